This design comes from an exercise in tuning for small area on the open sky130 flow, not from production work.
Where RTL was checked, it was by simulation tests only, not by an equivalence proof against the original.
Order is by start time. A run may have started before the one above it ended, and the first run may already hold edits.
The series may have gaps, and a smaller design here may also do less where the tests do not look.
Only the layout flow was run in runs 3 and 4; the RTL was not checked for function there.
Power and IR drop assume default switching activity.

<file path="flow/design.v">
parameter	IDLE_MSB		=	14;
parameter	SI_DataL		=	15;
parameter	SO_DataL		=	7;
parameter	WRITE_MODE		=	2'b00;
parameter	READ_MODE		  =	2'b10;
parameter	INI_NUMBER	  =	4'd11;
parameter	IDLE		      =	1'b0;
parameter	TRANSFER		  =	1'b1;
parameter	BW_RATE			  =	6'h2c;
parameter	POWER_CONTROL	=	6'h2d;
parameter	DATA_FORMAT		=	6'h31;
parameter	INT_ENABLE		=	6'h2E;
parameter	INT_MAP			  =	6'h2F;
parameter	THRESH_ACT		=	6'h24;
parameter	THRESH_INACT	=	6'h25;
parameter	TIME_INACT		=	6'h26;
parameter	ACT_INACT_CTL	=	6'h27;
parameter	THRESH_FF		  =	6'h28;
parameter	TIME_FF			  =	6'h29;
parameter	INT_SOURCE		=	6'h30;  
parameter	X_LB 			    =	6'h32;  
parameter	X_HB			    =	6'h33;  
parameter	Y_LB			    =	6'h34;  
parameter	Y_HB			    =	6'h35;  
parameter	Z_LB			    =	6'h36;  
parameter	Z_HB			    =	6'h37;  
module spi_controller (		
							iRSTN,
							iSPI_CLK,
							iSPI_CLK_OUT,
							iP2S_DATA,
							iSPI_GO,
							oSPI_END,					
							oS2P_DATA,							
							iSPI_SDI,
							oSPI_SDO,
							oSPI_SDO_EN,
							oSPI_CSN,							
							oSPI_CLK);
parameter	IDLE_MSB		=	14;
parameter	SI_DataL		=	15;
parameter	SO_DataL		=	7;
parameter	WRITE_MODE		=	2'b00;
parameter	READ_MODE		  =	2'b10;
parameter	INI_NUMBER	  =	4'd11;
parameter	IDLE		      =	1'b0;
parameter	TRANSFER		  =	1'b1;
parameter	BW_RATE			  =	6'h2c;
parameter	POWER_CONTROL	=	6'h2d;
parameter	DATA_FORMAT		=	6'h31;
parameter	INT_ENABLE		=	6'h2E;
parameter	INT_MAP			  =	6'h2F;
parameter	THRESH_ACT		=	6'h24;
parameter	THRESH_INACT	=	6'h25;
parameter	TIME_INACT		=	6'h26;
parameter	ACT_INACT_CTL	=	6'h27;
parameter	THRESH_FF		  =	6'h28;
parameter	TIME_FF			  =	6'h29;
parameter	INT_SOURCE		=	6'h30;  
parameter	X_LB 			    =	6'h32;  
parameter	X_HB			    =	6'h33;  
parameter	Y_LB			    =	6'h34;  
parameter	Y_HB			    =	6'h35;  
parameter	Z_LB			    =	6'h36;  
parameter	Z_HB			    =	6'h37;  
input				              iRSTN;
input				              iSPI_CLK;
input				              iSPI_CLK_OUT;
input	      [SI_DataL:0]  iP2S_DATA; 
input	      			        iSPI_GO;
output	  			          oSPI_END;
output	reg [SO_DataL:0]	oS2P_DATA;
input				              iSPI_SDI;
output				            oSPI_SDO;
output				            oSPI_SDO_EN;
output	   			          oSPI_CSN;
output				            oSPI_CLK;
wire          read_mode, write_address;
reg           spi_count_en;
reg  	[3:0]		spi_count;
assign read_mode = iP2S_DATA[SI_DataL];
assign write_address = spi_count[3];
assign oSPI_END = ~|spi_count;
assign oSPI_CSN = ~iSPI_GO;
assign oSPI_CLK = spi_count_en ? iSPI_CLK_OUT : 1'b1;
assign oSPI_SDO_EN = spi_count_en && (!read_mode || write_address);
assign oSPI_SDO = iP2S_DATA[spi_count];
always @ (posedge iSPI_CLK or negedge iRSTN)
	if (!iRSTN)
	begin
		spi_count_en <= 1'b0;
		spi_count <= 4'hf;
		oS2P_DATA <= {(SO_DataL+1){1'b0}};
	end
	else 
	begin
		if (oSPI_END)
			spi_count_en <= 1'b0;
		else if (iSPI_GO)
			spi_count_en <= 1'b1;
		if (!spi_count_en)	
  		spi_count <= 4'hf;		
		else
			spi_count	<= spi_count - 4'b1;
    if (read_mode && !write_address)
		  oS2P_DATA <= {oS2P_DATA[SO_DataL-1:0], iSPI_SDI};
	end
endmodule
module spi_ee_config (			
								iRSTN,															
								iSPI_CLK,								
								iSPI_CLK_OUT,								
								iG_INT2,
								oDATA_L,
								oDATA_H,
								iSPI_SDI,
								oSPI_SDO,
								oSPI_SDO_EN,
								oSPI_CSN,
								oSPI_CLK);
parameter	IDLE_MSB		=	14;
parameter	SI_DataL		=	15;
parameter	SO_DataL		=	7;
parameter	WRITE_MODE		=	2'b00;
parameter	READ_MODE		  =	2'b10;
parameter	INI_NUMBER	  =	4'd11;
parameter	IDLE		      =	1'b0;
parameter	TRANSFER		  =	1'b1;
parameter	BW_RATE			  =	6'h2c;
parameter	POWER_CONTROL	=	6'h2d;
parameter	DATA_FORMAT		=	6'h31;
parameter	INT_ENABLE		=	6'h2E;
parameter	INT_MAP			  =	6'h2F;
parameter	THRESH_ACT		=	6'h24;
parameter	THRESH_INACT	=	6'h25;
parameter	TIME_INACT		=	6'h26;
parameter	ACT_INACT_CTL	=	6'h27;
parameter	THRESH_FF		  =	6'h28;
parameter	TIME_FF			  =	6'h29;
parameter	INT_SOURCE		=	6'h30;  
parameter	X_LB 			    =	6'h32;  
parameter	X_HB			    =	6'h33;  
parameter	Y_LB			    =	6'h34;  
parameter	Y_HB			    =	6'h35;  
parameter	Z_LB			    =	6'h36;  
parameter	Z_HB			    =	6'h37;  
input					          iRSTN;
input					          iSPI_CLK, iSPI_CLK_OUT;
input					          iG_INT2;
output reg [SO_DataL:0] oDATA_L;
output reg [SO_DataL:0] oDATA_H;
input					          iSPI_SDI;
output					        oSPI_SDO;
output					        oSPI_SDO_EN;
output					        oSPI_CSN;
output					        oSPI_CLK;       
reg	    [3:0] 	       ini_index;
reg		  [SI_DataL-2:0] write_data;
reg		  [SI_DataL:0]	 p2s_data;
reg                    spi_go;
wire                   spi_end;
wire	  [SO_DataL:0]	 s2p_data; 
reg     [SO_DataL:0]	 low_byte_data;
reg		       		       spi_state;
reg                    high_byte;  
reg                    read_back;  
reg                    clear_status, read_ready;
reg     [3:0]          clear_status_d;
reg                    high_byte_d, read_back_d;
reg	    [IDLE_MSB:0]   read_idle_count;  
spi_controller u_spi_controller (		
							.iRSTN(iRSTN),
							.iSPI_CLK(iSPI_CLK),
							.iSPI_CLK_OUT(iSPI_CLK_OUT),
							.iP2S_DATA(p2s_data),
							.iSPI_GO(spi_go),
							.oSPI_END(spi_end),			
							.oS2P_DATA(s2p_data),			
							.iSPI_SDI(iSPI_SDI),
							.oSPI_SDO(oSPI_SDO),
							.oSPI_SDO_EN(oSPI_SDO_EN),
							.oSPI_CSN(oSPI_CSN),							
							.oSPI_CLK(oSPI_CLK));
always @ (ini_index)
	case (ini_index)
    0      : write_data = {THRESH_ACT,8'h20};
    1      : write_data = {THRESH_INACT,8'h03};
    2      : write_data = {TIME_INACT,8'h01};
    3      : write_data = {ACT_INACT_CTL,8'h7f};
    4      : write_data = {THRESH_FF,8'h09};
    5      : write_data = {TIME_FF,8'h46};
    6      : write_data = {BW_RATE,8'h09};  
    7      : write_data = {INT_ENABLE,8'h10};	
    8      : write_data = {INT_MAP,8'h10};
    9      : write_data = {DATA_FORMAT,8'h40};
	  default: write_data = {POWER_CONTROL,8'h08};
	endcase
always@(posedge iSPI_CLK or negedge iRSTN)
	if(!iRSTN)
	begin
		ini_index	<= 4'b0;
		spi_go		<= 1'b0;
		spi_state	<= IDLE;
		read_idle_count <= 0;  
		high_byte <= 1'b0;  
		read_back <= 1'b0;  
    clear_status <= 1'b0;
		read_ready <= 1'b0;
		p2s_data <= {(SI_DataL+1){1'b0}};
		low_byte_data <= {(SO_DataL+1){1'b0}};
		oDATA_L <= {(SO_DataL+1){1'b0}};
		oDATA_H <= {(SO_DataL+1){1'b0}};
	end
	else if(ini_index < INI_NUMBER) 
		case(spi_state)
			IDLE : begin
					p2s_data  <= {WRITE_MODE, write_data};
					spi_go		<= 1'b1;
					spi_state	<= TRANSFER;
			end
			TRANSFER : begin
					if (spi_end)
					begin
		        ini_index	<= ini_index + 4'b1;
						spi_go		<= 1'b0;
						spi_state	<= IDLE;							
					end
			end
		endcase
  else 
		case(spi_state)
			IDLE : begin
				  read_idle_count <= read_idle_count + 1;
					if (high_byte)  
				  begin
					  p2s_data[15:8] <= {READ_MODE, X_HB};						
					  read_back      <= 1'b1;
					end
				  else if (read_ready)
				  begin
					  p2s_data[15:8] <= {READ_MODE, X_LB};						
					  read_back      <= 1'b1;
					end
				  else if (!clear_status_d[3]&&iG_INT2 || read_idle_count[IDLE_MSB])
				  begin
					  p2s_data[15:8] <= {READ_MODE, INT_SOURCE};
					  clear_status   <= 1'b1;
          end
          if (high_byte || read_ready || read_idle_count[IDLE_MSB] || !clear_status_d[3]&&iG_INT2)
          begin
					  spi_go		<= 1'b1;
					  spi_state	<= TRANSFER;
					end
				  if (read_back_d)  
				  begin
				  	if (high_byte_d)
				  	begin
				  	  oDATA_H <= s2p_data;	
				  	  oDATA_L <= low_byte_data;			  		
				  	end
				  	else
				  		low_byte_data <= s2p_data;
				  end
			end
			TRANSFER : begin
					if (spi_end)
					begin
						spi_go		<= 1'b0;
						spi_state	<= IDLE;
						if (read_back)
						begin
							read_back <= 1'b0;
					    high_byte <= !high_byte;
					    read_ready <= 1'b0;					
					  end
					  else
					  begin
              clear_status <= 1'b0;
              read_ready <= s2p_data[6];					  	
					    read_idle_count <= 0;
            end
					end
			end
		endcase
always@(posedge iSPI_CLK or negedge iRSTN)
	if(!iRSTN)
	begin
		high_byte_d <= 1'b0;
		read_back_d <= 1'b0;
		clear_status_d <= 4'b0;
	end
	else
	begin
		high_byte_d <= high_byte;
		read_back_d <= read_back;
		clear_status_d <= {clear_status_d[2:0], clear_status};
	end
endmodule					
module led_driver (iRSTN, iCLK, iDIG, iG_INT2, oLED);
input				       iRSTN;
input				       iCLK;
input		    [9:0]  iDIG;
input		           iG_INT2;
output	    [7:0]  oLED;
wire				[4:0]  select_data;
wire               signed_bit;
wire				[3:0]  abs_select_high;
reg				  [1:0]  int2_d;
reg	        [23:0] int2_count;
reg	               int2_count_en;
assign select_data = iG_INT2 ? iDIG[9:5] :   
                               (iDIG[9]?(iDIG[8]?iDIG[8:4]:5'h10):(iDIG[8]?5'hf:iDIG[8:4]));  
assign signed_bit = select_data[4];
assign abs_select_high = signed_bit ? ~select_data[3:0] : select_data[3:0];  
assign oLED = int2_count[23] ? ((abs_select_high[3:1] == 3'h0) ? 8'h18 :
				                        (abs_select_high[3:1] == 3'h1) ? (signed_bit?8'h8:8'h10) :
				                        (abs_select_high[3:1] == 3'h2) ? (signed_bit?8'hc:8'h30) :
				                        (abs_select_high[3:1] == 3'h3) ? (signed_bit?8'h4:8'h20) :
				                        (abs_select_high[3:1] == 3'h4) ? (signed_bit?8'h6:8'h60) :
				                        (abs_select_high[3:1] == 3'h5) ? (signed_bit?8'h2:8'h40) :
				                        (abs_select_high[3:1] == 3'h6) ? (signed_bit?8'h3:8'hc0) :
				                                                         (signed_bit?8'h1:8'h80)):
				                        (int2_count[20] ? 8'h0 : 8'hff);  
always@(posedge iCLK or negedge iRSTN)
	if (!iRSTN)
  begin
    int2_count_en	<= 1'b0;	
    int2_count <= 24'h800000;
    int2_d <= 2'b00;
  end
	else
	begin
		int2_d <= {int2_d[0], iG_INT2};
		if (!int2_d[1] && int2_d[0])
    begin
      int2_count_en	<= 1'b1;		
	    int2_count <= 24'h0;
	  end
	  else if (int2_count[23])
	  	int2_count_en	<= 1'b0; 	
    else
	  	int2_count <= int2_count + 1;
	end
endmodule
module DE0_NANO_G_Sensor(
	clk,
	rst_n,
	spi_clk_out,
	LED,
	DATA_X,
	G_SENSOR_CS_N,
	G_SENSOR_INT,
	I2C_SCLK,
	I2C_SDAT_IN,
	I2C_SDAT_OUT,
	I2C_SDAT_OE
);
input 		          		clk;
input 		          		rst_n;
input 		          		spi_clk_out;
output		     [7:0]		LED;
output		    [15:0]		DATA_X;
output		          		G_SENSOR_CS_N;
input 		          		G_SENSOR_INT;
output		          		I2C_SCLK;
input 		          		I2C_SDAT_IN;
output		          		I2C_SDAT_OUT;
output		          		I2C_SDAT_OE;
wire	[15:0]  data_x;
assign DATA_X = data_x;
spi_ee_config u_spi_ee_config (			
						.iRSTN(rst_n),															
						.iSPI_CLK(clk),								
						.iSPI_CLK_OUT(spi_clk_out),								
						.iG_INT2(G_SENSOR_INT),            
						.oDATA_L(data_x[7:0]),
						.oDATA_H(data_x[15:8]),
						.iSPI_SDI(I2C_SDAT_IN),
						.oSPI_SDO(I2C_SDAT_OUT),
						.oSPI_SDO_EN(I2C_SDAT_OE),
						.oSPI_CSN(G_SENSOR_CS_N),
						.oSPI_CLK(I2C_SCLK));
led_driver u_led_driver	(	
						.iRSTN(rst_n),
						.iCLK(clk),
						.iDIG(data_x[9:0]),
						.iG_INT2(G_SENSOR_INT),            
						.oLED(LED));	
endmodule
</file>
<file path="flow/run.sh">
#!/bin/bash
# synth_recipe.tcl (not shown) runs the flow's synth.tcl, then flattens the netlist and writes it again
# the make line also repeats each setting of config.mk as NAME=value (left out here)
make -C /OpenROAD-flow-scripts/flow DESIGN_CONFIG=/design/flow/config.mk WORK_HOME=/design/flow/orfs CLKGATE_MAP_FILE= SYNTH_SCRIPT=/design/flow/synth_recipe.tcl finish
</file>
<file path="flow/config.mk">
export PLATFORM = sky130hd
export DESIGN_NAME = DE0_NANO_G_Sensor
export DESIGN_NICKNAME = DE0_NANO_G_Sensor
export VERILOG_FILES = /design/flow/design.v
export SDC_FILE = /design/flow/constraint.sdc
export NUM_CORES = 4
export LEC_CHECK = 0
export CAP_MARGIN = 20
export CORE_MARGIN = 2
export CORE_UTILIZATION = 40
export SLEW_MARGIN = 20
</file>
<file path="flow/constraint.sdc">
create_clock -name core_clock -period 10.0 [get_ports {clk}]
set_input_delay 2.0000 -clock core_clock [delete_from_list [all_inputs] [get_ports {clk}]]
set_output_delay 2.0000 -clock core_clock [all_outputs]
set_load 0.01 [all_outputs]
</file>
==> impl_results.md, run 1 <==
* Result of the run: no timing/DRC/antenna violations
* Clock tree from TritonCTS: yes
* Post-Synthesis Cells at 505
* CTS clock-pin slew for the worst setup and hold paths at 0.07 ns
* Final Hold Fails at 0
* Wire length of the first global-routing pass at 17.8 mm
* Maxcap violations at 0
* Total number of vias at 3,780
* Leakage component of the power at 2.53 nW
* Clock root buffer: clkbuf_16
* Count of port buffers added during placement at 32
* Crit path from: G_SENSOR_INT
* Most area-consuming cells after synthesis: dfrtp_1, mux2_2, o21ai_0, a21oi_1, nor2_1
* Height of the die at 118 um
* Leading area contributor after synthesis: dfrtp_1
* Synthesized netlist net count at 519
* Power after layout at 0.846 mW
* Dominant synthesized flop cell: dfrtp_1
* Beginning of the worst register-to-register path: u_spi_ee_config.ini_index[0]
* Power per cell area at 141 nW/um^2
* DP Wirelength at 6.98 mm
* Pre-antenna DRT Iters at 4
* Stage delay of the slowest cell on the critical path at 0.64 ns
* Remaining global-route overflow at 0
* Startpoint class of the critical path: input port
* Overall fraction of global-route tracks in use at 15.5%
* Final number of setup-violating endpoints at 0
* Number of buffers on the longest clock path at 2
* Share of Yosys cell area claimed by the top area cell type at 49.2%
* Most frequent CP cell: clkdlybuf4s50_1
* CTS hold repair buffers at 0
* Kind of critical path: input port to primary output
* Clock latency reported for the late side of the worst-skew pair at 0.35 ns
* Path class of the lowest-slack min-delay path: register to register
* Post-Synthesis Cell Area at 5240 um^2
* Crit path capture type: primary output
* Post-synthesis to final-layout area growth at 14.5%
* Worst-case vdd ir drop at 0.0000741 V
* Quantity of gates resized following cts at 0
* Yosys cell types at 57
* Max FO, Critical Path at 15
* Remaining routing DRC violations at 0
* Level count of the clock H-tree at 3
* Final worst-path cycle share at 62.2%
* Initial antenna violation count at 0
* Post-detailed-placement cell area at 5690 um^2
* DR WL/cell at 14.7 um
* Count of buffer and inverter cells on the critical path at 2
* Via count of the first global-routing pass at 3,651
* Final ANT Viol Nets at 0
* Cells along the critical path: clkdlybuf4s50_1 -> or2_2 -> o211ai_1 -> mux2i_1 -> o21ai_0 -> clkdlybuf4s50_1
* Most numerous cell in the Yosys netlist: dfrtp_1
* Floorplan die width at 118 um
* Cell with the largest stage delay on the worst path: clkdlybuf4s50_1
* Family of cells with the greatest summed delay on the critical path: buffers and inverters
* Gpl congestion at 0.796
* Arrival @ worst endpoint at 4.22 ns
* Initial standard-cell utilization of the core at 41.2%
* Worst-margin pin slew at 0.943 ns
* Number of enable flip-flop cells after synthesis at 0
* Per-cell via count in the routed design at 5.38
* Final net count at 539
* Final worst-path setup slack at 3.78 ns
* RSZ-0062 raised after global routing: no
* Maximum number of pins on one net before global-route repair at 63
* DIE AREA at 14,000 um^2
* Share of post-route cells with drive strength above 1 at 13.4%
* Slew Limit Fails at 0
* Number of buffers created by CTS at 9
* Number of post-CTS setup repair buffers at 0
* Setup slack at placement at 3.81 ns
* Final wirelength at 10.3 mm
* I/O pins at 33
* Min-delay src: u_spi_ee_config.clear_status_d[1]
* Critical path required time at 8.00 ns
* Yosys warnings at 3
* Clock Sinks at 108
* Slew Limit Headroom at 36.8%
* Final hold slack at 0.352 ns
* Final setup TNS at 0 ns
* Clock tree skew after final layout at 0.00801 ns
* Core footprint at 12,700 um^2
* Highest attainable clock frequency at 0.161 GHz
* Most frequent cells after synthesis: dfrtp_1, nor2_1, nand2_1
* Post-route cell area at 6000 um^2
* Number of standard-cell rows in the floorplan at 41
* Average footprint of a synthesized cell at 10.4 um^2
* Count of routing violations after the opening detailed-route iteration at 297
* Async set-or-reset flop fraction in the synthesized netlist at 100%
* Minimum clock period at 6.22 ns
* Sequential element share of the synthesized area at 51.7%
* Count of inserted antenna diode cells at 0
* Synth Register Bits at 108
==> metal layers <==
layer	track usage, %	up-vias	share of wire (%)
li1	-	1844	-
met1	20.6	1865	48
met2	25.7	59	48
met3	2.56	12	2.8
met4	5.28	0	1.5
met5	0	-	0
==> worst register-to-register path, stage by stage, from the launching register on <==
cell     delay [ns]
dfrtp_1        0.52
ha_1           0.38
o21ai_0        0.19
nor2_1         0.22
nand3_1        0.64
mux2_2         0.52
==> power by group <==
group / total (mW) / internal, mW / switching [mW]
Combinational: 0.0310 / 0.0104 / 0.0206
Clock: 0.367 / 0.198 / 0.169
Sequential: 0.449 / 0.443 / 0.00617
==> cell families (layout without fill, tap and decap cells) <==
group,after synthesis,in the layout,share of synthesized area [%]
and+or+nand+nor,169,169,16.3
DFF,108,108,51.7
muxes,44,44,9.93
AOI/OAI and AO/OA,107,107,12.8
xor gates and xnor gates,20,20,3.34
adders and majority gates,9,9,2.15
buffers and inverters,48,73,3.75
==> through the flow <==
| stage | util [%] | std cells |
|---|---|---|
| 3_5_place_dp | 44.7 | 686 |
| 5_1_grt | 47.2 | 702 |
| 3_3_place_gp | 44.7 | 686 |
| 2_1_floorplan | - | 505 |
| 4_1_cts | 47.1 | 702 |
| 6_report | 47.2 | 702 |
==> worst paths after layout <==
check / slack, ns / endpoint / cells after the start
setup / recovery: 3.78 / LED[2] / 6
min in group asynchronous: 1.65 / u_led_driver.int2_count[16] / 1
max in group asynchronous: 7.15 / u_spi_ee_config.read_idle_count[1] / 2
hold / removal: 0.35 / u_spi_ee_config.clear_status_d[2] / 0
hold reg to reg: 0.35 / u_spi_ee_config.clear_status_d[2] / 0
setup reg to reg: 7.41 / u_spi_ee_config.oDATA_L[1] / 5
==> state kept, by name, summed over array words and instances (netlist names), 2 cells and up <==
name / count
u_spi_ee_config.clear_status_d: 4
u_led_driver.int2_count: 24
u_spi_ee_config.u_spi_controller.spi_count: 4
u_spi_ee_config.u_spi_controller.oS2P_DATA: 8
u_spi_ee_config.p2s_data: 14
u_spi_ee_config.oDATA_L: 8
u_spi_ee_config.low_byte_data: 8
u_spi_ee_config.read_idle_count: 15
u_spi_ee_config.ini_index: 4
u_spi_ee_config.oDATA_H: 8
u_led_driver.int2_d: 2
==> cell usage in the layout (no fill, tap or decap), types with 7 or more instances in the layout <==
| cell | instances |
|---|---|
| o21ai_0 | 34 |
| clkdlybuf4s50_1 | 31 |
| dfrtp_1 | 103 |
| nor3_1 | 8 |
| ha_1 | 9 |
| nand3_1 | 19 |
| or3_1 | 17 |
| nand2_1 | 37 |
| mux2_2 | 34 |
| a21oi_1 | 32 |
| nor2_1 | 41 |
| clkbuf_16 | 9 |
| inv_1 | 23 |
| nand4_1 | 9 |
| mux2i_1 | 7 |
| xnor2_1 | 16 |
==> final cells by class <==
type	count	area (um^2)
fillers	1201	6720
flip-flops and latches	108	2710
multi-input cells	349	2350
repair buffers	34	333
clock buffers	9	225
well taps	172	215
inverters	23	86.3
clock inverters	7	81.3
==> run 2: changes to the inputs <==
==> flow/design.v (replaced) <==
module DE0_NANO_G_Sensor(
	clk,
	rst_n,
	spi_clk_out,
	LED,
	DATA_X,
	G_SENSOR_CS_N,
	G_SENSOR_INT,
	I2C_SCLK,
	I2C_SDAT_IN,
	I2C_SDAT_OUT,
	I2C_SDAT_OE
);
input              clk;
input              rst_n;
input              spi_clk_out;
output      [7:0]  LED;
output reg [15:0]  DATA_X;
output             G_SENSOR_CS_N;
input              G_SENSOR_INT;
output             I2C_SCLK;
input              I2C_SDAT_IN;
output             I2C_SDAT_OUT;
output             I2C_SDAT_OE;
localparam [3:0] S_HB = 4'd12, S_ST = 4'd13, S_LB = 4'd14;
reg  [3:0]  st;
reg         go;         
reg         en;         
reg  [3:0]  cnt;        
reg         je;         
reg  [7:0]  s2p;        
reg  [7:0]  low_byte;
reg  [14:0] idle_cnt;
wire rd      = st[3] & st[2];
wire spi_end = en & (cnt == 4'd0);
wire idle    = ~go;
wire is_st   = (st == S_ST);
wire is_lb   = (st == S_LB);
wire is_hb   = (st == S_HB);
wire hb_go   = je & is_lb;
wire lb_go   = je & is_st & s2p[7];
wire guard   = is_st & (idle_cnt[14:2] == 13'd0);
wire st_go   = idle_cnt[14] | (G_SENSOR_INT & ~guard);
wire start   = ~rd | hb_go | lb_go | st_go;
reg [13:0] wdata;
always @(*)
	case (st)
	4'd1   : wdata = {6'h24, 8'h20};  
	4'd2   : wdata = {6'h25, 8'h03};  
	4'd3   : wdata = {6'h26, 8'h01};  
	4'd4   : wdata = {6'h27, 8'h7f};  
	4'd5   : wdata = {6'h28, 8'h09};  
	4'd6   : wdata = {6'h29, 8'h46};  
	4'd7   : wdata = {6'h2c, 8'h09};  
	4'd8   : wdata = {6'h2e, 8'h10};  
	4'd9   : wdata = {6'h2f, 8'h10};  
	4'd10  : wdata = {6'h31, 8'h40};  
	default: wdata = {6'h2d, 8'h08};  
	endcase
wire [15:0] word = rd ? {2'b10, 4'b1100, ~is_st, is_hb, 8'h08} : {2'b00, wdata};
assign G_SENSOR_CS_N = ~go;
assign I2C_SCLK      = en ? spi_clk_out : 1'b1;
assign I2C_SDAT_OE   = en & (~rd | cnt[3]);
assign I2C_SDAT_OUT  = word[cnt];
always @(posedge clk or negedge rst_n)
	if (!rst_n) begin
		go <= 1'b0;
		en <= 1'b0;
		st <= 4'd1;
	end else begin
		if (idle) begin
			if (start) go <= 1'b1;
			if (rd & start) st <= hb_go ? S_HB : lb_go ? S_LB : S_ST;
		end else if (spi_end) begin
			go <= 1'b0;
			if (!rd) st <= st + 4'd1;
		end
		if (spi_end) en <= 1'b0;
		else if (go) en <= 1'b1;
	end
always @(posedge clk) begin
	cnt <= en ? cnt - 4'd1 : 4'hf;
	je  <= spi_end & rd;
	s2p <= {s2p[6:0], I2C_SDAT_IN};
	if (~rd | (spi_end & is_st)) idle_cnt <= 15'd0;
	else                         idle_cnt <= idle_cnt + {14'd0, idle};
	if (je & is_lb) low_byte <= s2p;
end
always @(posedge clk or negedge rst_n)
	if (!rst_n) DATA_X <= 16'd0;
	else if (je & is_hb) DATA_X <= {s2p, low_byte};
reg  [1:0]  int2_d;
reg         act_n;      
reg  [22:0] act_cnt;
wire        int_rise = ~int2_d[1] & int2_d[0];
always @(posedge clk or negedge rst_n)
	if (!rst_n) begin
		int2_d <= 2'b00;
		act_n  <= 1'b1;
	end else begin
		int2_d <= {int2_d[0], G_SENSOR_INT};
		if (int_rise) act_n <= 1'b0;
		else if (&act_cnt) act_n <= 1'b1;
	end
always @(posedge clk)
	act_cnt <= int_rise ? 23'd0 : act_cnt + 23'd1;
wire [4:0] sel = G_SENSOR_INT ? DATA_X[9:5] :
                 (DATA_X[9] ? (DATA_X[8] ? DATA_X[8:4] : 5'h10) : (DATA_X[8] ? 5'h0f : DATA_X[8:4]));
wire       sgn = sel[4];
wire [2:0] mag = sgn ? ~sel[3:1] : sel[3:1];
reg [7:0] tilt;
always @(*)
	case (mag)
	3'd0: tilt = 8'h18;
	3'd1: tilt = sgn ? 8'h08 : 8'h10;
	3'd2: tilt = sgn ? 8'h0c : 8'h30;
	3'd3: tilt = sgn ? 8'h04 : 8'h20;
	3'd4: tilt = sgn ? 8'h06 : 8'h60;
	3'd5: tilt = sgn ? 8'h02 : 8'h40;
	3'd6: tilt = sgn ? 8'h03 : 8'hc0;
	default: tilt = sgn ? 8'h01 : 8'h80;
	endcase
assign LED = act_n ? tilt : (act_cnt[20] ? 8'h00 : 8'hff);
endmodule
==> impl_results.md, run 2 <==
* Result of the run: no timing/DRC/antenna violations
* Post-Synthesis Cells at 390
* Count of routing violations after the opening detailed-route iteration at 171
* Cell with the largest stage delay on the worst path: clkdlybuf4s50_1
* Number of buffers on the longest clock path at 2
* Family of cells with the greatest summed delay on the critical path: buffers and inverters
* Slew Limit Headroom at 35.4%
* Portion of total power attributed to the clock network at 40.6%
* Average footprint of a synthesized cell at 9.73 um^2
* Path class of the lowest-slack min-delay path: register to register
* Yosys warnings at 1
* CTS clock-pin slew for the worst setup and hold paths at 0.10 ns
* Quantity of gates resized following cts at 0
* Most frequent cells in the layout: dfxtp_1, nor2_1, clkdlybuf4s50_1
* Critical path required time at 8.00 ns
* Clock Sinks at 84
* Overall fraction of global-route tracks in use at 14.9%
* Internal power component at 0.479 mW
* Number of standard-cell rows in the floorplan at 35
* Post-Synthesis Cell Area at 3790 um^2
* Final worst-path cycle share at 60.7%
* Final worst-path setup slack at 3.93 ns
* Arrival @ worst endpoint at 4.07 ns
* Minimum clock period at 6.07 ns
* Total number of vias at 2,771
* Clock tree from TritonCTS: yes
* Final setup TNS at 0 ns
* Highest attainable clock frequency at 0.165 GHz
* Switch Pwr at 0.148 mW
* Kind of critical path: input port to primary output
* Layout fillers at 860
* Most numerous cell in the Yosys netlist: dfxtp_1
* Final wirelength at 7.13 mm
* Pre-antenna DRT Iters at 4
* DR WL/cell at 13.0 um
* Final number of setup-violating endpoints at 0
* Level count of the clock H-tree at 3
* Height of the die at 101 um
* Clock root buffer: clkbuf_8
* Power per cell area at 142 nW/um^2
* Final ANT Viol Nets at 0
* Most area-consuming cells after synthesis: dfxtp_1, dfrtp_1, edfxtp_1, xor2_1, mux2_2
* Number of buffers created by CTS at 9
* Largest reg by FF count: act_cnt
* Seq. cell area at 1890 um^2
* Final hold slack at 0.373 ns
* Maxcap violations at 0
* Registers with the most flip-flops: act_cnt (23), DATA_X (16), idle_cnt (15)
* Floorplan die width at 101 um
* Wire length of the first global-routing pass at 12.1 mm
* Core footprint at 9240 um^2
* Most frequent cells after synthesis: dfxtp_1, nor2_1, nand2_1
* Sequential element share of the synthesized area at 49.8%
* Number of enable flip-flop cells after synthesis at 8
* Number of cells in the design after placement at 534
* Final net count at 431
* Via count of the first global-routing pass at 2,652
* Stage delay of the slowest cell on the critical path at 0.65 ns
* Setup slack at placement at 3.94 ns
* DP Wirelength at 4.91 mm
* RSZ-0062 raised after global routing: no
* Number of post-CTS setup repair buffers at 0
* Most common library cell in the layout ignoring fill and taps: dfxtp_1
* DIE AREA at 10,300 um^2
* Post-synthesis to final-layout area growth at 16.7%
* Area of combinational cells with multiple inputs at 1780 um^2
* Remaining global-route overflow at 0
* Count of port buffers added during placement at 32
* Initial standard-cell utilization of the core at 41.1%
* Crit path capture type: primary output
* Async set-or-reset flop fraction in the synthesized netlist at 29.8%
* Leakage component of the power at 1.74 nW
* Startpoint class of the critical path: input port
* Switching part of the total power at 23.6%
* Dominant synthesized flop cell: dfxtp_1
* I/O pins at 33
* Yosys cell types at 49
* Leading area contributor after synthesis: dfxtp_1
* Flip-flop count of the largest register after layout at 23
* Share of Yosys cell area claimed by the top area cell type at 26.9%
* Clock tree skew after final layout at 0.00974 ns
* Worst-case vdd ir drop at 0.000101 V
* Synth Register Bits at 84
* Gpl congestion at 0.802
* Combinational cell fraction of total power at 2.7%
* Cells along the critical path: clkdlybuf4s50_1 -> nor2b_1 -> o31ai_1 -> nand2_1 -> o21ai_0 -> clkdlybuf4s50_1
* Worst-margin pin slew at 0.961 ns
* Count of inserted antenna diode cells at 0
* Initial antenna violation count at 0
* Max FO, Critical Path at 10
* Count of buffer and inverter cells on the critical path at 2
* Final Hold Fails at 0
* Share of post-route cells with drive strength above 1 at 9.50%
* Slew Limit Fails at 0
* Maximum number of pins on one net before global-route repair at 26
* Power share of the sequential group at 56.7%
* Synthesized netlist net count at 405
* Remaining routing DRC violations at 0
* Final instance count without filler cells at 550
* Clock latency reported for the late side of the worst-skew pair at 0.36 ns
* Most frequent CP cell: clkdlybuf4s50_1
* Per-cell via count in the routed design at 5.04
* Power after layout at 0.628 mW
* CTS hold repair buffers at 0
==> run 2: changes by cell type in the layout (fill, tap and decap cells not counted), sizes merged, moves of 8 or more <==
cell and change:
mux2 -17, edfxtp +8, o21ai -16, dfxtp +51, or3 -14, nand2 -9, xor2 +18, a21oi -21
dfrtp -80
==> run 2: final timing paths <==
kind                               from  cells past startpoint        end  slack (ns)
setup reg to reg                 cnt[0]                      7      st[1]        7.51
hold reg to reg                  s2p[5]                      0     s2p[6]        0.37
setup / recovery           G_SENSOR_INT                      6     LED[4]        3.93
min in group asynchronous         rst_n                      2  DATA_X[2]        2.00
hold / removal                   s2p[5]                      0     s2p[6]        0.37
max in group asynchronous         rst_n                      2      act_n        7.69
==> run 2: cells by family (layout without fill, tap and decap cells) <==
family                     after synthesis  after routing  synth area share (%)
xor gates and xnor gates                36             36                  8.31
AOI/OAI and AO/OA                       56             56                  9.53
and+or+nand+nor                        149            149                  19.0
muxes                                   22             22                  6.69
DFF                                     84             84                  49.8
buffers and inverters                   33             64                  3.36
adders and majority gates               10             10                  3.30
==> run 2: final cells by class <==
class	count	area share [%]
flip-flops and latches	84	42.7
multi-input cells	273	40.1
well taps	129	3.64
clock inverters	7	2.01
inverters	14	1.19
clock buffers	9	2.80
repair buffers	34	7.57
==> run 2: per-layer routing <==
| layer | GRT usage (%) | share of wire, % | up-vias |
|---|---|---|---|
| met3 | 4.69 | 3.5 | 9 |
| met5 | 0 | 0 | - |
| met4 | 5.41 | 1.2 | 0 |
| li1 | - | - | 1422 |
| met1 | 19.3 | 48 | 1304 |
| met2 | 23.5 | 47 | 36 |
==> run 2: worst register-to-register path, delay by kind of cell, from the launching register on <==
kind	cells	cell delay (ns)
AOI/OAI and AO/OA	1	0.22
adders and majority gates	1	0.19
buffers and inverters	1	0.26
DFF	1	0.44
muxes	1	0.27
and+or+nand+nor	3	1.01
==> run 2: power groups by stage <==
| stage | logic, mW | clock network, mW | registers, mW |
|---|---|---|---|
| 2_1_floorplan | 0.0108 | 0 | 0.362 |
| 3_3_place_gp | 0.0169 | 0 | 0.363 |
| 3_5_place_dp | 0.0171 | 0 | 0.363 |
| 4_1_cts | 0.0174 | 0.263 | 0.356 |
| 5_1_grt | 0.0205 | 0.279 | 0.357 |
| 6_report | 0.0168 | 0.255 | 0.356 |
==> run 2: stage by stage <==
step	utilization (%)	cell area, um^2
floorplan	-	3790
global placement	45.6	4220
detailed placement	45.6	4220
CTS	47.9	4430
global route	47.9	4430
finish	47.9	4430
==> run 3: changes to the inputs <==
--- a/flow/design.v
+++ b/flow/design.v
@@ -30,7 +30,7 @@
 reg         je;         
 reg  [7:0]  s2p;        
 reg  [7:0]  low_byte;
-reg  [14:0] idle_cnt;
+reg  [14:0] idle_lf;    
 wire rd      = st[3] & st[2];
 wire spi_end = en & (cnt == 4'd0);
 wire idle    = ~go;
@@ -39,8 +39,9 @@
 wire is_hb   = (st == S_HB);
 wire hb_go   = je & is_lb;
 wire lb_go   = je & is_st & s2p[7];
-wire guard   = is_st & (idle_cnt[14:2] == 13'd0);
-wire st_go   = idle_cnt[14] | (G_SENSOR_INT & ~guard);
+wire guard   = is_st & cnt[3] & cnt[2];
+wire timeout = (idle_lf == 15'h00fe);
+wire st_go   = timeout | (G_SENSOR_INT & ~guard);
 wire start   = ~rd | hb_go | lb_go | st_go;
 reg [13:0] wdata;
 always @(*)
@@ -79,11 +80,13 @@
 		else if (go) en <= 1'b1;
 	end
 always @(posedge clk) begin
-	cnt <= en ? cnt - 4'd1 : 4'hf;
+	if (en | (idle & cnt[2])) cnt <= cnt - 4'd1;
+	else if (go)              cnt <= 4'hf;
 	je  <= spi_end & rd;
 	s2p <= {s2p[6:0], I2C_SDAT_IN};
-	if (~rd | (spi_end & is_st)) idle_cnt <= 15'd0;
-	else                         idle_cnt <= idle_cnt + {14'd0, idle};
+	if (~rd | (spi_end & is_st)) idle_lf <= 15'h7fff;
+	else if (spi_end & is_hb)    idle_lf <= 15'h7ffc;
+	else                         idle_lf <= {idle_lf[13:0], idle_lf[14] ^ idle_lf[13]};
 	if (je & is_lb) low_byte <= s2p;
 end
 always @(posedge clk or negedge rst_n)
@@ -91,8 +94,10 @@
 	else if (je & is_hb) DATA_X <= {s2p, low_byte};
 reg  [1:0]  int2_d;
 reg         act_n;      
-reg  [22:0] act_cnt;
+reg  [20:0] pre_lf;     
+reg  [2:0]  phase;      
 wire        int_rise = ~int2_d[1] & int2_d[0];
+wire        tick     = (pre_lf == 21'h155400);
 always @(posedge clk or negedge rst_n)
 	if (!rst_n) begin
 		int2_d <= 2'b00;
@@ -100,10 +105,14 @@
 	end else begin
 		int2_d <= {int2_d[0], G_SENSOR_INT};
 		if (int_rise) act_n <= 1'b0;
-		else if (&act_cnt) act_n <= 1'b1;
+		else if (tick & (&phase)) act_n <= 1'b1;
 	end
-always @(posedge clk)
-	act_cnt <= int_rise ? 23'd0 : act_cnt + 23'd1;
+always @(posedge clk) begin
+	if (int_rise | tick) pre_lf <= 21'h1fffff;
+	else                 pre_lf <= {pre_lf[19:0], pre_lf[20] ^ pre_lf[18]};
+	if (int_rise) phase <= 3'd0;
+	else          phase <= phase + {2'd0, tick};
+end
 wire [4:0] sel = G_SENSOR_INT ? DATA_X[9:5] :
                  (DATA_X[9] ? (DATA_X[8] ? DATA_X[8:4] : 5'h10) : (DATA_X[8] ? 5'h0f : DATA_X[8:4]));
 wire       sgn = sel[4];
@@ -120,5 +129,5 @@
 	3'd6: tilt = sgn ? 8'h03 : 8'hc0;
 	default: tilt = sgn ? 8'h01 : 8'h80;
 	endcase
-assign LED = act_n ? tilt : (act_cnt[20] ? 8'h00 : 8'hff);
+assign LED = act_n ? tilt : (phase[0] ? 8'h00 : 8'hff);
 endmodule
--- a/flow/config.mk
+++ b/flow/config.mk
@@ -5,6 +5,7 @@
 export SDC_FILE = /design/flow/constraint.sdc
 export NUM_CORES = 4
 export LEC_CHECK = 0
+export ABC_AREA = 1
 export CAP_MARGIN = 20
 export CORE_MARGIN = 2
 export CORE_UTILIZATION = 40
==> impl_results.md, run 3 <==
* Clock tree from TritonCTS: yes
* Family of cells with the greatest summed delay on the critical path: buffers and inverters
* Switch Pwr at 0.136 mW
* Highest attainable clock frequency at 0.170 GHz
* Largest reg by FF count: pre_lf
* Remaining global-route overflow at 0
* Final setup TNS at 0 ns
* Sequential element share of the synthesized area at 53.4%
* Result of the run: no timing/DRC/antenna violations
* Via count of the first global-routing pass at 2,559
* RSZ-0062 raised after global routing: no
* Slew Limit Headroom at 48.7%
* Count of routing violations after the opening detailed-route iteration at 58
* Most area-consuming cells after synthesis: dfxtp_1, dfrtp_1, nand2_1, edfxtp_1, inv_1
* Initial antenna violation count at 0
* Count of inserted antenna diode cells at 0
* Critical path required time at 8.00 ns
* Count of buffer and inverter cells on the critical path at 4
* Leakage component of the power at 2.01 nW
* Internal power component at 0.471 mW
* Most common library cell in the layout ignoring fill and taps: nand2_1
* Power per cell area at 143 nW/um^2
* Final instance count without filler cells at 557
* Simple-Gate Fraction of Synth Area at 24.0%
* Max FO, Critical Path at 8
* Final ANT Viol Nets at 0
* Registers with the most flip-flops: pre_lf (21), DATA_X (16), idle_lf (15)
* Combinational cell fraction of total power at 2.0%
* Power share of the sequential group at 58.5%
* Switching part of the total power at 22.4%
* Clock latency reported for the late side of the worst-skew pair at 0.35 ns
* Count of port buffers added during placement at 32
* Worst-margin pin slew at 0.766 ns
* Dominant synthesized flop cell: dfxtp_1
* Post-Synthesis Cells at 411
* CTS hold repair buffers at 0
* Synth Register Bits at 85
* Remaining routing DRC violations at 0
* Level count of the clock H-tree at 3
* Clock root buffer: clkbuf_8
* Startpoint class of the critical path: input port
* Pre-antenna DRT Iters at 4
* Path class of the lowest-slack min-delay path: register to register
* Clock tree skew after final layout at 0.0111 ns
* Setup slack at placement at 4.09 ns
* Post-synthesis to final-layout area growth at 15.9%
* Number of buffers on the longest clock path at 2
* Share of Yosys cell area claimed by the top area cell type at 26.3%
* Maxcap violations at 0
* Slew Limit Fails at 0
* Final net count at 459
* Multiplexer share of the synthesized area at 4.94%
* Maximum number of pins on one net before global-route repair at 26
* Layout fillers at 848
* Stage delay of the slowest cell on the critical path at 0.53 ns
* Crit path capture type: primary output
* Wire length of the first global-routing pass at 11.6 mm
* Minimum clock period at 5.89 ns
* Gpl congestion at 0.871
* Number of post-CTS setup repair buffers at 0
* Portion of total power attributed to the clock network at 39.4%
* Cells along the critical path: clkdlybuf4s50_1 -> inv_1 -> nand2_1 -> o21ai_1 -> inv_1 -> o21ai_0 -> nand2_1 -> nand2_1 -> clkdlybuf4s50_1
* Initial standard-cell utilization of the core at 41.4%
* Average footprint of a synthesized cell at 8.88 um^2
* Most frequent CP cell: nand2_1
* Height of the die at 99.5 um
* Core footprint at 8810 um^2
* Most numerous cell in the Yosys netlist: nand2_1
* Core occupancy in the finished layout at 48.0%
* Final number of setup-violating endpoints at 0
* DIE AREA at 9900 um^2
* Yosys warnings at 1
* Final hold slack at 0.363 ns
* Worst-case vdd ir drop at 0.0000708 V
* Leading area contributor after synthesis: dfxtp_1
* Most frequent cells after synthesis: nand2_1, inv_1, dfxtp_1
* Number of enable flip-flop cells after synthesis at 12
* Synthesized netlist net count at 426
* Post-Synth Adder-Cell Area at 3.43%
* Most frequent cells in the layout: nand2_1, inv_1, dfxtp_1
* Number of buffers created by CTS at 9
* Flip-flop count of the largest register after layout at 21
* Kind of critical path: input port to primary output
* Yosys cell types at 37
* Final worst-path cycle share at 58.9%
* I/O pins at 33
* Overall fraction of global-route tracks in use at 14.5%
* Compound-cell area share of the yosys netlist at 5.38%
* Final worst-path setup slack at 4.11 ns
* Combinational family with the most area after synthesis: simple AND/OR/NAND/NOR gates
* Async set-or-reset flop fraction in the synthesized netlist at 29.4%
* Cell with the largest stage delay on the worst path: clkdlybuf4s50_1
* Clock Sinks at 85
* Arrival @ worst endpoint at 3.89 ns
* Final Hold Fails at 0
* DP Wirelength at 4.68 mm
* Share of post-route cells with drive strength above 1 at 10.9%
* Post-Synthesis Cell Area at 3650 um^2
* Number of standard-cell rows in the floorplan at 34
* CTS clock-pin slew for the worst setup and hold paths at 0.08 ns
* Per-cell via count in the routed design at 4.79
* DR WL/cell at 12.0 um
* Number of cells in the design after placement at 541
* Post-synthesis xor/xnor area fraction at 0.720%
* Total number of vias at 2,669
* Final wirelength at 6.67 mm
* Quantity of gates resized following cts at 0
* Floorplan die width at 99.5 um
-- run 3: changes by cell type after synthesis, sizes merged, moves of 6 or more --
cell    before  now
or2          1   16
xor2        22    0
nor2b        6    0
nor4         6    0
nor2        47   35
nor3        11    2
nand3       19   25
buf          2   10
and3         7    0
nand2       28  112
inv         14   55
xnor2       14    3
clkbuf      17    1
-- run 3: final cells by class --
cell class,count,area (um^2),share of cell area [%]
flip-flops and latches,85,1950,46.1
multi-input cells,259,1400,33.2
repair buffers,33,328,7.75
inverters,56,213,5.03
clock buffers,11,163,3.85
well taps,108,135,3.19
clock inverters,5,38.8,0.917
-- run 3: cell families (layout without fill, tap and decap cells) --
| kind of cell | Yosys count | after routing |
|---|---|---|
| AO/OA/AOI/OAI | 36 | 36 |
| AND/OR/NAND/NOR | 198 | 198 |
| XOR/XNOR | 3 | 3 |
| flip-flops | 85 | 85 |
| adder cells (fa/ha/maj) | 10 | 10 |
| buffers and inverters | 67 | 105 |
| multiplexers | 12 | 12 |
-- run 3: final timing paths --
| path | start | slack [ns] | to | depth (start not counted) |
|---|---|---|---|---|
| setup / recovery | G_SENSOR_INT | 4.11 | LED[4] | 9 |
| hold reg to reg | s2p[6] | 0.36 | s2p[7] | 0 |
| hold / removal | s2p[6] | 0.36 | s2p[7] | 0 |
| min in group asynchronous | rst_n | 2.03 | DATA_X[2] | 2 |
| max in group asynchronous | rst_n | 7.67 | act_n | 2 |
| setup reg to reg | cnt[0] | 8.05 | idle_lf[3] | 9 |
-- run 3: routing by layer --
| layer | routed length [um] | share of wire [%] | global-route usage (%) |
|---|---|---|---|
| met1 | 3410 | 51 | 19.9 |
| met2 | 2900 | 43 | 21.6 |
| met3 | 260 | 3.9 | 4.08 |
| met4 | 101 | 1.5 | 5.69 |
| met5 | 0 | 0 | 0 |
-- run 3: worst register-to-register path: stages, from the launching register on --
cell and delay (ns):
edfxtp_1 0.51, inv_1 0.20, ha_1 0.24, nand2_1 0.12, nor2_4 0.07, nand2_1 0.06, nand2_1 0.05, inv_1 0.07
nand2_1 0.18, or2_2 0.33
-- run 3: power by group through the flow --
stage          Clock (mW)  Combinational, mW  Sequential [mW]
2_1_floorplan           0            0.00649            0.362
3_3_place_gp            0             0.0124            0.362
3_5_place_dp            0             0.0127            0.362
4_1_cts             0.246             0.0128            0.355
5_1_grt             0.262             0.0148            0.356
6_report            0.239             0.0123            0.355
-- run 3: metrics by stage --
| stage | cell area [um^2] | total power, mW |
|---|---|---|
| after global routing | 4230 | 0.632 |
| after detailed placement | 4030 | 0.375 |
| final | 4230 | 0.606 |
| after global placement | 4030 | 0.375 |
| after CTS | 4230 | 0.614 |
| after floorplan | 3650 | 0.368 |
==> run 4: changes to the inputs <==
--- a/flow/config.mk
+++ b/flow/config.mk
@@ -5,7 +5,6 @@
 export SDC_FILE = /design/flow/constraint.sdc
 export NUM_CORES = 4
 export LEC_CHECK = 0
-export ABC_AREA = 1
 export CAP_MARGIN = 20
 export CORE_MARGIN = 2
 export CORE_UTILIZATION = 40
==> impl_results.md, run 4 <==
* Result of the run: no timing/DRC/antenna violations
* Wire length of the first global-routing pass at 11.9 mm
* Path class of the lowest-slack min-delay path: register to register
* Total number of vias at 2,474
* Final ANT Viol Nets at 0
* Final worst-path setup slack at 3.64 ns
* Clock root buffer: clkbuf_8
* Final net count at 369
* Quantity of gates resized following cts at 0
* Leading area contributor after synthesis: dfxtp_1
* Async set-or-reset flop fraction in the synthesized netlist at 29.4%
* Max FO, Critical Path at 12
* Power after layout at 0.615 mW
* Kind of critical path: input port to primary output
* Final worst-path cycle share at 63.6%
* Slew Limit Headroom at 55.1%
* Critical path required time at 8.00 ns
* RSZ-0062 raised after global routing: no
* Share of post-route cells with drive strength above 1 at 17.5%
* Number of post-CTS setup repair buffers at 0
* CTS hold repair buffers at 0
* Dominant synthesized flop cell: dfxtp_1
* Yosys cell types at 67
* Final setup TNS at 0 ns
* Final Hold Fails at 0
* I/O pins at 33
* Height of the die at 99.5 um
* CTS clock-pin slew for the worst setup and hold paths at 0.08 ns
* Slew Limit Fails at 0
* Core footprint at 8760 um^2
* Leakage component of the power at 1.62 nW
* Initial antenna violation count at 0
* Clock latency reported for the late side of the worst-skew pair at 0.35 ns
* DP Wirelength at 4.66 mm
* Remaining routing DRC violations at 0
* Number of buffers created by CTS at 9
* Most frequent cells after synthesis: dfxtp_1, dfrtp_1, or3_1
* Share of Yosys cell area claimed by the top area cell type at 26.3%
* Count of port buffers added during placement at 32
* DR WL/cell at 14.7 um
* Registers with the most flip-flops: pre_lf (21), DATA_X (16), idle_lf (15)
* Post-Synthesis Cell Area at 3650 um^2
* Gpl congestion at 0.865
* Count of routing violations after the opening detailed-route iteration at 68
* Floorplan die width at 99.5 um
* DIE AREA at 9900 um^2
* Power per cell area at 147 nW/um^2
* Most common library cell in the layout ignoring fill and taps: dfxtp_1
* Overall fraction of global-route tracks in use at 15.0%
* Core occupancy in the finished layout at 47.6%
* Synth Register Bits at 85
* Maximum number of pins on one net before global-route repair at 26
* Post-synthesis to final-layout area growth at 14.4%
* Flip-flop count of the largest register after layout at 21
* Via count of the first global-routing pass at 2,460
* Final wirelength at 6.85 mm
* Minimum clock period at 6.36 ns
* Worst-case vdd ir drop at 0.0000753 V
* Clock tree skew after final layout at 0.0120 ns
* Setup slack at placement at 3.63 ns
* Average footprint of a synthesized cell at 11.0 um^2
* Crit path capture type: primary output
* Final number of setup-violating endpoints at 0
* Largest reg by FF count: pre_lf
* Clock tree from TritonCTS: yes
* Sequential element share of the synthesized area at 53.4%
* Highest attainable clock frequency at 0.157 GHz
* Arrival @ worst endpoint at 4.36 ns
* Most area-consuming cells after synthesis: dfxtp_1, dfrtp_1, edfxtp_1, mux2_2, or3_1
* Worst-margin pin slew at 0.673 ns
* Count of inserted antenna diode cells at 0
* Clock Sinks at 85
* Pre-antenna DRT Iters at 4
* Number of standard-cell rows in the floorplan at 34
* Post-Synthesis Cells at 331
* Synthesized netlist net count at 346
* Startpoint class of the critical path: input port
* Most frequent cells in the layout: dfxtp_1, clkdlybuf4s50_1, dfrtp_1, or3_1, nand2_1
* Most numerous cell in the Yosys netlist: dfxtp_1
* Yosys warnings at 1
* Number of enable flip-flop cells after synthesis at 12
* Remaining global-route overflow at 0
* Number of buffers on the longest clock path at 2
* Final hold slack at 0.371 ns
* Maxcap violations at 0
* Level count of the clock H-tree at 3
* Initial standard-cell utilization of the core at 41.6%
* Per-cell via count in the routed design at 5.30
## run 4: changes by cell type in the layout (fill, tap and decap cells not counted), moves of 5 or more
cell	change
nand2_1	-87
inv_1	-42
or3_1	+23
nor2_1	-19
mux2_2	+18
nand3_1	-18
mux2_4	-12
or2_1	-8
a21oi_1	-7
or2_2	+6
o21ai_1	+5
## run 4: area by class of cell
cell class              count  area, um^2
fillers                   821        4590
flip-flops and latches     85        1950
multi-input cells         214        1520
repair buffers             33         328
well taps                 108         135
clock buffers               9         124
clock inverters             7        78.8
inverters                  11        41.3
## run 4: stage by stage
stage | area [um^2] | cells
after floorplan | 3650 | 331
after global placement | 3970 | 451
after detailed placement | 3970 | 451
after CTS | 4170 | 467
after global routing | 4170 | 467
final | 4170 | 467
## run 4: worst max-delay path, stage by stage
cell,delay [ns]
clkdlybuf4s50_1,0.74
inv_1,0.15
a21o_1,0.22
o21ai_1,0.22
mux2_2,0.37
o21ai_1,0.12
clkdlybuf4s50_1,0.54
## run 4: routing by layer
metal | track usage (%) | up-vias | wire (um)
met3 | 4.15 | 6 | 219
met2 | 22.9 | 35 | 3170
met1 | 20.9 | 1194 | 3400
met5 | 0 | - | 0
li1 | - | 1239 | -
met4 | 4.32 | 0 | 52
## run 4: cells by family after synthesis
| family | synth area share (%) |
|---|---|
| muxes | 6.11 |
| adders and majority gates | 3.43 |
| buffers and inverters | 5.04 |
| DFF | 53.4 |
| xor gates and xnor gates | 1.89 |
| and+or+nand+nor | 17.5 |
| AOI/OAI and AO/OA | 12.6 |
## run 4: power breakdown
part | internal, mW | switching (mW) | total [mW]
combinational | 0.00460 | 0.00567 | 0.0103
sequential | 0.353 | 0.00328 | 0.356
clock | 0.120 | 0.129 | 0.248
total | 0.477 | 0.138 | 0.615
## run 4: final timing paths
| kind | from | depth (start not counted) | slack, ns | to |
|---|---|---|---|---|
| setup reg to reg | pre_lf[1] | 7 | 7.88 | phase[2] |
| setup / recovery | G_SENSOR_INT | 7 | 3.64 | LED[2] |
| max in group asynchronous | rst_n | 2 | 7.69 | st[0] |
| hold reg to reg | s2p[6] | 0 | 0.37 | s2p[7] |
| hold / removal | s2p[6] | 0 | 0.37 | s2p[7] |
| min in group asynchronous | rst_n | 2 | 2.00 | DATA_X[9] |
==> run 5: changes to the inputs <==
--- a/flow/design.v
+++ b/flow/design.v
@@ -22,25 +22,25 @@
 input              I2C_SDAT_IN;
 output             I2C_SDAT_OUT;
 output             I2C_SDAT_OE;
-localparam [3:0] S_HB = 4'd12, S_ST = 4'd13, S_LB = 4'd14;
+localparam [3:0] S_ST = 4'd13, S_LB = 4'd14, S_HB = 4'd15;
+reg  [4:0]  k;
 reg  [3:0]  st;
-reg         go;         
-reg         en;         
-reg  [3:0]  cnt;        
-reg         je;         
 reg  [7:0]  s2p;        
 reg  [7:0]  low_byte;
-reg  [14:0] idle_lf;    
+reg  [14:0] idle_q;     
 wire rd      = st[3] & st[2];
-wire spi_end = en & (cnt == 4'd0);
+wire en      = ~k[4];
+wire go      = en | (k[3:0] == 4'd0);
 wire idle    = ~go;
+wire spi_end = (k == 5'd0);
+wire je      = (k == 5'd31);        
 wire is_st   = (st == S_ST);
 wire is_lb   = (st == S_LB);
 wire is_hb   = (st == S_HB);
 wire hb_go   = je & is_lb;
 wire lb_go   = je & is_st & s2p[7];
-wire guard   = is_st & cnt[3] & cnt[2];
-wire timeout = (idle_lf == 15'h00fe);
+wire guard   = is_st & k[4] & k[3] & k[2];
+wire timeout = (idle_q == 15'h5500);
 wire st_go   = timeout | (G_SENSOR_INT & ~guard);
 wire start   = ~rd | hb_go | lb_go | st_go;
 reg [13:0] wdata;
@@ -58,35 +58,28 @@
 	4'd10  : wdata = {6'h31, 8'h40};  
 	default: wdata = {6'h2d, 8'h08};  
 	endcase
-wire [15:0] word = rd ? {2'b10, 4'b1100, ~is_st, is_hb, 8'h08} : {2'b00, wdata};
+wire [15:0] word = rd ? {2'b10, 4'b1100, st[1], st[1] & st[0], 8'h08} : {2'b00, wdata};
 assign G_SENSOR_CS_N = ~go;
 assign I2C_SCLK      = en ? spi_clk_out : 1'b1;
-assign I2C_SDAT_OE   = en & (~rd | cnt[3]);
-assign I2C_SDAT_OUT  = word[cnt];
+assign I2C_SDAT_OE   = en & (~rd | k[3]);
+assign I2C_SDAT_OUT  = word[k[3:0]];
 always @(posedge clk or negedge rst_n)
 	if (!rst_n) begin
-		go <= 1'b0;
-		en <= 1'b0;
+		k  <= 5'd27;
 		st <= 4'd1;
 	end else begin
-		if (idle) begin
-			if (start) go <= 1'b1;
-			if (rd & start) st <= hb_go ? S_HB : lb_go ? S_LB : S_ST;
-		end else if (spi_end) begin
-			go <= 1'b0;
-			if (!rd) st <= st + 4'd1;
-		end
-		if (spi_end) en <= 1'b0;
-		else if (go) en <= 1'b1;
+		if (idle & start) k <= 5'd16;
+		else if (go | k[2]) k <= k - 5'd1;
+		if (idle & start & rd) st <= hb_go ? S_HB : lb_go ? S_LB : S_ST;
+		else if (spi_end & ~rd) st <= st + 4'd1;
 	end
+wire idle_ld0 = ~rd | (spi_end & is_st);
+wire idle_ld2 = spi_end & is_hb;
+wire idle_ld  = idle_ld0 | idle_ld2;
 always @(posedge clk) begin
-	if (en | (idle & cnt[2])) cnt <= cnt - 4'd1;
-	else if (go)              cnt <= 4'hf;
-	je  <= spi_end & rd;
 	s2p <= {s2p[6:0], I2C_SDAT_IN};
-	if (~rd | (spi_end & is_st)) idle_lf <= 15'h7fff;
-	else if (spi_end & is_hb)    idle_lf <= 15'h7ffc;
-	else                         idle_lf <= {idle_lf[13:0], idle_lf[14] ^ idle_lf[13]};
+	idle_q[0]    <= idle_ld ? idle_ld2 : ~(idle_q[14] ^ idle_q[13]);
+	idle_q[14:1] <= ~(idle_q[13:0] | {14{idle_ld}});
 	if (je & is_lb) low_byte <= s2p;
 end
 always @(posedge clk or negedge rst_n)
@@ -94,10 +87,11 @@
 	else if (je & is_hb) DATA_X <= {s2p, low_byte};
 reg  [1:0]  int2_d;
 reg         act_n;      
-reg  [20:0] pre_lf;     
+reg  [20:0] pre_q;      
 reg  [2:0]  phase;      
 wire        int_rise = ~int2_d[1] & int2_d[0];
-wire        tick     = (pre_lf == 21'h155400);
+wire        tick     = (pre_q == 21'h0ccd55);    
+wire        pre_ld   = int_rise | tick;
 always @(posedge clk or negedge rst_n)
 	if (!rst_n) begin
 		int2_d <= 2'b00;
@@ -108,8 +102,8 @@
 		else if (tick & (&phase)) act_n <= 1'b1;
 	end
 always @(posedge clk) begin
-	if (int_rise | tick) pre_lf <= 21'h1fffff;
-	else                 pre_lf <= {pre_lf[19:0], pre_lf[20] ^ pre_lf[18]};
+	pre_q[0]    <= ~pre_ld & (pre_q[20] ^ pre_q[18]);
+	pre_q[20:1] <= ~(pre_q[19:0] | {20{pre_ld}});
 	if (int_rise) phase <= 3'd0;
 	else          phase <= phase + {2'd0, tick};
 end
==> impl_results.md, run 5 <==
* Result of the run: no timing/DRC/antenna violations
* Portion of total power attributed to the clock network at 37.7%
* Share of Yosys cell area claimed by the top area cell type at 26.1%
* Initial standard-cell utilization of the core at 41.3%
* Floorplan die width at 98.8 um
* Most common library cell in the layout ignoring fill and taps: nor2_1
* Pre-antenna DRT Iters at 4
* Leading area contributor after synthesis: dfxtp_1
* Post-synthesis to final-layout area growth at 14.2%
* Number of enable flip-flop cells after synthesis at 8
* Per-cell via count in the routed design at 5.04
* Count of inserted antenna diode cells at 0
* Arrival @ worst endpoint at 4.02 ns
* Family of cells with the greatest summed delay on the critical path: buffers and inverters
* Quantity of gates resized following cts at 0
* Number of cells in the design after placement at 452
* DP Wirelength at 4.29 mm
* Final net count at 371
* Final hold slack at 0.356 ns
* CTS hold repair buffers at 0
* Maxcap violations at 0
* Clock Sinks at 83
* Height of the die at 98.8 um
* Highest metal used: met4
* Combinational cell fraction of total power at 2.6%
* Wire length of the first global-routing pass at 10.9 mm
* Largest reg by FF count: pre_q
* Path class of the lowest-slack min-delay path: register to register
* Yosys cell types at 73
* Number of buffers on the longest clock path at 2
* Yosys warnings at 1
* Share of post-route cells with drive strength above 1 at 16.4%
* Number of post-CTS setup repair buffers at 0
* Kind of critical path: input port to primary output
* Average footprint of a synthesized cell at 11.0 um^2
* Highest attainable clock frequency at 0.166 GHz
* Most frequent CP cell: clkdlybuf4s50_1
* Synthesized netlist net count at 343
* Cell with the largest stage delay on the worst path: clkdlybuf4s50_1
* Core footprint at 8720 um^2
* Detailed route wirelength on metal2 at 2.66 mm
* Number of buffers created by CTS at 9
* RSZ-0062 raised after global routing: no
* Flip-flop count of the largest register after layout at 21
* Minimum clock period at 6.02 ns
* Remaining global-route overflow at 0
* Most numerous cell in the Yosys netlist: nor2_1
* Switch Pwr at 0.135 mW
* DIE AREA at 9770 um^2
* Worst-case vdd ir drop at 0.0000991 V
* Final Hold Fails at 0
* Final worst-path cycle share at 60.2%
* Via count of the first global-routing pass at 2,178
* Dominant synthesized flop cell: dfxtp_1
* Async set-or-reset flop fraction in the synthesized netlist at 33.7%
* Final ANT Viol Nets at 0
* DR WL/cell at 13.4 um
* Gpl congestion at 0.795
* Switching part of the total power at 22.5%
* CTS clock-pin slew for the worst setup and hold paths at 0.09 ns
* I/O pins at 33
* Count of buffer and inverter cells on the critical path at 3
* Post-Synthesis Cells at 327
* Cells along the critical path: clkdlybuf4s50_1 -> inv_1 -> a21oi_1 -> o211ai_1 -> o21a_1 -> o21ai_1 -> clkdlybuf4s50_1
* Crit path capture type: primary output
* Max FO, Critical Path at 9
* Clock tree skew after final layout at 0.0101 ns
* Maximum number of pins on one net before global-route repair at 29
* Slew Limit Headroom at 62.1%
* Count of port buffers added during placement at 32
* Final worst-path setup slack at 3.98 ns
* Overall fraction of global-route tracks in use at 13.9%
* Initial antenna violation count at 0
* Critical path required time at 8.00 ns
* Post-Synthesis Cell Area at 3600 um^2
* Most frequent cells in the layout: nor2_1, dfxtp_1, clkdlybuf4s50_1
* Clock tree from TritonCTS: yes
* Most area-consuming cells after synthesis: dfxtp_1, dfrtp_1, edfxtp_1, nor2_1, dfstp_2
* Clock root buffer: clkbuf_8
* Wl on met1 at 3.26 mm
* Worst-margin pin slew at 0.569 ns
* Level count of the clock H-tree at 3
* Sequential element share of the synthesized area at 52.5%
* Final wirelength at 6.26 mm
* Amount of wire on met3 after detailed routing at 259 um
* Final number of setup-violating endpoints at 0
* Slew Limit Fails at 0
* Internal power component at 0.465 mW
* Power per cell area at 146 nW/um^2
* Most frequent cells after synthesis: nor2_1, dfxtp_1, dfrtp_1
* Final setup TNS at 0 ns
* Number of standard-cell rows in the floorplan at 34
* Clock latency reported for the late side of the worst-skew pair at 0.35 ns
* Remaining routing DRC violations at 0
* Synth Register Bits at 83
* Stage delay of the slowest cell on the critical path at 0.67 ns
* Registers with the most flip-flops: pre_q (21), DATA_X (16), idle_q (15)
* Total number of vias at 2,358
* Startpoint class of the critical path: input port
* Count of routing violations after the opening detailed-route iteration at 189
* Power share of the sequential group at 59.7%
* Setup slack at placement at 3.99 ns
* Leakage component of the power at 1.80 nW
* Final instance count without filler cells at 468
-- run 5: final timing paths --
check | startpoint | endpoint | slack [ns] | cells after the start
worst max-delay path | G_SENSOR_INT | LED[2] | 3.98 | 7
worst min-delay path | s2p[5] | s2p[6] | 0.36 | 0
worst max register to register | k[0] | st[1] | 7.94 | 5
worst min register to register | s2p[5] | s2p[6] | 0.36 | 0
max in group asynchronous | rst_n | st[0] | 7.65 | 2
min in group asynchronous | rst_n | k[2] | 2.03 | 2
-- run 5: kinds of logic (layout without fill, tap and decap cells) --
logic type,Yosys count,after routing,synth area share (%)
AO/OA/AOI/OAI,57,57,10.7
adder cells (fa/ha/maj),13,13,4.42
buffers and inverters,29,62,5.18
flip-flops,83,83,52.5
XOR/XNOR,7,7,1.70
AND/OR/NAND/NOR,119,119,18.6
multiplexers,19,19,6.88
-- run 5: cell type report --
class	count	area, um^2
Tap cell	108	135
Clock buffer	11	153
Clock inverter	5	32.5
Multi-Input combinational cell	215	1520
Fill cell	799	4610
Inverter	13	48.8
Sequential cell	83	1890
Timing Repair Buffer	33	328
-- run 5: power groups by stage --
stage | sequential, mW | combinational [mW] | clock [mW]
finish | 0.358 | 0.0158 | 0.226
global route | 0.360 | 0.0183 | 0.248
CTS | 0.359 | 0.0164 | 0.236
detailed placement | 0.366 | 0.0164 | 0
global placement | 0.366 | 0.0159 | 0
floorplan | 0.364 | 0.0106 | 0
-- run 5: per-stage QoR --
stage / utilization [%] / power (mW) / area, um^2
3_3_place_gp: 45.0 / 0.382 / 3920
3_5_place_dp: 45.0 / 0.382 / 3920
5_1_grt: 47.1 / 0.627 / 4110
6_report: 47.1 / 0.601 / 4110
2_1_floorplan: - / 0.374 / 3600
4_1_cts: 47.1 / 0.611 / 4110
-- run 5: metal layers --
metal	track usage, %	up-vias
li1	-	1202
met1	20.3	1098
met2	19.8	51
met3	4.11	7
met4	4.74	0
met5	0	-
-- run 5: worst reg2reg max path: cells and delay by family, from the launching register on --
kind,cells,cell delay [ns]
buffers and inverters,1,0.19
flip-flops,1,0.72
adder cells (fa/ha/maj),1,0.27
AO/OA/AOI/OAI,3,0.77
==> run 6: changes to the inputs <==
--- a/flow/config.mk
+++ b/flow/config.mk
@@ -8,4 +8,6 @@
 export CAP_MARGIN = 20
 export CORE_MARGIN = 2
 export CORE_UTILIZATION = 40
+export CTS_CLUSTER_DIAMETER = 100
+export CTS_CLUSTER_SIZE = 30
 export SLEW_MARGIN = 20
==> impl_results.md, run 6 <==
* Leading area contributor after synthesis: dfxtp_1
* Initial antenna violation count at 0
* CTS clock-pin slew for the worst setup and hold paths at 0.09 ns
* Path class of the lowest-slack min-delay path: register to register
* Level count of the clock H-tree at 3
* Maximum number of pins on one net before global-route repair at 29
* Leakage component of the power at 1.80 nW
* Largest reg by FF count: pre_q
* Number of enable flip-flop cells after synthesis at 8
* Seq. cell area at 1890 um^2
* Count of port buffers added during placement at 32
* Clock latency reported for the late side of the worst-skew pair at 0.35 ns
* Quantity of gates resized following cts at 0
* Clock tree from TritonCTS: yes
* Share of Yosys cell area claimed by the top area cell type at 26.1%
* Critical Path Stages at 7
* Final worst-path cycle share at 60.2%
* Overall fraction of global-route tracks in use at 13.9%
* Beginning of the worst register-to-register path: k[0]
* Count of inserted antenna diode cells at 0
* Floorplan die width at 98.8 um
* Most frequent CP cell: clkdlybuf4s50_1
* Final number of setup-violating endpoints at 0
* Final ANT Viol Nets at 0
* Minimum clock period at 6.02 ns
* Final instance count without filler cells at 468
* Post-Synthesis Cells at 327
* Final setup TNS at 0 ns
* Power per cell area at 146 nW/um^2
* Crit path capture type: primary output
* Final hold slack at 0.356 ns
* I/O pins at 33
* CTS hold repair buffers at 0
* Post-detailed-placement cell area at 3920 um^2
* DIE AREA at 9770 um^2
* Worst-margin pin slew at 0.569 ns
* Slew Limit Fails at 0
* Max FO, Critical Path at 9
* Highest attainable clock frequency at 0.166 GHz
* Gpl congestion at 0.795
* Registers with the most flip-flops: pre_q (21), DATA_X (16), idle_q (15)
* Dominant synthesized flop cell: dfxtp_1
* Remaining global-route overflow at 0
* Cell with the largest stage delay on the worst path: clkdlybuf4s50_1
* Flip-flop count of the largest register after layout at 21
* Result of the run: no timing/DRC/antenna violations
* Area of combinational cells with multiple inputs at 1520 um^2
* Core footprint at 8720 um^2
* Wire length of the first global-routing pass at 10.9 mm
* Synth Register Bits at 83
* Number of post-CTS setup repair buffers at 0
* Yosys cell types at 73
* Worst-case vdd ir drop at 0.0000991 V
* Stage delay of the slowest cell on the critical path at 0.67 ns
* Cells along the critical path: clkdlybuf4s50_1 -> inv_1 -> a21oi_1 -> o211ai_1 -> o21a_1 -> o21ai_1 -> clkdlybuf4s50_1
* Post-route cell area at 4110 um^2
* Number of cells in the design after placement at 452
* Per-cell via count in the routed design at 5.04
* Final wirelength at 6.26 mm
* Crit path from: G_SENSOR_INT
* Maxcap violations at 0
* Count of buffer and inverter cells on the critical path at 3
* Clock tree skew after final layout at 0.0101 ns
* Via count of the first global-routing pass at 2,178
* Async set-or-reset flop fraction in the synthesized netlist at 33.7%
* DR WL/cell at 13.4 um
* Final Hold Fails at 0
* Kind of critical path: input port to primary output
* Pre-antenna DRT Iters at 4
* Most area-consuming cells after synthesis: dfxtp_1, dfrtp_1, edfxtp_1, nor2_1, dfstp_2
* Most numerous cell in the Yosys netlist: nor2_1
* Sequential element share of the synthesized area at 52.5%
* Layout fillers at 799
* Remaining routing DRC violations at 0
* Total number of vias at 2,358
* Most frequent cells in the layout: nor2_1, dfxtp_1, clkdlybuf4s50_1
* Clock root buffer: clkbuf_8
* Number of standard-cell rows in the floorplan at 34
* Post-synthesis to final-layout area growth at 14.2%
* Worst-case register-to-register setup slack at 7.94 ns
* Post-Synthesis Cell Area at 3600 um^2
* Share of post-route cells with drive strength above 1 at 16.4%
* Yosys warnings at 1
* Number of buffers created by CTS at 9
* End point of the critical path: LED[2]
* Final net count at 371
* Initial standard-cell utilization of the core at 41.3%
* Family of cells with the greatest summed delay on the critical path: buffers and inverters
* Synthesized netlist net count at 343
* Capture point of the worst reg-to-reg path: st[1]
* Average footprint of a synthesized cell at 11.0 um^2
* Most frequent cells after synthesis: nor2_1, dfxtp_1, dfrtp_1
* DP Wirelength at 4.29 mm
* Critical path required time at 8.00 ns
* Slew Limit Headroom at 62.1%
* RSZ-0062 raised after global routing: no
* Count of routing violations after the opening detailed-route iteration at 189
* Number of buffers on the longest clock path at 2
* Number of cell instances on the worst register-to-register path at 5
* Clock Sinks at 83
* Most common library cell in the layout ignoring fill and taps: nor2_1
* Startpoint class of the critical path: input port
* Arrival @ worst endpoint at 4.02 ns
* Height of the die at 98.8 um
[run 6: cell counts in the layout (fill, tap and decap cells not counted)]
Identical to the previous run, type by type.
[run 6: worst min-delay path by stage]
stage / endpoint / slack, ns / cells past startpoint / startpoint
after floorplan: s2p[1] / 0.35 / 0 / s2p[0]
after global placement: s2p[6] / 0.36 / 0 / s2p[5]
after detailed placement: s2p[6] / 0.36 / 0 / s2p[5]
after CTS: s2p[6] / 0.36 / 0 / s2p[5]
after global routing: s2p[6] / 0.37 / 0 / s2p[5]
final: s2p[6] / 0.36 / 0 / s2p[5]
[run 6: cells by family (layout without fill, tap and decap cells)]
kind of cell	Yosys count	after routing	share of synthesized area [%]
simple gates	119	119	18.6
fa+ha+maj	13	13	4.42
buf+inv	29	62	5.18
xor+xnor	7	7	1.70
mux	19	19	6.88
compound gates	57	57	10.7
flops	83	83	52.5
[run 6: layer usage]
| layer | part of all wire [%] | wire length [um] | GRT usage (%) |
|---|---|---|---|
| met1 | 52 | 3260 | 20.3 |
| met2 | 43 | 2660 | 19.8 |
| met3 | 4.1 | 259 | 4.11 |
| met4 | 1.2 | 76 | 4.74 |
| met5 | 0 | 0 | 0 |
[run 6: area by class of cell]
type | count | share of cell area, %
Sequential cell | 83 | 46.0
Clock inverter | 5 | 0.792
Timing Repair Buffer | 33 | 7.98
Multi-Input combinational cell | 215 | 37.1
Tap cell | 108 | 3.29
Clock buffer | 11 | 3.71
Inverter | 13 | 1.19
[run 6: report_power, final]
part,leakage [nW],total [mW],internal (mW),switching [mW]
logic,0.874,0.0158,0.00790,0.00791
clock network,0.100,0.226,0.106,0.120
registers,0.823,0.358,0.351,0.00747
total,1.80,0.601,0.465,0.135
[run 6: metrics by stage]
stage          worst slack (ns)  total power, mW  util, %
3_3_place_gp               4.05            0.382     45.0
4_1_cts                    3.99            0.611     47.1
2_1_floorplan              5.24            0.374        -
5_1_grt                    3.85            0.627     47.1
3_5_place_dp               3.99            0.382     45.0
6_report                   3.98            0.601     47.1
==> run 7: changes to the inputs <==
==> flow/flow/run.sh (new file) <==
#!/bin/bash
# Standard ORFS layout, with single-strength port buffers and no CTS dummy loads.
set -euo pipefail
export BUFFER_PORTS_ARGS="-buffer_cell sky130_fd_sc_hd__buf_1"
export CTS_ARGS="-sink_clustering_enable -repair_clock_nets -dont_use_dummy_load"
bash standard.sh > standard.log 2>&1
==> flow/standard.sh (new file) <==
#!/bin/bash
# synth_recipe.tcl (not shown) runs the flow's synth.tcl, then flattens the netlist and writes it again
# the make line also repeats each setting of config.mk as NAME=value (left out here)
make -C /OpenROAD-flow-scripts/flow DESIGN_CONFIG=/design/flow/config.mk WORK_HOME=/design/flow/orfs CLKGATE_MAP_FILE= SYNTH_SCRIPT=/design/flow/synth_recipe.tcl "${@:-finish}"
--- a/flow/config.mk
+++ b/flow/config.mk
@@ -8,6 +8,4 @@
 export CAP_MARGIN = 20
 export CORE_MARGIN = 2
 export CORE_UTILIZATION = 40
-export CTS_CLUSTER_DIAMETER = 100
-export CTS_CLUSTER_SIZE = 30
 export SLEW_MARGIN = 20
removed: flow/run.sh
==> impl_results.md, run 7 <==
* Cell depth of the worst min-delay path at 0
* Layout fillers at 818
* Clock tree from TritonCTS: yes
* Max FO, Critical Path at 9
* Worst-margin pin slew at 0.743 ns
* Final worst-path setup slack at 4.70 ns
* Worst-case vdd ir drop at 0.000106 V
* Remaining routing DRC violations at 0
* Worst-case register-to-register setup slack at 7.96 ns
* Post-Synthesis Cells at 327
* Cell with the largest stage delay on the worst path: a21oi_1
* Remaining global-route overflow at 0
* Initial antenna violation count at 0
* Power per cell area at 144 nW/um^2
* Final setup TNS at 0 ns
* Post-Synthesis Cell Area at 3600 um^2
* Number of cell instances on the worst register-to-register path at 5
* Synth Register Bits at 83
* Final ANT Viol Nets at 0
* Count of port buffers added during placement at 32
* Height of the die at 98.8 um
* CTS clock-pin slew for the worst setup and hold paths at 0.07 ns
* Gpl congestion at 0.873
* Setup slack at placement at 4.71 ns
* Level count of the clock H-tree at 3
* Count of routing violations after the opening detailed-route iteration at 146
* Post-synthesis to final-layout area growth at 6.75%
* Switching part of the total power at 20.7%
* Number of cells in the design after placement at 451
* Wire length of the first global-routing pass at 11.2 mm
* Maxcap violations at 0
* Clock root buffer: clkbuf_8
* Sequential element share of the synthesized area at 52.5%
* Leakage component of the power at 1.68 nW
* Total number of vias at 2,375
* Most frequent cells after synthesis: nor2_1, dfxtp_1, dfrtp_1
* Share of Yosys cell area claimed by the top area cell type at 26.1%
* Average footprint of a synthesized cell at 11.0 um^2
* Capture point of the worst reg-to-reg path: st[1]
* Crit path capture type: primary output
* Count of inserted antenna diode cells at 0
* Wl on met1 at 3.17 mm
* Largest reg by FF count: pre_q
* Post-detailed-placement cell area at 3720 um^2
* Number of standard-cell rows in the floorplan at 34
* Leading area contributor after synthesis: dfxtp_1
* Switch Pwr at 0.114 mW
* Most numerous cell in the Yosys netlist: nor2_1
* Detailed route wirelength on metal2 at 2.66 mm
* Number of enable flip-flop cells after synthesis at 8
* Number of buffers created by CTS at 9
* DP Wirelength at 4.35 mm
* Yosys cell types at 73
* Via count of the first global-routing pass at 2,354
* Initial standard-cell utilization of the core at 41.3%
* Per-cell via count in the routed design at 5.16
* Slew Limit Headroom at 50.5%
* Dominant synthesized flop cell: dfxtp_1
* Beginning of the worst register-to-register path: k[0]
* Final instance count without filler cells at 460
* Min-delay src: s2p[0]
* I/O pins at 33
* Final wirelength at 6.25 mm
* Amount of wire on met3 after detailed routing at 308 um
* Maximum number of pins on one net before global-route repair at 29
* DR WL/cell at 13.6 um
* Most frequent CP cell: buf_1
* Count of buffer and inverter cells on the critical path at 3
* Final Hold Fails at 0
* Clock tree skew after final layout at 0.0297 ns
* Final number of setup-violating endpoints at 0
* Power share of the sequential group at 65.0%
* Slew Limit Fails at 0
* Overall fraction of global-route tracks in use at 14.2%
* Core occupancy in the finished layout at 44.0%
* Minimum clock period at 5.30 ns
* Floorplan die width at 98.8 um
* Most common library cell in the layout ignoring fill and taps: nor2_1
* CTS hold repair buffers at 0
* Number of post-CTS setup repair buffers at 0
* Stage delay of the slowest cell on the critical path at 0.32 ns
* Flip-flop count of the largest register after layout at 21
* Most area-consuming cells after synthesis: dfxtp_1, dfrtp_1, edfxtp_1, nor2_1, dfstp_2
* Share of post-route cells with drive strength above 1 at 15.1%
* Post-route cell area at 3840 um^2
* Internal power component at 0.438 mW
* Family of cells with the greatest summed delay on the critical path: compound AO/OA/AOI/OAI gates
* Final net count at 370
* Number of buffers on the longest clock path at 2
* Portion of total power attributed to the clock network at 32.4%
* Combinational cell fraction of total power at 2.6%
* Kind of critical path: input port to primary output
* Result of the run: no timing/DRC/antenna violations
* Async set-or-reset flop fraction in the synthesized netlist at 33.7%
* Final worst-path cycle share at 53.0%
* Yosys warnings at 1
* Core footprint at 8720 um^2
* Registers with the most flip-flops: pre_q (21), DATA_X (16), idle_q (15)
* Critical path required time at 8.00 ns
* Highest metal used: met4
* Cells along the critical path: buf_1 -> inv_1 -> a21oi_1 -> o211ai_1 -> o21a_1 -> o21ai_1 -> buf_1
* Pre-antenna DRT Iters at 4
* Most frequent cells in the layout: nor2_1, dfxtp_1, buf_1
* Path class of the lowest-slack min-delay path: register to register
* Quantity of gates resized following cts at 0
* Arrival @ worst endpoint at 3.30 ns
* Power after layout at 0.552 mW
* Capture endpoint of the worst hold path: s2p[1]
* Clock Sinks at 83
* Final hold slack at 0.369 ns
* Clock latency reported for the late side of the worst-skew pair at 0.35 ns
* DIE AREA at 9770 um^2
* Highest attainable clock frequency at 0.189 GHz
* RSZ-0062 raised after global routing: no
* Startpoint class of the critical path: input port
* Synthesized netlist net count at 343
## run 7: worst max-delay path by stage
stage	end	cells after the start	slack [ns]	start
after floorplan	LED[3]	5	5.24	G_SENSOR_INT
after global placement	LED[2]	7	4.78	G_SENSOR_INT
after detailed placement	LED[2]	7	4.71	G_SENSOR_INT
after CTS	LED[2]	7	4.69	G_SENSOR_INT
after global routing	LED[2]	7	4.50	G_SENSOR_INT
final	LED[2]	7	4.70	G_SENSOR_INT
## run 7: final cells by class
| cell class | count | area, um^2 | area share, % |
|---|---|---|---|
| clock buffer | 9 | 124 | 3.22 |
| inverter | 13 | 48.8 | 1.27 |
| multi-input combinational | 215 | 1520 | 39.6 |
| sequential | 83 | 1890 | 49.2 |
| tap | 108 | 135 | 3.52 |
| timing repair buffer | 32 | 121 | 3.16 |
## run 7: cell families (layout without fill, tap and decap cells)
| family | count (synthesis) | after routing | synth area share [%] |
|---|---|---|---|
| buffers and inverters | 29 | 54 | 5.18 |
| DFF | 83 | 83 | 52.5 |
| and+or+nand+nor | 119 | 119 | 18.6 |
| muxes | 19 | 19 | 6.88 |
| xor gates and xnor gates | 7 | 7 | 1.70 |
| AOI/OAI and AO/OA | 57 | 57 | 10.7 |
| adders and majority gates | 13 | 13 | 4.42 |
## run 7: power groups by stage
| stage | combinational [mW] | clock [mW] | sequential [mW] |
|---|---|---|---|
| after floorplan | 0.0106 | 0 | 0.364 |
| after global placement | 0.0144 | 0 | 0.366 |
| after detailed placement | 0.0149 | 0 | 0.366 |
| after CTS | 0.0149 | 0.185 | 0.359 |
| after global routing | 0.0170 | 0.198 | 0.361 |
| final | 0.0143 | 0.179 | 0.359 |
## run 7: worst register-to-register path, cell delays in order, from the launching register on
cell and delay (ns):
dfstp_2 0.71, inv_1 0.18, ha_1 0.27, a21boi_2 0.35, a21oi_1 0.12, a211o_1 0.30
## run 7: routing by layer
layer,track usage (%),vias up
met4,6.53,0
met1,20.0,1128
met2,20.9,52
li1,-,1185
met5,0,-
met3,2.84,10
==> run 8: changes to the inputs <==
==> flow/flow/run.sh (replaced) <==
#!/bin/bash
set -euo pipefail
export BUFFER_PORTS_ARGS="-buffer_cell sky130_fd_sc_hd__buf_1"
export CTS_ARGS="-sink_clustering_enable -repair_clock_nets -dont_use_dummy_load -sink_clustering_size 40 -sink_clustering_max_diameter 200 -buf_list sky130_fd_sc_hd__clkbuf_16 -root_buf sky130_fd_sc_hd__clkbuf_16"
bash standard.sh > standard.log 2>&1
==> impl_results.md, run 8 <==
* Most frequent cells after synthesis: nor2_1, dfxtp_1, dfrtp_1
* Slew Limit Fails at 0
* Via count of the first global-routing pass at 2,355
* Share of post-route cells with drive strength above 1 at 15.1%
* Post-detailed-placement cell area at 3720 um^2
* Area of combinational cells with multiple inputs at 1520 um^2
* Wire length of the first global-routing pass at 11.4 mm
* Final instance count without filler cells at 460
* Initial antenna violation count at 0
* Crit path capture type: primary output
* Worst-margin pin slew at 0.742 ns
* Remaining global-route overflow at 0
* Clock tree from TritonCTS: yes
* Gpl congestion at 0.873
* Overall fraction of global-route tracks in use at 14.3%
* Maximum number of pins on one net before global-route repair at 29
* Synth Register Bits at 83
* Cell with the largest stage delay on the worst path: a21oi_1
* Final setup TNS at 0 ns
* Average footprint of a synthesized cell at 11.0 um^2
* Yosys cell types at 73
* Number of standard-cell rows in the floorplan at 34
* Leading area contributor after synthesis: dfxtp_1
* Height of the die at 98.8 um
* Clock root buffer: clkbuf_16
* Pre-antenna DRT Iters at 5
* Count of routing violations after the opening detailed-route iteration at 166
* Final worst-path cycle share at 53.0%
* Worst-case vdd ir drop at 0.0000986 V
* Final number of setup-violating endpoints at 0
* Stage delay of the slowest cell on the critical path at 0.32 ns
* I/O pins at 33
* Core footprint at 8720 um^2
* Clock Sinks at 83
* Clock tree skew after final layout at 0.0192 ns
* Quantity of gates resized following cts at 0
* Largest reg by FF count: pre_q
* Clock latency reported for the late side of the worst-skew pair at 0.32 ns
* RSZ-0062 raised after global routing: no
* Cells along the critical path: buf_1 -> inv_1 -> a21oi_1 -> o211ai_1 -> o21a_1 -> o21ai_1 -> buf_1
* Final wirelength at 6.31 mm
* Number of enable flip-flop cells after synthesis at 8
* Minimum clock period at 5.30 ns
* Critical path required time at 8.00 ns
* CTS clock-pin slew for the worst setup and hold paths at 0.05 ns
* Initial standard-cell utilization of the core at 41.3%
* Number of buffers on the longest clock path at 2
* Leakage component of the power at 1.72 nW
* Count of port buffers added during placement at 32
* Synthesized netlist net count at 343
* Floorplan die width at 98.8 um
* Number of post-CTS setup repair buffers at 0
* DR WL/cell at 13.7 um
* Startpoint class of the critical path: input port
* Slew Limit Headroom at 50.5%
* Power per cell area at 162 nW/um^2
* Post-synthesis to final-layout area growth at 9.56%
* Number of cells in the design after placement at 451
* Registers with the most flip-flops: pre_q (21), DATA_X (16), idle_q (15)
* Number of buffers created by CTS at 9
* CTS hold repair buffers at 0
* Kind of critical path: input port to primary output
* Final Hold Fails at 0
* Arrival @ worst endpoint at 3.30 ns
* Async set-or-reset flop fraction in the synthesized netlist at 33.7%
* Dominant synthesized flop cell: dfxtp_1
* Count of buffer and inverter cells on the critical path at 3
* Most numerous cell in the Yosys netlist: nor2_1
* DP Wirelength at 4.35 mm
* Final net count at 370
* Yosys warnings at 1
* Count of inserted antenna diode cells at 0
* Most frequent cells in the layout: nor2_1, dfxtp_1, buf_1
* Path class of the lowest-slack min-delay path: register to register
* Seq. cell area at 1890 um^2
* Layout fillers at 806
* Most frequent CP cell: buf_1
* Post-Synthesis Cells at 327
* Final ANT Viol Nets at 0
* Most common library cell in the layout ignoring fill and taps: nor2_1
* Maxcap violations at 0
* Total number of vias at 2,364
* Sequential element share of the synthesized area at 52.5%
* Post-route cell area at 3940 um^2
* Result of the run: no timing/DRC/antenna violations
* DIE AREA at 9770 um^2
* Highest attainable clock frequency at 0.189 GHz
* Share of Yosys cell area claimed by the top area cell type at 26.1%
* Level count of the clock H-tree at 3
* Most area-consuming cells after synthesis: dfxtp_1, dfrtp_1, edfxtp_1, nor2_1, dfstp_2
* Per-cell via count in the routed design at 5.14
* Remaining routing DRC violations at 0
* Max FO, Critical Path at 9
* Family of cells with the greatest summed delay on the critical path: compound AO/OA/AOI/OAI gates
* Post-Synthesis Cell Area at 3600 um^2
* Flip-flop count of the largest register after layout at 21
[run 8: logic make-up (layout without fill, tap and decap cells)]
logic type / count (synthesis) / after routing / share of synthesized area [%]
simple gates: 119 / 119 / 18.6
fa+ha+maj: 13 / 13 / 4.42
compound gates: 57 / 57 / 10.7
xor+xnor: 7 / 7 / 1.70
buf+inv: 29 / 54 / 5.18
flops: 83 / 83 / 52.5
mux: 19 / 19 / 6.88
[run 8: stage by stage]
stage / utilization [%] / hold slack, ns / setup slack [ns] / total power, mW
6_report: 45.2 / 0.368 / 4.70 / 0.638
5_1_grt: 45.2 / 0.380 / 4.51 / 0.663
4_1_cts: 45.2 / 0.373 / 4.70 / 0.645
3_5_place_dp: 42.6 / 0.357 / 4.71 / 0.381
3_3_place_gp: 42.6 / 0.359 / 4.78 / 0.380
2_1_floorplan: - / 0.347 / 5.24 / 0.374
[run 8: cell type report]
| class | count | share of cell area [%] |
|---|---|---|
| inverters | 13 | 1.24 |
| multi-input cells | 215 | 38.6 |
| flip-flops and latches | 83 | 47.9 |
| clock buffers | 9 | 5.71 |
| well taps | 108 | 3.43 |
| repair buffers | 32 | 3.08 |
[run 8: path summary, 6_finish.rpt]
kind / start / endpoint / slack, ns / cells after the start
worst max-delay path: G_SENSOR_INT / LED[2] / 4.70 / 7
worst min-delay path: s2p[5] / s2p[6] / 0.37 / 0
worst max register to register: k[0] / st[1] / 7.97 / 5
worst min register to register: s2p[5] / s2p[6] / 0.37 / 0
max in group asynchronous: rst_n / DATA_X[5] / 7.76 / 1
min in group asynchronous: rst_n / DATA_X[0] / 1.75 / 1
[run 8: power by group]
group / switching, mW / internal, mW / total [mW]
Clock: 0.106 / 0.158 / 0.264
Combinational: 0.00807 / 0.00642 / 0.0145
Sequential: 0.00799 / 0.352 / 0.360
[run 8: routing by layer]
metal  up-vias  share of wire [%]  global-route usage [%]
met1      1121                 50                    20.1
li1       1188                  -                       -
met2        51                 44                    22.1
met5         -                  0                       0
met4         0               0.78                    4.64
met3         4                4.6                    3.05
==> run 9: changes to the inputs <==
==> flow/flow/run.sh (replaced) <==
#!/bin/bash
set -euo pipefail
export BUFFER_PORTS_ARGS="-buffer_cell sky130_fd_sc_hd__buf_1"
export CTS_ARGS="-sink_clustering_enable -repair_clock_nets -dont_use_dummy_load -sink_clustering_size 30 -sink_clustering_max_diameter 200 -buf_list sky130_fd_sc_hd__clkbuf_8 -root_buf sky130_fd_sc_hd__clkbuf_8 -sink_clustering_levels 1"
bash standard.sh > standard.log 2>&1
--- a/flow/config.mk
+++ b/flow/config.mk
@@ -7,5 +7,5 @@
 export LEC_CHECK = 0
 export CAP_MARGIN = 20
 export CORE_MARGIN = 2
-export CORE_UTILIZATION = 40
+export CORE_UTILIZATION = 60
 export SLEW_MARGIN = 20
==> impl_results.md, run 9 <==
* Number of cell instances on the worst register-to-register path at 5
* Yosys cell types at 73
* Share of post-route cells with drive strength above 1 at 15.0%
* Cell depth of the worst min-delay path at 0
* Sequential element share of the synthesized area at 52.5%
* Remaining routing DRC violations at 0
* Leakage component of the power at 1.68 nW
* Most numerous cell in the Yosys netlist: nor2_1
* Overall fraction of global-route tracks in use at 19.9%
* Clock root buffer: clkbuf_8
* Most frequent cells after synthesis: nor2_1, dfxtp_1, dfrtp_1
* Final Hold Fails at 0
* Crit path capture type: primary output
* Path class of the lowest-slack min-delay path: register to register
* Slew Limit Fails at 0
* Post-detailed-placement cell area at 3680 um^2
* I/O pins at 33
* Final wirelength at 5.99 mm
* Registers with the most flip-flops: pre_q (21), DATA_X (16), idle_q (15)
* Critical path required time at 8.00 ns
* Area of combinational cells with multiple inputs at 1520 um^2
* Most frequent cells in the layout: nor2_1, dfxtp_1, buf_1
* DP Wirelength at 4.23 mm
* Number of standard-cell rows in the floorplan at 28
* Post-Synthesis Cell Area at 3600 um^2
* Gpl congestion at 0.781
* Core footprint at 5850 um^2
* Total number of vias at 2,379
* Level count of the clock H-tree at 3
* Share of Yosys cell area claimed by the top area cell type at 26.1%
* Flip-flop count of the largest register after layout at 21
* Number of buffers on the longest clock path at 2
* Layer with the highest usage after global routing: met2
* Count of routing violations after the opening detailed-route iteration at 118
* Beginning of the worst register-to-register path: k[0]
* Cell with the largest stage delay on the worst path: a21oi_1
* Setup slack at placement at 4.71 ns
* Global-route met1 utilization at 27.9%
* Capture endpoint of the worst hold path: s2p[5]
* Largest reg by FF count: pre_q
* Maximum number of pins on one net before global-route repair at 29
* Quantity of gates resized following cts at 0
* Clock Sinks at 83
* Startpoint class of the critical path: input port
* Final net count at 371
* Met3 Resource Use GR at 5.49%
* Number of buffers created by CTS at 9
* Final worst-path cycle share at 53.3%
* Worst-case register-to-register setup slack at 7.90 ns
* Worst-case vdd ir drop at 0.000109 V
* Remaining global-route overflow at 0
* DR WL/cell at 14.0 um
* Floorplan die width at 81.4 um
* Synth Register Bits at 83
* Initial standard-cell utilization of the core at 61.5%
* Dominant synthesized flop cell: dfxtp_1
* Capture point of the worst reg-to-reg path: st[1]
* Min-delay src: s2p[4]
* Yosys warnings at 1
* Max FO, Critical Path at 9
* Average footprint of a synthesized cell at 11.0 um^2
* Number of enable flip-flop cells after synthesis at 8
* Count of inserted antenna diode cells at 0
* Post-synthesis to final-layout area growth at 5.77%
* Initial antenna violation count at 0
* Worst-margin pin slew at 0.575 ns
* Cells along the critical path: buf_1 -> inv_1 -> a21oi_1 -> o211ai_1 -> o21a_1 -> o21ai_1 -> buf_1
* Per-cell via count in the routed design at 5.56
* Leading area contributor after synthesis: dfxtp_1
* Minimum clock period at 5.33 ns
* Wire length of the first global-routing pass at 10.1 mm
* Seq. cell area at 1890 um^2
* Async set-or-reset flop fraction in the synthesized netlist at 33.7%
* Height of the die at 81.4 um
* CTS clock-pin slew for the worst setup and hold paths at 0.08 ns
* Most common library cell in the layout ignoring fill and taps: nor2_1
* Kind of critical path: input port to primary output
* Maxcap violations at 0
* Result of the run: no timing/DRC/antenna violations
* Crit path from: G_SENSOR_INT
* Post-Synthesis Cells at 327
* Final worst-path setup slack at 4.67 ns
* Power after layout at 0.549 mW
* Layout fillers at 493
* Stage delay of the slowest cell on the critical path at 0.33 ns
* Synthesized netlist net count at 343
* Clock latency reported for the late side of the worst-skew pair at 0.33 ns
* Highest attainable clock frequency at 0.188 GHz
* Most area-consuming cells after synthesis: dfxtp_1, dfrtp_1, edfxtp_1, nor2_1, dfstp_2
* Final setup TNS at 0 ns
* Met2 layer usage reported by global route at 30.5%
* Slew Limit Headroom at 61.5%
* Most frequent CP cell: buf_1
* Clock tree from TritonCTS: yes
* DIE AREA at 6630 um^2
* Power per cell area at 144 nW/um^2
* Post-route cell area at 3810 um^2
* Pre-antenna DRT Iters at 4
* Final hold slack at 0.351 ns
* Final number of setup-violating endpoints at 0
* Arrival @ worst endpoint at 3.33 ns
* Via count of the first global-routing pass at 2,135
* CTS hold repair buffers at 0
* Final ANT Viol Nets at 0
* RSZ-0062 raised after global routing: no
* Clock tree skew after final layout at 0.0276 ns
* Count of port buffers added during placement at 32
* Number of post-CTS setup repair buffers at 0
==> run 9: cell counts after synthesis <==
Identical to the previous run, type by type.
==> run 9: final cells by class <==
type / count / area share (%)
multi-input cells: 215 / 40.0
flip-flops and latches: 83 / 49.6
well taps: 75 / 2.47
clock buffers: 9 / 3.25
inverters: 13 / 1.28
repair buffers: 33 / 3.35
==> run 9: per-layer routing <==
layer / share of wire, % / wire [um]
met3: 4.5 / 271
met2: 45 / 2670
met1: 50 / 3010
met5: 0 / 0
met4: 0.52 / 31
==> run 9: through the flow <==
stage	std cells	utilization (%)
final	428	65.1
after global routing	428	65.1
after CTS	428	65.1
after detailed placement	419	62.9
after global placement	419	62.9
after floorplan	327	-
==> run 9: cells by family after synthesis <==
| kind of cell | after synthesis | share of synthesized area [%] |
|---|---|---|
| buf+inv | 29 | 5.18 |
| mux | 19 | 6.88 |
| xor+xnor | 7 | 1.70 |
| compound gates | 57 | 10.7 |
| simple gates | 119 | 18.6 |
| flops | 83 | 52.5 |
| fa+ha+maj | 13 | 4.42 |
==> run 9: critical path: cells and delay by family <==
family	cells	cell delay, ns
buffers and inverters	3	0.57
AO/OA/AOI/OAI	4	0.76
==> run 9: worst max path at each step <==
stage | end | depth (start not counted) | slack (ns)
6_report | LED[2] | 7 | 4.67
5_1_grt | LED[2] | 7 | 4.52
4_1_cts | LED[2] | 7 | 4.71
3_5_place_dp | LED[2] | 7 | 4.71
3_3_place_gp | LED[2] | 7 | 4.77
2_1_floorplan | LED[3] | 5 | 5.24
==> run 9: power by group <==
group	switching, mW	leakage [nW]	internal, mW
Clock	0.0947	0.0647	0.0805
Combinational	0.00805	0.790	0.00663
Sequential	0.00774	0.823	0.351
Total	0.111	1.68	0.438
==> run 10: changes to the inputs <==
==> flow/flow/run.sh (replaced) <==
#!/bin/bash
# Standard ORFS layout with: single-strength port buffers, no CTS dummy loads,
# logic cells limited to their smallest drive strengths, and power recovery
# (downsizing of non-critical cells) after global routing.
set -euo pipefail
export BUFFER_PORTS_ARGS="-buffer_cell sky130_fd_sc_hd__buf_1"
export CTS_ARGS="-sink_clustering_enable -repair_clock_nets -dont_use_dummy_load"
export RECOVER_POWER=100
export DONT_USE_CELLS="sky130_fd_sc_hd__a2111o_2 sky130_fd_sc_hd__a2111o_4 sky130_fd_sc_hd__a2111oi_2 sky130_fd_sc_hd__a2111oi_4 sky130_fd_sc_hd__a211o_2 sky130_fd_sc_hd__a211o_4 sky130_fd_sc_hd__a211oi_2 sky130_fd_sc_hd__a211oi_4 sky130_fd_sc_hd__a21bo_2 sky130_fd_sc_hd__a21bo_4 sky130_fd_sc_hd__a21boi_2 sky130_fd_sc_hd__a21boi_4 sky130_fd_sc_hd__a21o_2 sky130_fd_sc_hd__a21o_4 sky130_fd_sc_hd__a21oi_2 sky130_fd_sc_hd__a21oi_4 sky130_fd_sc_hd__a221o_2 sky130_fd_sc_hd__a221o_4 sky130_fd_sc_hd__a221oi_2 sky130_fd_sc_hd__a221oi_4 sky130_fd_sc_hd__a22o_2 sky130_fd_sc_hd__a22o_4 sky130_fd_sc_hd__a22oi_2 sky130_fd_sc_hd__a22oi_4 sky130_fd_sc_hd__a2bb2o_2 sky130_fd_sc_hd__a2bb2o_4 sky130_fd_sc_hd__a2bb2oi_2 sky130_fd_sc_hd__a2bb2oi_4 sky130_fd_sc_hd__a311o_2 sky130_fd_sc_hd__a311o_4 sky130_fd_sc_hd__a311oi_2 sky130_fd_sc_hd__a311oi_4 sky130_fd_sc_hd__a31o_2 sky130_fd_sc_hd__a31o_4 sky130_fd_sc_hd__a31oi_2 sky130_fd_sc_hd__a31oi_4 sky130_fd_sc_hd__a32o_2 sky130_fd_sc_hd__a32o_4 sky130_fd_sc_hd__a32oi_2 sky130_fd_sc_hd__a32oi_4 sky130_fd_sc_hd__a41o_2 sky130_fd_sc_hd__a41o_4 sky130_fd_sc_hd__a41oi_2 sky130_fd_sc_hd__a41oi_4 sky130_fd_sc_hd__and2_2 sky130_fd_sc_hd__and2_4 sky130_fd_sc_hd__and2b_2 sky130_fd_sc_hd__and2b_4 sky130_fd_sc_hd__and3_2 sky130_fd_sc_hd__and3_4 sky130_fd_sc_hd__and3b_2 sky130_fd_sc_hd__and3b_4 sky130_fd_sc_hd__and4_2 sky130_fd_sc_hd__and4_4 sky130_fd_sc_hd__and4b_2 sky130_fd_sc_hd__and4b_4 sky130_fd_sc_hd__and4bb_2 sky130_fd_sc_hd__and4bb_4 sky130_fd_sc_hd__fa_2 sky130_fd_sc_hd__fa_4 sky130_fd_sc_hd__ha_2 sky130_fd_sc_hd__ha_4 sky130_fd_sc_hd__maj3_2 sky130_fd_sc_hd__maj3_4 sky130_fd_sc_hd__mux2_2 sky130_fd_sc_hd__mux2_4 sky130_fd_sc_hd__mux2_8 sky130_fd_sc_hd__mux2i_2 sky130_fd_sc_hd__mux2i_4 sky130_fd_sc_hd__mux4_2 sky130_fd_sc_hd__mux4_4 sky130_fd_sc_hd__nand2_2 sky130_fd_sc_hd__nand2_4 sky130_fd_sc_hd__nand2_8 sky130_fd_sc_hd__nand2b_2 sky130_fd_sc_hd__nand2b_4 sky130_fd_sc_hd__nand3_2 sky130_fd_sc_hd__nand3_4 sky130_fd_sc_hd__nand3b_2 sky130_fd_sc_hd__nand3b_4 sky130_fd_sc_hd__nand4_2 sky130_fd_sc_hd__nand4_4 sky130_fd_sc_hd__nand4b_2 sky130_fd_sc_hd__nand4b_4 sky130_fd_sc_hd__nand4bb_2 sky130_fd_sc_hd__nand4bb_4 sky130_fd_sc_hd__nor2_2 sky130_fd_sc_hd__nor2_4 sky130_fd_sc_hd__nor2_8 sky130_fd_sc_hd__nor2b_2 sky130_fd_sc_hd__nor2b_4 sky130_fd_sc_hd__nor3_2 sky130_fd_sc_hd__nor3_4 sky130_fd_sc_hd__nor3b_2 sky130_fd_sc_hd__nor3b_4 sky130_fd_sc_hd__nor4_2 sky130_fd_sc_hd__nor4_4 sky130_fd_sc_hd__nor4b_2 sky130_fd_sc_hd__nor4b_4 sky130_fd_sc_hd__nor4bb_2 sky130_fd_sc_hd__nor4bb_4 sky130_fd_sc_hd__o2111a_2 sky130_fd_sc_hd__o2111a_4 sky130_fd_sc_hd__o2111ai_2 sky130_fd_sc_hd__o2111ai_4 sky130_fd_sc_hd__o211a_2 sky130_fd_sc_hd__o211a_4 sky130_fd_sc_hd__o211ai_2 sky130_fd_sc_hd__o211ai_4 sky130_fd_sc_hd__o21a_2 sky130_fd_sc_hd__o21a_4 sky130_fd_sc_hd__o21ai_2 sky130_fd_sc_hd__o21ai_4 sky130_fd_sc_hd__o21ba_2 sky130_fd_sc_hd__o21ba_4 sky130_fd_sc_hd__o21bai_2 sky130_fd_sc_hd__o21bai_4 sky130_fd_sc_hd__o221a_2 sky130_fd_sc_hd__o221a_4 sky130_fd_sc_hd__o221ai_2 sky130_fd_sc_hd__o221ai_4 sky130_fd_sc_hd__o22a_2 sky130_fd_sc_hd__o22a_4 sky130_fd_sc_hd__o22ai_2 sky130_fd_sc_hd__o22ai_4 sky130_fd_sc_hd__o2bb2a_2 sky130_fd_sc_hd__o2bb2a_4 sky130_fd_sc_hd__o2bb2ai_2 sky130_fd_sc_hd__o2bb2ai_4 sky130_fd_sc_hd__o311a_2 sky130_fd_sc_hd__o311a_4 sky130_fd_sc_hd__o311ai_2 sky130_fd_sc_hd__o311ai_4 sky130_fd_sc_hd__o31a_2 sky130_fd_sc_hd__o31a_4 sky130_fd_sc_hd__o31ai_2 sky130_fd_sc_hd__o31ai_4 sky130_fd_sc_hd__o32a_2 sky130_fd_sc_hd__o32a_4 sky130_fd_sc_hd__o32ai_2 sky130_fd_sc_hd__o32ai_4 sky130_fd_sc_hd__o41a_2 sky130_fd_sc_hd__o41a_4 sky130_fd_sc_hd__o41ai_2 sky130_fd_sc_hd__o41ai_4 sky130_fd_sc_hd__or2_2 sky130_fd_sc_hd__or2_4 sky130_fd_sc_hd__or2b_2 sky130_fd_sc_hd__or2b_4 sky130_fd_sc_hd__or3_2 sky130_fd_sc_hd__or3_4 sky130_fd_sc_hd__or3b_2 sky130_fd_sc_hd__or3b_4 sky130_fd_sc_hd__or4_2 sky130_fd_sc_hd__or4_4 sky130_fd_sc_hd__or4b_2 sky130_fd_sc_hd__or4b_4 sky130_fd_sc_hd__or4bb_2 sky130_fd_sc_hd__or4bb_4 sky130_fd_sc_hd__xnor2_2 sky130_fd_sc_hd__xnor2_4 sky130_fd_sc_hd__xnor3_2 sky130_fd_sc_hd__xnor3_4 sky130_fd_sc_hd__xor2_2 sky130_fd_sc_hd__xor2_4 sky130_fd_sc_hd__xor3_2 sky130_fd_sc_hd__xor3_4 "
bash standard.sh > standard.log 2>&1
--- a/flow/config.mk
+++ b/flow/config.mk
@@ -7,5 +7,5 @@
 export LEC_CHECK = 0
 export CAP_MARGIN = 20
 export CORE_MARGIN = 2
-export CORE_UTILIZATION = 60
+export CORE_UTILIZATION = 40
 export SLEW_MARGIN = 20
==> impl_results.md, run 10 <==
* CTS hold repair buffers at 0
* Kind of critical path: input port to primary output
* Critical path required time at 8.00 ns
* Final Hold Fails at 0
* Most frequent cells after synthesis: nor2_1, dfxtp_1, dfrtp_1
* Pre-antenna DRT Iters at 5
* Worst-case register-to-register setup slack at 6.98 ns
* Average footprint of a synthesized cell at 11.0 um^2
* Clock root buffer: clkbuf_8
* Slew Limit Headroom at -5.97%
* Level count of the clock H-tree at 3
* Most frequent cells in the layout: nor2_1, dfxtp_1, buf_1
* Clock latency reported for the late side of the worst-skew pair at 0.35 ns
* Height of the die at 98.8 um
* Path class of the lowest-slack min-delay path: register to register
* Power per cell area at 148 nW/um^2
* Final wirelength at 6.24 mm
* Synth Register Bits at 83
* Max FO, Critical Path at 9
* Initial standard-cell utilization of the core at 41.3%
* Leakage component of the power at 1.59 nW
* Most area-consuming cells after synthesis: dfxtp_1, dfrtp_1, edfxtp_1, nor2_1, dfstp_2
* Number of buffers created by CTS at 9
* Final ANT Viol Nets at 0
* Cell with the largest stage delay on the worst path: a21oi_1
* Final net count at 370
* Count of port buffers added during placement at 32
* Count of routing violations after the opening detailed-route iteration at 193
* Largest reg by FF count: pre_q
* Count of inserted antenna diode cells at 0
* SO Faults: max-capacitance violations, max-slew violations
* Synthesized netlist net count at 343
* Worst-margin pin slew at 1.59 ns
* Leading area contributor after synthesis: dfxtp_1
* Crit path capture type: primary output
* Minimum clock period at 5.30 ns
* Beginning of the worst register-to-register path: k[0]
* Clock tree from TritonCTS: yes
* Number of post-CTS setup repair buffers at 0
* Yosys warnings at 1
* RSZ-0062 raised after global routing: no
* Remaining global-route overflow at 0
* Share of Yosys cell area claimed by the top area cell type at 26.1%
* CTS clock-pin slew for the worst setup and hold paths at 0.06 ns
* End point of the critical path: LED[2]
* Final worst-path cycle share at 53.0%
* Total number of vias at 2,367
* Worst-case vdd ir drop at 0.000106 V
* Result of the run: finished with violations
* Post-synthesis to final-layout area growth at 3.65%
* Crit path from: G_SENSOR_INT
* Registers with the most flip-flops: pre_q (21), DATA_X (16), idle_q (15)
* Arrival @ worst endpoint at 3.30 ns
* Dominant synthesized flop cell: dfxtp_1
* Post-route cell area at 3730 um^2
* Capture point of the worst reg-to-reg path: idle_q[6]
* Post-Synthesis Cell Area at 3600 um^2
* Initial antenna violation count at 0
* Clock tree skew after final layout at 0.0292 ns
* Gpl congestion at 0.873
* Startpoint class of the critical path: input port
* Cells along the critical path: clkbuf_1 -> inv_1 -> a21oi_1 -> o211ai_1 -> o21a_1 -> o21ai_0 -> buf_1
* I/O pins at 33
* Remaining routing DRC violations at 0
* Most numerous cell in the Yosys netlist: nor2_1
* Slew Limit Fails at 29
* Final number of setup-violating endpoints at 0
* Flip-flop count of the largest register after layout at 21
* Stage delay of the slowest cell on the critical path at 0.32 ns
* DIE AREA at 9770 um^2
* Core footprint at 8720 um^2
* Number of enable flip-flop cells after synthesis at 8
* Maximum number of pins on one net before global-route repair at 29
* Overall fraction of global-route tracks in use at 14.2%
* Post-detailed-placement cell area at 3720 um^2
* Most common library cell in the layout ignoring fill and taps: nor2_1
* DP Wirelength at 4.35 mm
* Number of cell instances on the worst register-to-register path at 6
* Post-Synthesis Cells at 327
* Yosys cell types at 73
* Final setup TNS at 0 ns
* Quantity of gates resized following cts at 0
* Floorplan die width at 98.8 um
* Clock Sinks at 83
* Sequential element share of the synthesized area at 52.5%
* Per-cell via count in the routed design at 5.15
* Via count of the first global-routing pass at 2,354
* Share of post-route cells with drive strength above 1 at 8.81%
* Layout fillers at 838
* Maxcap violations at 2
* Highest attainable clock frequency at 0.189 GHz
* Async set-or-reset flop fraction in the synthesized netlist at 33.7%
* Wire length of the first global-routing pass at 11.2 mm
* DR WL/cell at 13.6 um
* Number of buffers on the longest clock path at 2
* Number of standard-cell rows in the floorplan at 34
-- run 10: how the worst min path moves through the flow --
stage	to	from	slack, ns	depth (start not counted)
after floorplan	s2p[1]	s2p[0]	0.35	0
after global placement	s2p[1]	s2p[0]	0.36	0
after detailed placement	s2p[1]	s2p[0]	0.36	0
after CTS	s2p[1]	s2p[0]	0.37	0
after global routing	s2p[1]	s2p[0]	0.38	0
final	s2p[6]	s2p[5]	0.37	0
-- run 10: layout make-up --
| type | count | area, um^2 | share of cell area [%] |
|---|---|---|---|
| multi-input combinational | 215 | 1410 | 37.9 |
| clock buffer | 9 | 124 | 3.32 |
| timing repair buffer | 32 | 120 | 3.22 |
| tap | 108 | 135 | 3.62 |
| sequential | 83 | 1890 | 50.7 |
| inverter | 13 | 48.8 | 1.31 |
-- run 10: kinds of logic (layout without fill, tap and decap cells) --
family | count (synthesis) | after routing | synth area share, %
and+or+nand+nor | 119 | 119 | 18.6
DFF | 83 | 83 | 52.5
AOI/OAI and AO/OA | 57 | 57 | 10.7
buffers and inverters | 29 | 54 | 5.18
muxes | 19 | 19 | 6.88
adders and majority gates | 13 | 13 | 4.42
xor gates and xnor gates | 7 | 7 | 1.70
-- run 10: where the power goes --
part / internal [mW] / switching (mW) / total (mW)
combinational: 0.00597 / 0.00754 / 0.0135
clock: 0.0804 / 0.0980 / 0.178
sequential: 0.351 / 0.00774 / 0.359
total: 0.438 / 0.113 / 0.551
-- run 10: per-stage QoR --
step | utilization [%] | total power [mW] | cells | setup WS, ns | hold WS (ns)
6_report | 42.8 | 0.551 | 460 | 4.70 | 0.366
5_1_grt | 42.8 | 0.574 | 460 | 4.48 | 0.381
4_1_cts | 44.0 | 0.559 | 460 | 4.69 | 0.370
3_5_place_dp | 42.6 | 0.381 | 451 | 4.71 | 0.357
3_3_place_gp | 42.6 | 0.380 | 451 | 4.78 | 0.359
2_1_floorplan | - | 0.374 | 327 | 5.24 | 0.347
-- run 10: per-layer routing --
layer  vias to the layer above  global-route usage, %  part of all wire, %
met5                         -                      0                    0
met4                         0                   6.53                  1.2
met3                         9                   2.84                  4.0
met2                        46                   20.9                   43
met1                      1126                   20.0                   51
li1                       1186                      -                    -
-- run 10: critical path, delay by kind of cell --
family / cells / cell delay (ns)
compound gates: 4 / 0.77
buf+inv: 3 / 0.53
==> run 11: changes to the inputs <==
==> flow/flow/run.sh (replaced) <==
#!/bin/bash
set -euo pipefail
export BUFFER_PORTS_ARGS="-buffer_cell sky130_fd_sc_hd__buf_1"
export CTS_ARGS="-sink_clustering_enable -repair_clock_nets -dont_use_dummy_load"
export RECOVER_POWER=100
bash standard.sh > standard.log 2>&1
==> impl_results.md, run 11 <==
* Result of the run: finished with violations
* SO Faults: max-capacitance violations, max-slew violations
* Final Hold Fails at 0
* Portion of total power attributed to the clock network at 32.4%
* Number of post-CTS setup repair buffers at 0
* Registers with the most flip-flops: pre_q (21), DATA_X (16), idle_q (15)
* Maxcap violations at 2
* Switching part of the total power at 20.6%
* Combinational cell fraction of total power at 2.5%
* Beginning of the worst register-to-register path: k[0]
* Number of enable flip-flop cells after synthesis at 8
* Highest attainable clock frequency at 0.189 GHz
* Sequential element share of the synthesized area at 52.5%
* Crit path capture type: primary output
* Clock tree from TritonCTS: yes
* Most common library cell in the layout ignoring fill and taps: nor2_1
* Floorplan die width at 98.8 um
* Share of Yosys cell area claimed by the top area cell type at 26.1%
* Average footprint of a synthesized cell at 11.0 um^2
* Via count of the first global-routing pass at 2,354
* Minimum clock period at 5.30 ns
* Pre-antenna DRT Iters at 5
* Dominant synthesized flop cell: dfxtp_1
* Largest reg by FF count: pre_q
* Startpoint class of the critical path: input port
* Arrival @ worst endpoint at 3.30 ns
* Remaining global-route overflow at 0
* DP Wirelength at 4.35 mm
* Most area-consuming cells after synthesis: dfxtp_1, dfrtp_1, edfxtp_1, nor2_1, dfstp_2
* Clock Sinks at 83
* Count of routing violations after the opening detailed-route iteration at 193
* Final setup TNS at 0 ns
* Post-synthesis to final-layout area growth at 3.65%
* Final ANT Viol Nets at 0
* Path class of the lowest-slack min-delay path: register to register
* Synthesized netlist net count at 343
* Synth Register Bits at 83
* Internal power component at 0.438 mW
* Overall fraction of global-route tracks in use at 14.2%
* Height of the die at 98.8 um
* Min-delay src: s2p[5]
* Maximum number of pins on one net before global-route repair at 29
* Post-Synthesis Cells at 327
* Core footprint at 8720 um^2
* Total number of vias at 2,367
* Gpl congestion at 0.873
* Share of post-route cells with drive strength above 1 at 8.81%
* Slew Limit Fails at 29
* Slew Limit Headroom at -5.97%
* Level count of the clock H-tree at 3
* CTS hold repair buffers at 0
* Count of port buffers added during placement at 32
* Most frequent cells in the layout: nor2_1, dfxtp_1, buf_1
* Power share of the sequential group at 65.2%
* Worst-margin pin slew at 1.59 ns
* Final wirelength at 6.24 mm
* DR WL/cell at 13.6 um
* RSZ-0062 raised after global routing: no
* Post-detailed-placement cell area at 3720 um^2
* Stage delay of the slowest cell on the critical path at 0.32 ns
* Flip-flop count of the largest register after layout at 21
* Worst-case vdd ir drop at 0.000106 V
* Number of standard-cell rows in the floorplan at 34
* Power after layout at 0.551 mW
* Post-route cell area at 3730 um^2
* DIE AREA at 9770 um^2
* Leakage component of the power at 1.59 nW
* Remaining routing DRC violations at 0
* Most frequent cells after synthesis: nor2_1, dfxtp_1, dfrtp_1
* Power per cell area at 148 nW/um^2
* Final net count at 370
* Final number of setup-violating endpoints at 0
* Async set-or-reset flop fraction in the synthesized netlist at 33.7%
* I/O pins at 33
* Post-Synthesis Cell Area at 3600 um^2
* Clock latency reported for the late side of the worst-skew pair at 0.35 ns
* Number of buffers on the longest clock path at 2
* Switch Pwr at 0.113 mW
* Number of buffers created by CTS at 9
* Cells along the critical path: clkbuf_1 -> inv_1 -> a21oi_1 -> o211ai_1 -> o21a_1 -> o21ai_0 -> buf_1
* Clock root buffer: clkbuf_8
* Cell with the largest stage delay on the worst path: a21oi_1
* Count of inserted antenna diode cells at 0
* Crit path from: G_SENSOR_INT
* CTS clock-pin slew for the worst setup and hold paths at 0.06 ns
* Quantity of gates resized following cts at 0
* Leading area contributor after synthesis: dfxtp_1
* Critical path required time at 8.00 ns
* Core occupancy in the finished layout at 42.8%
* Clock tree skew after final layout at 0.0292 ns
* Most numerous cell in the Yosys netlist: nor2_1
* Yosys cell types at 73
* Final worst-path cycle share at 53.0%
* Max FO, Critical Path at 9
* Initial antenna violation count at 0
* Yosys warnings at 1
* Final hold slack at 0.366 ns
* Per-cell via count in the routed design at 5.15
* Layout fillers at 838
* Kind of critical path: input port to primary output
* Wire length of the first global-routing pass at 11.2 mm
* Initial standard-cell utilization of the core at 41.3%
## run 11: cell counts after synthesis
No cell type changed its count.
## run 11: worst paths after layout
path	end	slack (ns)	cells after the start
worst max-delay path	LED[2]	4.70	7
worst min-delay path	s2p[6]	0.37	0
worst max register to register	idle_q[6]	6.98	6
worst min register to register	s2p[6]	0.37	0
max in group asynchronous	DATA_X[5]	7.00	1
min in group asynchronous	DATA_X[0]	2.05	1
## run 11: per-layer routing
layer	vias up	wire length (um)	share of wire [%]	GRT usage, %
met5	-	0	0	0
met4	0	74	1.2	6.53
met3	9	252	4.0	2.84
met2	46	2710	43	20.9
met1	1126	3210	51	20.0
li1	1186	-	-	-
## run 11: critical path: cells and delay by family
family	cells	cell delay, ns
buffers and inverters	3	0.53
AO/OA/AOI/OAI	4	0.77
## run 11: through the flow
stage / std cells / setup WS, ns
2_1_floorplan: 327 / 5.24
3_3_place_gp: 451 / 4.78
3_5_place_dp: 451 / 4.71
4_1_cts: 460 / 4.69
5_1_grt: 460 / 4.48
6_report: 460 / 4.70
## run 11: layout make-up
| type | instances | area, um^2 | share of cell area [%] |
|---|---|---|---|
| Sequential cell | 83 | 1890 | 50.7 |
| Inverter | 13 | 48.8 | 1.31 |
| Multi-Input combinational cell | 215 | 1410 | 37.9 |
| Timing Repair Buffer | 32 | 120 | 3.22 |
| Tap cell | 108 | 135 | 3.62 |
| Clock buffer | 9 | 124 | 3.32 |
## run 11: cell families (layout without fill, tap and decap cells)
group,Yosys count,after routing,synth area share [%]
AOI/OAI and AO/OA,57,57,10.7
xor gates and xnor gates,7,7,1.70
adders and majority gates,13,13,4.42
buffers and inverters,29,54,5.18
DFF,83,83,52.5
muxes,19,19,6.88
and+or+nand+nor,119,119,18.6
## run 11: power groups by stage
stage                     combinational, mW  sequential [mW]  clock, mW
after floorplan                      0.0106            0.364          0
after global placement               0.0144            0.366          0
after detailed placement             0.0149            0.366          0
after CTS                            0.0149            0.359      0.185
after global routing                 0.0161            0.361      0.198
final                                0.0135            0.359      0.178

-- port drivers added, routing unchanged --
Ports are ideal in the flow. The routed layouts listed here were re-timed in OpenROAD.
Step 1 (the two cells are an assumption about what drives the block):
set clk [get_ports {clk}]
set_driving_cell -lib_cell sky130_fd_sc_hd__clkbuf_16 $clk
set_driving_cell -lib_cell sky130_fd_sc_hd__buf_2 [delete_from_list [all_inputs] $clk]
Step 2 moves the port delays by t, midway between the first and last clock arrival at a register: inputs arrive t later, outputs are due t later. That takes back most of the time a late clock gives input paths.
Three values: ideal ports, drivers, drivers and shift; two values: the first two.
run	t, ns	setup slack, ns	worst register clock-pin slew, ns	cell pins on the clock port's net
run 1	0.382	3.784 / 3.755 / 3.755	0.08 / 0.08	1
run 2	0.383	3.926 / 3.876 / 3.876	0.10 / 0.10	1
run 3	0.373	4.107 / 4.072 / 4.072	0.09 / 0.09	1
run 4	0.377	3.645 / 3.620 / 3.620	0.09 / 0.09	1
run 5	0.371	3.981 / 3.949 / 3.949	0.09 / 0.09	1
run 6	0.371	3.981 / 3.949 / 3.949	0.09 / 0.09	1
run 7	0.359	4.702 / 4.672 / 4.672	0.08 / 0.08	1
run 8	0.339	4.697 / 4.667 / 4.667	0.06 / 0.06	1
run 9	0.346	4.671 / 4.647 / 4.647	0.08 / 0.08	1
run 10	0.359	4.701 / 4.673 / 4.673	0.08 / 0.08	1
run 11	0.359	4.701 / 4.673 / 4.673	0.08 / 0.08	1
The setup slack of run 2, which loses most, moves by -0.050 ns with the drivers and by -0.050 ns with both steps.
